Context: an optimization exercise on an open-source flow, tuned for small area and a short achievable clock period. The choices shown serve that exercise and are no tape-out recipe. RTL that was checked went through simulation tests only; none was proved equivalent to the original. Runs are listed by start time; runs that overlapped did not see each other's results, and the first one shown may already differ from the original design. The series may have gaps, and a smaller design here may also do less where the tests do not look. For run 3, only the layout was checked, not whether the RTL still works.

--- flow/config.mk ---
export PLATFORM = sky130hd
export DESIGN_NAME = me
export DESIGN_NICKNAME = me
export VERILOG_FILES = /design/flow/design.v
export SDC_FILE = /design/flow/constraint.sdc
export NUM_CORES = 4
export LEC_CHECK = 0
export CAP_MARGIN = 20
export CORE_MARGIN = 2
export CORE_UTILIZATION = 40
export SLEW_MARGIN = 20
--- flow/run.sh ---
#!/bin/bash
# synth_recipe.tcl (not shown) runs the flow's synth.tcl, then flattens the netlist and writes it again
# the make line also repeats each setting of config.mk as NAME=value (left out here)
make -C /OpenROAD-flow-scripts/flow DESIGN_CONFIG=/design/flow/config.mk WORK_HOME=/design/flow/orfs CLKGATE_MAP_FILE= SYNTH_SCRIPT=/design/flow/synth_recipe.tcl finish
--- flow/constraint.sdc ---
create_clock -name core_clock -period 40.0 [get_ports {clk}]
set_input_delay 8.0000 -clock core_clock [delete_from_list [all_inputs] [get_ports {clk}]]
set_output_delay 8.0000 -clock core_clock [all_outputs]
set_load 0.01 [all_outputs]
--- flow/design.v ---
module pe(
	input wire	[7:0]data1,
	input wire	[7:0]data2,
	output wire	[7:0]data_out
	);
	assign data_out =(data1>=data2)?(data1-data2):(data2-data1);
endmodule
module array(
	input wire	clk,
	input wire [7:0]data_in0,
	input wire [7:0]data_in1,
	input wire [7:0]data_in2,
	input wire [7:0]data_in3,
	input wire [7:0]data_ref00,
	input wire [7:0]data_ref01,
	input wire [7:0]data_ref02,
	input wire [7:0]data_ref03,
	input wire [7:0]data_ref10,
	input wire [7:0]data_ref11,
	input wire [7:0]data_ref12,
	input wire [7:0]data_ref13,
	input wire [7:0]data_ref20,
	input wire [7:0]data_ref21,
	input wire [7:0]data_ref22,
	input wire [7:0]data_ref23,
	input wire [7:0]data_ref30,
	input wire [7:0]data_ref31,
	input wire [7:0]data_ref32,
	input wire [7:0]data_ref33,
	output reg [11:0]mad
	);
	reg [7:0] re[3:0][3:0];
	wire [7:0] w[3:0][3:0];
	wire [7:0] abs[3:0][3:0];
	wire [11:0]mad_wire;
	genvar i,j;
	always @(posedge clk) begin
			re[0][0]<=data_in0;
			re[0][1]<=data_in1;
			re[0][2]<=data_in2;
			re[0][3]<=data_in3;
			re[1][0]<=re[0][0];
			re[1][1]<=re[0][1];
			re[1][2]<=re[0][2];
			re[1][3]<=re[0][3];
			re[2][0]<=re[1][0];
			re[2][1]<=re[1][1];
			re[2][2]<=re[1][2];
			re[2][3]<=re[1][3];
			re[3][0]<=re[2][0];
			re[3][1]<=re[2][1];
			re[3][2]<=re[2][2];
			re[3][3]<=re[2][3];
	end
	assign w[0][0] = re[3][0];
	assign w[0][1] = re[3][1];
	assign w[0][2] = re[3][2];
	assign w[0][3] = re[3][3];
	assign w[1][0] = re[2][0];
	assign w[1][1] = re[2][1];
	assign w[1][2] = re[2][2];
	assign w[1][3] = re[2][3];
	assign w[2][0] = re[1][0];
	assign w[2][1] = re[1][1];
	assign w[2][2] = re[1][2];
	assign w[2][3] = re[1][3];
	assign w[3][0] = re[0][0];
	assign w[3][1] = re[0][1];
	assign w[3][2] = re[0][2];
	assign w[3][3] = re[0][3];
	pe pe00(.data1(w[0][0]),.data2(data_ref00),.data_out(abs[0][0]));
	pe pe01(.data1(w[0][1]),.data2(data_ref01),.data_out(abs[0][1]));
	pe pe02(.data1(w[0][2]),.data2(data_ref02),.data_out(abs[0][2]));
	pe pe03(.data1(w[0][3]),.data2(data_ref03),.data_out(abs[0][3]));
	pe pe10(.data1(w[1][0]),.data2(data_ref10),.data_out(abs[1][0]));
	pe pe11(.data1(w[1][1]),.data2(data_ref11),.data_out(abs[1][1]));
	pe pe12(.data1(w[1][2]),.data2(data_ref12),.data_out(abs[1][2]));
	pe pe13(.data1(w[1][3]),.data2(data_ref13),.data_out(abs[1][3]));
	pe pe20(.data1(w[2][0]),.data2(data_ref20),.data_out(abs[2][0]));
	pe pe21(.data1(w[2][1]),.data2(data_ref21),.data_out(abs[2][1]));
	pe pe22(.data1(w[2][2]),.data2(data_ref22),.data_out(abs[2][2]));
	pe pe23(.data1(w[2][3]),.data2(data_ref23),.data_out(abs[2][3]));
	pe pe30(.data1(w[3][0]),.data2(data_ref30),.data_out(abs[3][0]));
	pe pe31(.data1(w[3][1]),.data2(data_ref31),.data_out(abs[3][1]));
	pe pe32(.data1(w[3][2]),.data2(data_ref32),.data_out(abs[3][2]));
	pe pe33(.data1(w[3][3]),.data2(data_ref33),.data_out(abs[3][3]));
	assign mad_wire = abs[0][0]+abs[0][1]+abs[0][2]+abs[0][3]
					+abs[1][0]+abs[1][1]+abs[1][2]+abs[1][3]
					+abs[2][0]+abs[2][1]+abs[2][2]+abs[2][3]
					+abs[3][0]+abs[3][1]+abs[3][2]+abs[3][3];
	always @(posedge clk) begin
		mad<=mad_wire;
	end
endmodule
module comparator(
	input wire [191:0] mad_12_16_in,
	input wire	clk,
	input wire	rst,
	input wire	compare, 
	input wire	[3:0]mv_vertical, 
	output	reg [11:0] min,
	output	reg [3:0] mvx,
	output	reg [3:0] mvy 
	);
	wire [11:0] mad[15:0];
	genvar unpk_idx;
	generate for (unpk_idx=0; unpk_idx<16; unpk_idx=unpk_idx+1) begin : unpack
		assign mad[unpk_idx] = mad_12_16_in[12*unpk_idx+11:12*unpk_idx];
	end endgenerate
	integer	i;
	reg [11:0] row_min;
	reg [3:0] row_idx;
	always @(*) begin
		row_min = mad[0];
		row_idx = 0;
		for(i=1;i<16;i=i+1)begin
			if (mad[i]<row_min) begin
				row_min = mad[i];
				row_idx = i;
			end
		end
	end
	always @(posedge clk) begin
		if (rst) begin
			min<=0;
			mvx<=0;
			mvy<=0;
		end
		else if (compare) begin
			if (mv_vertical==0 || row_min<min) begin 
				min<=row_min;
				mvx<=row_idx;
				mvy<=mv_vertical;
			end
		end
	end
endmodule
module ctl(
	input wire clk,
	input wire rst,
	output 	reg	rd1,rd2,
	output	reg	[10:0]	addr1_0, addr1_1, 
	output	reg	[10:0]	addr2_0, addr2_1, 
	output	reg	[3:0]	mv_vertical,
	output	reg	compare
	);
	reg	[4:0] cnt_inloop;
	always @(posedge clk) begin
		if (rst) begin
			cnt_inloop<=0;
			addr2_0<=0;
			addr2_1<=0;
		end
		else if (cnt_inloop==19) begin 
			cnt_inloop<=0;
			if (addr2_0==1916) begin
				addr2_0<=0;
				addr2_1<=addr2_1+4; 
			end
			else begin
				addr2_0<=addr2_0+4; 
			end
		end
		else  begin
			cnt_inloop<=cnt_inloop+1;
		end
	end
	always @(posedge clk) begin
		if (rst) begin
			addr1_0<=0;
			addr1_1<=0;
		end
		else if (cnt_inloop==0) begin
			addr1_0<=addr2_0;
			addr1_1<=addr2_1;
		end
		else if (cnt_inloop != 19) begin
			addr1_1<=addr1_1+1;
		end
	end
	always @(posedge clk ) begin
		if (rst) begin
			compare<=0;
		end
		else if (cnt_inloop==0 || cnt_inloop==1 || cnt_inloop==2 || cnt_inloop==19) begin
			compare<=0;
		end
		else begin
			compare<=1;
		end
	end
	always @(posedge clk) begin
		if (rst) mv_vertical<=0;
		else case(cnt_inloop)
		0:;
		1:;
		2:;
		3:mv_vertical<=0;
		4:mv_vertical<=1;
		5:mv_vertical<=2;
		6:mv_vertical<=3;
		7:mv_vertical<=4;
		8:mv_vertical<=5;
		9:mv_vertical<=6;
		10:mv_vertical<=7;
		11:mv_vertical<=8;
		12:mv_vertical<=9;
		13:mv_vertical<=10;
		14:mv_vertical<=11;
		15:mv_vertical<=12;
		16:mv_vertical<=13;
		17:mv_vertical<=14;
		18:mv_vertical<=15;
		default:;
		endcase
	end
	always @(posedge clk) begin
		if (rst) begin
			rd2<=0;
		end
		else if (cnt_inloop==19) begin
			rd2<=1;
		end
		else begin
			rd2<=0;
		end
	end
	always @(posedge clk) begin
		if (rst) begin
			rd1<=0;
		end
		else if (cnt_inloop !=19) begin
			rd1<=1;
		end
		else begin
			rd1<=0;
		end
	end
endmodule
module me(
	input wire clk,
	input wire rst,
	input wire [7:0]data_in0,
	input wire [7:0]data_in1,
	input wire [7:0]data_in2,
	input wire [7:0]data_in3,
	input wire [7:0]data_in4,
	input wire [7:0]data_in5,
	input wire [7:0]data_in6,
	input wire [7:0]data_in7,
	input wire [7:0]data_in8,
	input wire [7:0]data_in9,
	input wire [7:0]data_in10,
	input wire [7:0]data_in11,
	input wire [7:0]data_in12,
	input wire [7:0]data_in13,
	input wire [7:0]data_in14,
	input wire [7:0]data_in15,
	input wire [7:0]data_in16,
	input wire [7:0]data_in17,
	input wire [7:0]data_in18,
	input wire [7:0]data_ref00,
	input wire [7:0]data_ref01,
	input wire [7:0]data_ref02,
	input wire [7:0]data_ref03,
	input wire [7:0]data_ref10,
	input wire [7:0]data_ref11,
	input wire [7:0]data_ref12,
	input wire [7:0]data_ref13,
	input wire [7:0]data_ref20,
	input wire [7:0]data_ref21,
	input wire [7:0]data_ref22,
	input wire [7:0]data_ref23,
	input wire [7:0]data_ref30,
	input wire [7:0]data_ref31,
	input wire [7:0]data_ref32,
	input wire [7:0]data_ref33,
	output wire rd1,
	output wire rd2,
	output wire [10:0]	addr1_0,
	output wire [10:0]	addr1_1,
	output wire [10:0]	addr2_0,
	output wire [10:0]	addr2_1,
	output wire [3:0]	mvx,
	output wire [3:0]	mvy,
	output wire [11:0]	min
	);
wire [191:0] mad_12_16_in;
wire compare;
wire [3:0]mv_vertical;
array array0(
	.clk(clk),
	.data_in0(data_in0),
	.data_in1(data_in1),
	.data_in2(data_in2),
	.data_in3(data_in3),
	.data_ref00(data_ref00),
	.data_ref01(data_ref01),
	.data_ref02(data_ref02),
	.data_ref03(data_ref03),
	.data_ref10(data_ref10),
	.data_ref11(data_ref11),
	.data_ref12(data_ref12),
	.data_ref13(data_ref13),
	.data_ref20(data_ref20),
	.data_ref21(data_ref21),
	.data_ref22(data_ref22),
	.data_ref23(data_ref23),
	.data_ref30(data_ref30),
	.data_ref31(data_ref31),
	.data_ref32(data_ref32),
	.data_ref33(data_ref33),
	.mad(mad_12_16_in[11:0])
	);
array array1(
	.clk(clk),
	.data_in0(data_in1),
	.data_in1(data_in2),
	.data_in2(data_in3),
	.data_in3(data_in4),
	.data_ref00(data_ref00),
	.data_ref01(data_ref01),
	.data_ref02(data_ref02),
	.data_ref03(data_ref03),
	.data_ref10(data_ref10),
	.data_ref11(data_ref11),
	.data_ref12(data_ref12),
	.data_ref13(data_ref13),
	.data_ref20(data_ref20),
	.data_ref21(data_ref21),
	.data_ref22(data_ref22),
	.data_ref23(data_ref23),
	.data_ref30(data_ref30),
	.data_ref31(data_ref31),
	.data_ref32(data_ref32),
	.data_ref33(data_ref33),
	.mad(mad_12_16_in[23:12])
	);
array array2(
	.clk(clk),
	.data_in0(data_in2),
	.data_in1(data_in3),
	.data_in2(data_in4),
	.data_in3(data_in5),
	.data_ref00(data_ref00),
	.data_ref01(data_ref01),
	.data_ref02(data_ref02),
	.data_ref03(data_ref03),
	.data_ref10(data_ref10),
	.data_ref11(data_ref11),
	.data_ref12(data_ref12),
	.data_ref13(data_ref13),
	.data_ref20(data_ref20),
	.data_ref21(data_ref21),
	.data_ref22(data_ref22),
	.data_ref23(data_ref23),
	.data_ref30(data_ref30),
	.data_ref31(data_ref31),
	.data_ref32(data_ref32),
	.data_ref33(data_ref33),
	.mad(mad_12_16_in[35:24])
	);
array array3(
	.clk(clk),
	.data_in0(data_in3),
	.data_in1(data_in4),
	.data_in2(data_in5),
	.data_in3(data_in6),
	.data_ref00(data_ref00),
	.data_ref01(data_ref01),
	.data_ref02(data_ref02),
	.data_ref03(data_ref03),
	.data_ref10(data_ref10),
	.data_ref11(data_ref11),
	.data_ref12(data_ref12),
	.data_ref13(data_ref13),
	.data_ref20(data_ref20),
	.data_ref21(data_ref21),
	.data_ref22(data_ref22),
	.data_ref23(data_ref23),
	.data_ref30(data_ref30),
	.data_ref31(data_ref31),
	.data_ref32(data_ref32),
	.data_ref33(data_ref33),
	.mad(mad_12_16_in[47:36])
	);
array array4(
	.clk(clk),
	.data_in0(data_in4),
	.data_in1(data_in5),
	.data_in2(data_in6),
	.data_in3(data_in7),
	.data_ref00(data_ref00),
	.data_ref01(data_ref01),
	.data_ref02(data_ref02),
	.data_ref03(data_ref03),
	.data_ref10(data_ref10),
	.data_ref11(data_ref11),
	.data_ref12(data_ref12),
	.data_ref13(data_ref13),
	.data_ref20(data_ref20),
	.data_ref21(data_ref21),
	.data_ref22(data_ref22),
	.data_ref23(data_ref23),
	.data_ref30(data_ref30),
	.data_ref31(data_ref31),
	.data_ref32(data_ref32),
	.data_ref33(data_ref33),
	.mad(mad_12_16_in[59:48])
	);
array array5(
	.clk(clk),
	.data_in0(data_in5),
	.data_in1(data_in6),
	.data_in2(data_in7),
	.data_in3(data_in8),
	.data_ref00(data_ref00),
	.data_ref01(data_ref01),
	.data_ref02(data_ref02),
	.data_ref03(data_ref03),
	.data_ref10(data_ref10),
	.data_ref11(data_ref11),
	.data_ref12(data_ref12),
	.data_ref13(data_ref13),
	.data_ref20(data_ref20),
	.data_ref21(data_ref21),
	.data_ref22(data_ref22),
	.data_ref23(data_ref23),
	.data_ref30(data_ref30),
	.data_ref31(data_ref31),
	.data_ref32(data_ref32),
	.data_ref33(data_ref33),
	.mad(mad_12_16_in[71:60])
	);
array array6(
	.clk(clk),
	.data_in0(data_in6),
	.data_in1(data_in7),
	.data_in2(data_in8),
	.data_in3(data_in9),
	.data_ref00(data_ref00),
	.data_ref01(data_ref01),
	.data_ref02(data_ref02),
	.data_ref03(data_ref03),
	.data_ref10(data_ref10),
	.data_ref11(data_ref11),
	.data_ref12(data_ref12),
	.data_ref13(data_ref13),
	.data_ref20(data_ref20),
	.data_ref21(data_ref21),
	.data_ref22(data_ref22),
	.data_ref23(data_ref23),
	.data_ref30(data_ref30),
	.data_ref31(data_ref31),
	.data_ref32(data_ref32),
	.data_ref33(data_ref33),
	.mad(mad_12_16_in[83:72])
	);
array array7(
	.clk(clk),
	.data_in0(data_in7),
	.data_in1(data_in8),
	.data_in2(data_in9),
	.data_in3(data_in10),
	.data_ref00(data_ref00),
	.data_ref01(data_ref01),
	.data_ref02(data_ref02),
	.data_ref03(data_ref03),
	.data_ref10(data_ref10),
	.data_ref11(data_ref11),
	.data_ref12(data_ref12),
	.data_ref13(data_ref13),
	.data_ref20(data_ref20),
	.data_ref21(data_ref21),
	.data_ref22(data_ref22),
	.data_ref23(data_ref23),
	.data_ref30(data_ref30),
	.data_ref31(data_ref31),
	.data_ref32(data_ref32),
	.data_ref33(data_ref33),
	.mad(mad_12_16_in[95:84])
	);
array array8(
	.clk(clk),
	.data_in0(data_in8),
	.data_in1(data_in9),
	.data_in2(data_in10),
	.data_in3(data_in11),
	.data_ref00(data_ref00),
	.data_ref01(data_ref01),
	.data_ref02(data_ref02),
	.data_ref03(data_ref03),
	.data_ref10(data_ref10),
	.data_ref11(data_ref11),
	.data_ref12(data_ref12),
	.data_ref13(data_ref13),
	.data_ref20(data_ref20),
	.data_ref21(data_ref21),
	.data_ref22(data_ref22),
	.data_ref23(data_ref23),
	.data_ref30(data_ref30),
	.data_ref31(data_ref31),
	.data_ref32(data_ref32),
	.data_ref33(data_ref33),
	.mad(mad_12_16_in[107:96])
	);
array array9(
	.clk(clk),
	.data_in0(data_in9),
	.data_in1(data_in10),
	.data_in2(data_in11),
	.data_in3(data_in12),
	.data_ref00(data_ref00),
	.data_ref01(data_ref01),
	.data_ref02(data_ref02),
	.data_ref03(data_ref03),
	.data_ref10(data_ref10),
	.data_ref11(data_ref11),
	.data_ref12(data_ref12),
	.data_ref13(data_ref13),
	.data_ref20(data_ref20),
	.data_ref21(data_ref21),
	.data_ref22(data_ref22),
	.data_ref23(data_ref23),
	.data_ref30(data_ref30),
	.data_ref31(data_ref31),
	.data_ref32(data_ref32),
	.data_ref33(data_ref33),
	.mad(mad_12_16_in[119:108])
	);
array array10(
	.clk(clk),
	.data_in0(data_in10),
	.data_in1(data_in11),
	.data_in2(data_in12),
	.data_in3(data_in13),
	.data_ref00(data_ref00),
	.data_ref01(data_ref01),
	.data_ref02(data_ref02),
	.data_ref03(data_ref03),
	.data_ref10(data_ref10),
	.data_ref11(data_ref11),
	.data_ref12(data_ref12),
	.data_ref13(data_ref13),
	.data_ref20(data_ref20),
	.data_ref21(data_ref21),
	.data_ref22(data_ref22),
	.data_ref23(data_ref23),
	.data_ref30(data_ref30),
	.data_ref31(data_ref31),
	.data_ref32(data_ref32),
	.data_ref33(data_ref33),
	.mad(mad_12_16_in[131:120])
	);
array array11(
	.clk(clk),
	.data_in0(data_in11),
	.data_in1(data_in12),
	.data_in2(data_in13),
	.data_in3(data_in14),
	.data_ref00(data_ref00),
	.data_ref01(data_ref01),
	.data_ref02(data_ref02),
	.data_ref03(data_ref03),
	.data_ref10(data_ref10),
	.data_ref11(data_ref11),
	.data_ref12(data_ref12),
	.data_ref13(data_ref13),
	.data_ref20(data_ref20),
	.data_ref21(data_ref21),
	.data_ref22(data_ref22),
	.data_ref23(data_ref23),
	.data_ref30(data_ref30),
	.data_ref31(data_ref31),
	.data_ref32(data_ref32),
	.data_ref33(data_ref33),
	.mad(mad_12_16_in[143:132])
	);
array array12(
	.clk(clk),
	.data_in0(data_in12),
	.data_in1(data_in13),
	.data_in2(data_in14),
	.data_in3(data_in15),
	.data_ref00(data_ref00),
	.data_ref01(data_ref01),
	.data_ref02(data_ref02),
	.data_ref03(data_ref03),
	.data_ref10(data_ref10),
	.data_ref11(data_ref11),
	.data_ref12(data_ref12),
	.data_ref13(data_ref13),
	.data_ref20(data_ref20),
	.data_ref21(data_ref21),
	.data_ref22(data_ref22),
	.data_ref23(data_ref23),
	.data_ref30(data_ref30),
	.data_ref31(data_ref31),
	.data_ref32(data_ref32),
	.data_ref33(data_ref33),
	.mad(mad_12_16_in[155:144])
	);
array array13(
	.clk(clk),
	.data_in0(data_in13),
	.data_in1(data_in14),
	.data_in2(data_in15),
	.data_in3(data_in16),
	.data_ref00(data_ref00),
	.data_ref01(data_ref01),
	.data_ref02(data_ref02),
	.data_ref03(data_ref03),
	.data_ref10(data_ref10),
	.data_ref11(data_ref11),
	.data_ref12(data_ref12),
	.data_ref13(data_ref13),
	.data_ref20(data_ref20),
	.data_ref21(data_ref21),
	.data_ref22(data_ref22),
	.data_ref23(data_ref23),
	.data_ref30(data_ref30),
	.data_ref31(data_ref31),
	.data_ref32(data_ref32),
	.data_ref33(data_ref33),
	.mad(mad_12_16_in[167:156])
	);
array array14(
	.clk(clk),
	.data_in0(data_in14),
	.data_in1(data_in15),
	.data_in2(data_in16),
	.data_in3(data_in17),
	.data_ref00(data_ref00),
	.data_ref01(data_ref01),
	.data_ref02(data_ref02),
	.data_ref03(data_ref03),
	.data_ref10(data_ref10),
	.data_ref11(data_ref11),
	.data_ref12(data_ref12),
	.data_ref13(data_ref13),
	.data_ref20(data_ref20),
	.data_ref21(data_ref21),
	.data_ref22(data_ref22),
	.data_ref23(data_ref23),
	.data_ref30(data_ref30),
	.data_ref31(data_ref31),
	.data_ref32(data_ref32),
	.data_ref33(data_ref33),
	.mad(mad_12_16_in[179:168])
	);
array array15(
	.clk(clk),
	.data_in0(data_in15),
	.data_in1(data_in16),
	.data_in2(data_in17),
	.data_in3(data_in18),
	.data_ref00(data_ref00),
	.data_ref01(data_ref01),
	.data_ref02(data_ref02),
	.data_ref03(data_ref03),
	.data_ref10(data_ref10),
	.data_ref11(data_ref11),
	.data_ref12(data_ref12),
	.data_ref13(data_ref13),
	.data_ref20(data_ref20),
	.data_ref21(data_ref21),
	.data_ref22(data_ref22),
	.data_ref23(data_ref23),
	.data_ref30(data_ref30),
	.data_ref31(data_ref31),
	.data_ref32(data_ref32),
	.data_ref33(data_ref33),
	.mad(mad_12_16_in[191:180])
	);
comparator comparator1(
	.clk(clk),
	.rst(rst),
	.compare(compare),
	.mad_12_16_in(mad_12_16_in),
	.mv_vertical(mv_vertical),
	.min(min),
	.mvx(mvx),
	.mvy(mvy)
	);
ctl ctl1(
	.clk(clk),
	.rst(rst),
	.rd1(rd1),
	.rd2(rd2),
	.addr1_0(addr1_0),
	.addr1_1(addr1_1),
	.addr2_0(addr2_0),
	.addr2_1(addr2_1),
	.mv_vertical(mv_vertical),
	.compare(compare)
	);
endmodule
==> results.txt, run 1 <==
----------------------------------------------------
[Final layout]
  Register ranked first by flip-flop count ... array15.re
  Flip-flop count of the largest register after layout ... 128
  Count of filler cells inserted in the layout ... 51,284
  Area Growth Syn to Fin ... 9.07%
  Total area of multi-input combinational cells ... 180,000 um2
  Register area ... 17,400 um2
  Final Net Count ... 30,442
  Share of layout cells above drive strength 1 ... 0.0613

[Setup path]
  Critical Path End Type ... register
  Setup crit start kind ... register
  Required time at the endpoint of the critical path ... 40,750 ps
  Origin of the critical flop-to-flop path ... array0.mad[5]
  Top cell by count, worst path ... sky130_fd_sc_hd__a21o_1
  Data arrival time of the critical path ... 38,200 ps
  Worst Path Max Fanout ... 16
  Largest incremental delay on the critical path ... 550 ps
  Critical setup path kind ... reg -> reg
  Setup crit start ... array0.mad[5]
  Max stage delay cell, worst path ... sky130_fd_sc_hd__or3b_1

[STA]
  Transition at the pin with the smallest max-transition slack ... 1200 ps
  Final-report setup violation count ... 0
  Relative slew margins ... 0.194
  Achievable clock frequency ... 26.7 MHz
  Final-report hold violation count ... 0
  Max-slew violations ... 0
  Final worst path period share ... 0.936
  Setup total negative slack ... 0 ps
  Unrepaired setup endpoints after global routing ... no
  Final period demand of the worst path ... 37,450 ps
  Worst Skew ... 107 ps

[Drt]
  Routed Antenna Nets ... 0
  Drt pass-1 iters ... 8
  1st-iter DRT viols ... 18,862
  Post-detailed-route wirelength per cell ... 30.1 um
  Post-DR vias/cell ... 5.72
  Residual DRC count ... 0
  Final routed wirelength across all metal layers ... 923 mm
  Vias after detailed routing ... 175,213

[Global route]
  Vias in the first global route ... 169,268
  Wire length of the first global-routing pass ... 1280 mm
  Number of antenna violations at the first check in global routing ... 41
  Maximum number of pins on one net before global-route repair ... 61
  Total gr overflow ... 0
  All-layer global routing usage ... 0.338

[Synth]
  Register bit count reported by yosys ... 870
  Number of distinct library cells after synthesis ... 100
  Number of flops mapped to enable cells by yosys ... 0
  Yosys warns ... 5
  Synthesized area divided by synthesized cell count ... 9.21 um2
  Most used flip-flop cell after synthesis ... sky130_fd_sc_hd__dfxtp_1
  Share of synthesized flip-flops with an asynchronous set or reset ... 0
  Cell count after synthesis ... 22,826
  Portion of the post-synthesis area used by sequential elements ... 0.0828
  Post-Syn Area ... 210,000 um2

[Clock network]
  Longest Clk Path Bufs ... 4
  Clock-pin slew on the worst setup and hold paths ... 70 ps
  Clock buffers created by TritonCTS ... 118
  Buffer type at the clock tree root ... sky130_fd_sc_hd__clkbuf_16
  Deepest level of the CTS H-tree ... 3
  Worst-skew pair later-pin latency ... 950 ps
  CTS sink cnt ... 870
  Count of hold buffers inserted by post-cts repair ... 0
  Clock tree from TritonCTS ... done

[Run]
  Maximum capacitance violations ... 0

[Floorplan]
  Site row count ... 266
  Total core area ... 524,000 um2
  I/O Pins ... 348
  Die Span Y ... 729 um
  Die outline width ... 729 um
  Starting utilization of the core area ... 0.401
  Die outline area ... 532,000 um2

[Place]
  Half-perimeter wire length after detailed placement ... 793 mm
  Count of port buffers added during placement ... 341
  Placer congestion estimate ... 1.09

[Worst hold path]
  Worst min-delay path startpoint ... array0.re[7][4]
  Path type of the worst min-delay path ... reg -> reg

[Outcome]
  Run status ... timing/DRC/antenna clean

----------------------------------------------------
## final timing paths
path | to | cells past startpoint | slack [ps]
worst min-delay path | array0.re[3][4] | 0 | 380
worst min register to register | array0.re[3][4] | 0 | 380
worst max register to register | comparator1.min[11] | 175 | 2550
worst max-delay path | comparator1.min[11] | 175 | 2550
## cells by family after synthesis
kind of cell | share of synthesized area
adder cells (fa/ha/maj) | 0.469
AO/OA/AOI/OAI | 0.126
AND/OR/NAND/NOR | 0.0849
buffers and inverters | 0.0612
multiplexers | 0.105
XOR/XNOR | 0.0705
flip-flops | 0.0828
other | 0.0000178
## synthesized netlist by cell type, drive strengths merged, types with 10 or more instances
cell type | number | area, um2
a21oi | 1733 | 8680
nand2b | 298 | 1860
buf | 163 | 662
nor3 | 36 | 180
mux2 | 591 | 6660
nand2 | 2260 | 8490
clkbuf | 98 | 368
a311oi | 17 | 199
inv | 3154 | 11800
o21ai | 663 | 3340
and3 | 17 | 111
o21bai | 261 | 1960
a211oi | 20 | 173
xor2 | 770 | 6740
a221oi | 158 | 1400
mux2i | 1540 | 15400
nand4 | 271 | 1700
o21a | 23 | 173
ha | 4459 | 55800
o211ai | 165 | 1240
and4 | 60 | 526
nor2 | 348 | 1310
a221o | 152 | 1520
a21boi | 143 | 1070
xnor2 | 922 | 8080
nor2b | 410 | 2560
or3 | 100 | 631
dfxtp | 870 | 17400
nand3 | 38 | 190
a2111oi | 10 | 88.8
a31oi | 117 | 738
and2 | 10 | 62.6
a21o | 695 | 5220
fa | 2144 | 42900
## critical path: cells and delay by family (launching register included)
kind            cells  cell delay (ps)
buf+inv            18             2260
mux                 9             2920
compound gates     89            18760
simple gates       43             8500
fa+ha+maj          16             4430
flops               1              330
## layer usage
layer | part of all wire | routed length, um | global-route usage | vias to the layer above
met5 | 0.00062 | 570 | 0.00581 | -
met4 | 0.060 | 54900 | 0.156 | 26
met3 | 0.11 | 106000 | 0.101 | 1989
met2 | 0.39 | 361000 | 0.473 | 9122
met1 | 0.43 | 401000 | 0.474 | 85607
li1 | - | - | - | 78469
## cell type report
class	instances	share of cell area
inverters	3154	0.0516
diodes	14	0.000153
well taps	6968	0.0380
repair buffers	867	0.0313
clock inverters	61	0.00347
multi-input cells	18546	0.785
clock buffers	150	0.0141
flip-flops and latches	870	0.0759
## placed cells by master (no fill, tap or decap), drive strengths merged, types with 143 or more instances in the layout
| master | instances |
|---|---|
| nor2 | 348 |
| o21ai | 663 |
| inv | 3160 |
| buf | 567 |
| a221oi | 158 |
| nand2b | 298 |
| clkdlybuf4s50 | 300 |
| clkbuf | 150 |
| o211ai | 165 |
| nand4 | 271 |
| mux2i | 1540 |
| ha | 4459 |
| a21o | 695 |
| nor2b | 410 |
| dfxtp | 870 |
| o21bai | 261 |
| nand2 | 2260 |
| fa | 2144 |
| a21oi | 1733 |
| xnor2 | 922 |
| mux2 | 591 |
| a221o | 152 |
| a21boi | 143 |
| xor2 | 770 |
## what timing repair did
item                       4_1_cts  5_1_grt
setup buffers                    0        6
setup endpoints to repair        0       20
gates resized for setup          0       18
## metrics by stage
step                      utilization  area, um2  setup WS [ps]  hold WS [ps]  cells
after floorplan                     -     210000           6620           334  22831
after global placement          0.430     225000            696           374  30398
after detailed placement        0.430     225000           1030           378  30399
after CTS                       0.437     229000            751           370  30610
after global routing            0.438     229000           3.93           389  30618
final                           0.438     229000           2550           376  30630
Power of run 1 is not shown: default switching activity piles up to over one toggle a cycle in this logic, so the estimate is an artifact.
==> run 2, diff against run 1 <==
==> flow/design.v (replaced) <==
module fa(input wire a, input wire b, input wire c, output wire s, output wire co);
	assign s  = a ^ b ^ c;
	assign co = (a & b) | (c & (a ^ b));
endmodule
module ha(input wire a, input wire b, output wire s, output wire co);
	assign s  = a ^ b;
	assign co = a & b;
endmodule
module pe(
	input  wire [7:0] a,
	input  wire [7:0] nb,
	output wire [7:0] x,
	output wire       co
	);
	wire [8:1] c;
	wire [7:0] d;
	ha h0(.a(a[0]), .b(nb[0]), .s(d[0]), .co(c[1]));
	genvar i;
	generate for (i = 1; i < 8; i = i + 1) begin : rc
		fa f(.a(a[i]), .b(nb[i]), .c(c[i]), .s(d[i]), .co(c[i+1]));
	end endgenerate
	assign co = c[8];
	assign x  = d ^ {8{~co}};
endmodule
module array(
	input  wire [7:0] x0,
	input  wire [7:0] x1,
	input  wire [7:0] x2,
	input  wire [7:0] x3,
	input  wire [7:0] x4,
	input  wire [7:0] x5,
	input  wire [7:0] x6,
	input  wire [7:0] x7,
	input  wire [7:0] x8,
	input  wire [7:0] x9,
	input  wire [7:0] x10,
	input  wire [7:0] x11,
	input  wire [7:0] x12,
	input  wire [7:0] x13,
	input  wire [7:0] x14,
	input  wire [7:0] x15,
	input  wire [15:0] co,
	output wire [11:0] s,
	output wire [11:0] c
	);
	wire t1, t2;
	fa ft1(.a(co[0]), .b(co[1]), .c(co[2]), .s(t1), .co(t2));
	wire t3, t4;
	fa ft3(.a(co[3]), .b(co[4]), .c(co[5]), .s(t3), .co(t4));
	wire t5, t6;
	fa ft5(.a(co[6]), .b(co[7]), .c(co[8]), .s(t5), .co(t6));
	wire t7, t8;
	fa ft7(.a(co[9]), .b(co[10]), .c(co[11]), .s(t7), .co(t8));
	wire t9, t10;
	fa ft9(.a(co[12]), .b(co[13]), .c(co[14]), .s(t9), .co(t10));
	wire t11, t12;
	fa ft11(.a(co[15]), .b(x0[0]), .c(x1[0]), .s(t11), .co(t12));
	wire t13, t14;
	ha ht13(.a(x2[0]), .b(x3[0]), .s(t13), .co(t14));
	wire t15, t16;
	fa ft15(.a(x0[1]), .b(x1[1]), .c(x2[1]), .s(t15), .co(t16));
	wire t17, t18;
	fa ft17(.a(x3[1]), .b(x4[1]), .c(x5[1]), .s(t17), .co(t18));
	wire t19, t20;
	fa ft19(.a(x4[0]), .b(x5[0]), .c(x6[0]), .s(t19), .co(t20));
	wire t21, t22;
	fa ft21(.a(x7[0]), .b(x8[0]), .c(x9[0]), .s(t21), .co(t22));
	wire t23, t24;
	fa ft23(.a(x10[0]), .b(x11[0]), .c(x12[0]), .s(t23), .co(t24));
	wire t25, t26;
	fa ft25(.a(x6[1]), .b(x7[1]), .c(x8[1]), .s(t25), .co(t26));
	wire t27, t28;
	fa ft27(.a(x9[1]), .b(x10[1]), .c(x11[1]), .s(t27), .co(t28));
	wire t29, t30;
	fa ft29(.a(x12[1]), .b(x13[1]), .c(x14[1]), .s(t29), .co(t30));
	wire t31, t32;
	fa ft31(.a(x15[1]), .b(t6), .c(t8), .s(t31), .co(t32));
	wire t33, t34;
	ha ht33(.a(t10), .b(t2), .s(t33), .co(t34));
	wire t35, t36;
	fa ft35(.a(x0[2]), .b(x1[2]), .c(x2[2]), .s(t35), .co(t36));
	wire t37, t38;
	fa ft37(.a(x3[2]), .b(x4[2]), .c(x5[2]), .s(t37), .co(t38));
	wire t39, t40;
	fa ft39(.a(x6[2]), .b(x7[2]), .c(x8[2]), .s(t39), .co(t40));
	wire t41, t42;
	fa ft41(.a(x9[2]), .b(x10[2]), .c(x11[2]), .s(t41), .co(t42));
	wire t43, t44;
	fa ft43(.a(x12[2]), .b(x13[2]), .c(x14[2]), .s(t43), .co(t44));
	wire t45, t46;
	fa ft45(.a(x0[3]), .b(x1[3]), .c(x2[3]), .s(t45), .co(t46));
	wire t47, t48;
	fa ft47(.a(x3[3]), .b(x4[3]), .c(x5[3]), .s(t47), .co(t48));
	wire t49, t50;
	fa ft49(.a(x6[3]), .b(x7[3]), .c(x8[3]), .s(t49), .co(t50));
	wire t51, t52;
	fa ft51(.a(x9[3]), .b(x10[3]), .c(x11[3]), .s(t51), .co(t52));
	wire t53, t54;
	fa ft53(.a(x0[4]), .b(x1[4]), .c(x2[4]), .s(t53), .co(t54));
	wire t55, t56;
	fa ft55(.a(x3[4]), .b(x4[4]), .c(x5[4]), .s(t55), .co(t56));
	wire t57, t58;
	fa ft57(.a(x6[4]), .b(x7[4]), .c(x8[4]), .s(t57), .co(t58));
	wire t59, t60;
	ha ht59(.a(x9[4]), .b(x10[4]), .s(t59), .co(t60));
	wire t61, t62;
	fa ft61(.a(x0[5]), .b(x1[5]), .c(x2[5]), .s(t61), .co(t62));
	wire t63, t64;
	fa ft63(.a(x3[5]), .b(x4[5]), .c(x5[5]), .s(t63), .co(t64));
	wire t65, t66;
	fa ft65(.a(x6[5]), .b(x7[5]), .c(x8[5]), .s(t65), .co(t66));
	wire t67, t68;
	ha ht67(.a(x9[5]), .b(x10[5]), .s(t67), .co(t68));
	wire t69, t70;
	fa ft69(.a(x0[6]), .b(x1[6]), .c(x2[6]), .s(t69), .co(t70));
	wire t71, t72;
	fa ft71(.a(x3[6]), .b(x4[6]), .c(x5[6]), .s(t71), .co(t72));
	wire t73, t74;
	fa ft73(.a(x6[6]), .b(x7[6]), .c(x8[6]), .s(t73), .co(t74));
	wire t75, t76;
	ha ht75(.a(x9[6]), .b(x10[6]), .s(t75), .co(t76));
	wire t77, t78;
	fa ft77(.a(x0[7]), .b(x1[7]), .c(x2[7]), .s(t77), .co(t78));
	wire t79, t80;
	fa ft79(.a(x3[7]), .b(x4[7]), .c(x5[7]), .s(t79), .co(t80));
	wire t81, t82;
	fa ft81(.a(x6[7]), .b(x7[7]), .c(x8[7]), .s(t81), .co(t82));
	wire t83, t84;
	ha ht83(.a(x9[7]), .b(x10[7]), .s(t83), .co(t84));
	wire t85, t86;
	fa ft85(.a(x13[0]), .b(x14[0]), .c(x15[0]), .s(t85), .co(t86));
	wire t87, t88;
	fa ft87(.a(t5), .b(t7), .c(t9), .s(t87), .co(t88));
	wire t89, t90;
	fa ft89(.a(t4), .b(t14), .c(t33), .s(t89), .co(t90));
	wire t91, t92;
	fa ft91(.a(t20), .b(t22), .c(t24), .s(t91), .co(t92));
	wire t93, t94;
	fa ft93(.a(t12), .b(t25), .c(t27), .s(t93), .co(t94));
	wire t95, t96;
	fa ft95(.a(x15[2]), .b(t34), .c(t26), .s(t95), .co(t96));
	wire t97, t98;
	fa ft97(.a(t28), .b(t30), .c(t16), .s(t97), .co(t98));
	wire t99, t100;
	fa ft99(.a(t18), .b(t35), .c(t37), .s(t99), .co(t100));
	wire t101, t102;
	ha ht101(.a(t39), .b(t41), .s(t101), .co(t102));
	wire t103, t104;
	fa ft103(.a(x12[3]), .b(x13[3]), .c(x14[3]), .s(t103), .co(t104));
	wire t105, t106;
	fa ft105(.a(x15[3]), .b(t36), .c(t38), .s(t105), .co(t106));
	wire t107, t108;
	fa ft107(.a(t40), .b(t42), .c(t44), .s(t107), .co(t108));
	wire t109, t110;
	fa ft109(.a(t45), .b(t47), .c(t49), .s(t109), .co(t110));
	wire t111, t112;
	fa ft111(.a(x11[4]), .b(x12[4]), .c(x13[4]), .s(t111), .co(t112));
	wire t113, t114;
	fa ft113(.a(x14[4]), .b(x15[4]), .c(t59), .s(t113), .co(t114));
	wire t115, t116;
	fa ft115(.a(t46), .b(t48), .c(t50), .s(t115), .co(t116));
	wire t117, t118;
	fa ft117(.a(t52), .b(t53), .c(t55), .s(t117), .co(t118));
	wire t119, t120;
	fa ft119(.a(x11[5]), .b(x12[5]), .c(x13[5]), .s(t119), .co(t120));
	wire t121, t122;
	fa ft121(.a(x14[5]), .b(x15[5]), .c(t60), .s(t121), .co(t122));
	wire t123, t124;
	fa ft123(.a(t67), .b(t54), .c(t56), .s(t123), .co(t124));
	wire t125, t126;
	fa ft125(.a(t58), .b(t61), .c(t63), .s(t125), .co(t126));
	wire t127, t128;
	fa ft127(.a(x11[6]), .b(x12[6]), .c(x13[6]), .s(t127), .co(t128));
	wire t129, t130;
	fa ft129(.a(x14[6]), .b(x15[6]), .c(t68), .s(t129), .co(t130));
	wire t131, t132;
	fa ft131(.a(t75), .b(t62), .c(t64), .s(t131), .co(t132));
	wire t133, t134;
	fa ft133(.a(t66), .b(t69), .c(t71), .s(t133), .co(t134));
	wire t135, t136;
	fa ft135(.a(x11[7]), .b(x12[7]), .c(x13[7]), .s(t135), .co(t136));
	wire t137, t138;
	fa ft137(.a(x14[7]), .b(x15[7]), .c(t76), .s(t137), .co(t138));
	wire t139, t140;
	fa ft139(.a(t83), .b(t70), .c(t72), .s(t139), .co(t140));
	wire t141, t142;
	fa ft141(.a(t74), .b(t77), .c(t79), .s(t141), .co(t142));
	wire t143, t144;
	fa ft143(.a(t1), .b(t3), .c(t13), .s(t143), .co(t144));
	wire t145, t146;
	ha ht145(.a(t85), .b(t19), .s(t145), .co(t146));
	wire t147, t148;
	fa ft147(.a(t86), .b(t29), .c(t15), .s(t147), .co(t148));
	wire t149, t150;
	fa ft149(.a(t17), .b(t88), .c(t31), .s(t149), .co(t150));
	wire t151, t152;
	ha ht151(.a(t89), .b(t91), .s(t151), .co(t152));
	wire t153, t154;
	fa ft153(.a(t43), .b(t32), .c(t101), .s(t153), .co(t154));
	wire t155, t156;
	fa ft155(.a(t90), .b(t92), .c(t94), .s(t155), .co(t156));
	wire t157, t158;
	fa ft157(.a(t95), .b(t97), .c(t99), .s(t157), .co(t158));
	wire t159, t160;
	fa ft159(.a(t103), .b(t51), .c(t102), .s(t159), .co(t160));
	wire t161, t162;
	fa ft161(.a(t96), .b(t98), .c(t100), .s(t161), .co(t162));
	wire t163, t164;
	fa ft163(.a(t105), .b(t107), .c(t109), .s(t163), .co(t164));
	wire t165, t166;
	fa ft165(.a(t104), .b(t111), .c(t57), .s(t165), .co(t166));
	wire t167, t168;
	fa ft167(.a(t113), .b(t106), .c(t108), .s(t167), .co(t168));
	wire t169, t170;
	fa ft169(.a(t110), .b(t115), .c(t117), .s(t169), .co(t170));
	wire t171, t172;
	fa ft171(.a(t112), .b(t119), .c(t65), .s(t171), .co(t172));
	wire t173, t174;
	fa ft173(.a(t114), .b(t121), .c(t116), .s(t173), .co(t174));
	wire t175, t176;
	fa ft175(.a(t118), .b(t123), .c(t125), .s(t175), .co(t176));
	wire t177, t178;
	fa ft177(.a(t120), .b(t127), .c(t73), .s(t177), .co(t178));
	wire t179, t180;
	fa ft179(.a(t122), .b(t129), .c(t124), .s(t179), .co(t180));
	wire t181, t182;
	fa ft181(.a(t126), .b(t131), .c(t133), .s(t181), .co(t182));
	wire t183, t184;
	fa ft183(.a(t128), .b(t135), .c(t81), .s(t183), .co(t184));
	wire t185, t186;
	fa ft185(.a(t130), .b(t137), .c(t132), .s(t185), .co(t186));
	wire t187, t188;
	fa ft187(.a(t134), .b(t139), .c(t141), .s(t187), .co(t188));
	wire t189, t190;
	fa ft189(.a(t84), .b(t136), .c(t78), .s(t189), .co(t190));
	wire t191, t192;
	fa ft191(.a(t80), .b(t82), .c(t138), .s(t191), .co(t192));
	wire t193, t194;
	ha ht193(.a(t140), .b(t142), .s(t193), .co(t194));
	wire t195, t196;
	fa ft195(.a(t21), .b(t23), .c(t11), .s(t195), .co(t196));
	wire t197, t198;
	fa ft197(.a(t144), .b(t146), .c(t147), .s(t197), .co(t198));
	wire t199, t200;
	ha ht199(.a(t93), .b(t149), .s(t199), .co(t200));
	wire t201, t202;
	fa ft201(.a(t148), .b(t150), .c(t152), .s(t201), .co(t202));
	wire t203, t204;
	fa ft203(.a(t153), .b(t155), .c(t157), .s(t203), .co(t204));
	wire t205, t206;
	fa ft205(.a(t154), .b(t159), .c(t156), .s(t205), .co(t206));
	wire t207, t208;
	fa ft207(.a(t158), .b(t161), .c(t163), .s(t207), .co(t208));
	wire t209, t210;
	fa ft209(.a(t165), .b(t160), .c(t162), .s(t209), .co(t210));
	wire t211, t212;
	fa ft211(.a(t167), .b(t164), .c(t169), .s(t211), .co(t212));
	wire t213, t214;
	fa ft213(.a(t166), .b(t171), .c(t168), .s(t213), .co(t214));
	wire t215, t216;
	fa ft215(.a(t173), .b(t170), .c(t175), .s(t215), .co(t216));
	wire t217, t218;
	fa ft217(.a(t172), .b(t177), .c(t174), .s(t217), .co(t218));
	wire t219, t220;
	fa ft219(.a(t179), .b(t176), .c(t181), .s(t219), .co(t220));
	wire t221, t222;
	fa ft221(.a(t178), .b(t183), .c(t180), .s(t221), .co(t222));
	wire t223, t224;
	fa ft223(.a(t185), .b(t182), .c(t187), .s(t223), .co(t224));
	wire t225, t226;
	fa ft225(.a(t184), .b(t189), .c(t191), .s(t225), .co(t226));
	wire t227, t228;
	fa ft227(.a(t193), .b(t186), .c(t188), .s(t227), .co(t228));
	wire t229, t230;
	ha ht229(.a(t190), .b(t192), .s(t229), .co(t230));
	wire t231, t232;
	ha ht231(.a(t87), .b(t143), .s(t231), .co(t232));
	wire t233, t234;
	fa ft233(.a(t196), .b(t151), .c(t199), .s(t233), .co(t234));
	wire t235, t236;
	fa ft235(.a(t200), .b(t198), .c(t201), .s(t235), .co(t236));
	wire t237, t238;
	fa ft237(.a(t202), .b(t205), .c(t204), .s(t237), .co(t238));
	wire t239, t240;
	fa ft239(.a(t206), .b(t209), .c(t208), .s(t239), .co(t240));
	wire t241, t242;
	fa ft241(.a(t210), .b(t213), .c(t212), .s(t241), .co(t242));
	wire t243, t244;
	fa ft243(.a(t214), .b(t217), .c(t216), .s(t243), .co(t244));
	wire t245, t246;
	fa ft245(.a(t218), .b(t221), .c(t220), .s(t245), .co(t246));
	wire t247, t248;
	fa ft247(.a(t225), .b(t222), .c(t224), .s(t247), .co(t248));
	wire t249, t250;
	fa ft249(.a(t194), .b(t229), .c(t226), .s(t249), .co(t250));
	wire t251, t252;
	ha ht251(.a(t145), .b(t195), .s(t251), .co(t252));
	wire t253, t254;
	fa ft253(.a(t232), .b(t197), .c(t233), .s(t253), .co(t254));
	wire t255, t256;
	fa ft255(.a(t234), .b(t203), .c(t235), .s(t255), .co(t256));
	wire t257, t258;
	fa ft257(.a(t207), .b(t236), .c(t237), .s(t257), .co(t258));
	wire t259, t260;
	fa ft259(.a(t211), .b(t238), .c(t239), .s(t259), .co(t260));
	wire t261, t262;
	fa ft261(.a(t215), .b(t240), .c(t241), .s(t261), .co(t262));
	wire t263, t264;
	fa ft263(.a(t219), .b(t242), .c(t243), .s(t263), .co(t264));
	wire t265, t266;
	fa ft265(.a(t223), .b(t244), .c(t245), .s(t265), .co(t266));
	wire t267, t268;
	fa ft267(.a(t227), .b(t246), .c(t247), .s(t267), .co(t268));
	wire t269, t270;
	fa ft269(.a(t228), .b(t249), .c(t248), .s(t269), .co(t270));
	wire t271, t272;
	ha ht271(.a(t230), .b(t250), .s(t271), .co(t272));
	assign s = {t272, t271, t268, t266, t264, t262, t260, t258, t256, t254, t252, t231};
	assign c = {1'b0, t270, t269, t267, t265, t263, t261, t259, t257, t255, t253, t251};
endmodule
module cpa(
	input  wire [11:0] a,
	input  wire [11:0] b,
	output wire [11:0] y
	);
	assign y = a + b;
endmodule
module comparator(
	input  wire [191:0] sad,
	output reg  [11:0] row_min,
	output reg  [3:0] row_idx
	);
	integer b, k;
	reg [15:0] alive, z;
	always @(*) begin
		alive = 16'hffff;
		for (b = 11; b >= 0; b = b - 1) begin
			for (k = 0; k < 16; k = k + 1)
				z[k] = alive[k] & ~sad[12*k + b];
			row_min[b] = ~|z;
			if (|z) alive = z;
		end
		row_idx = 4'd15;
		for (k = 15; k >= 0; k = k - 1)
			if (alive[k]) row_idx = k;
	end
endmodule
module ctl(
	input  wire rst,
	input  wire [4:0]  cnt,
	input  wire [8:0]  a2x,
	input  wire [8:0]  a2y,
	input  wire [8:0]  a1x,
	input  wire [10:0] a1y,
	output reg  [4:0]  cnt_n,
	output reg  [8:0]  a2x_n,
	output reg  [8:0]  a2y_n,
	output reg  [8:0]  a1x_n,
	output reg  [10:0] a1y_n,
	output wire rd1_n,
	output wire rd2_n
	);
	wire last = (cnt == 5'd19);
	always @(*) begin
		cnt_n = cnt;
		a2x_n = a2x;
		a2y_n = a2y;
		a1x_n = a1x;
		a1y_n = a1y;
		if (rst) begin
			cnt_n = 0;
			a2x_n = 0;
			a2y_n = 0;
		end else if (last) begin
			cnt_n = 0;
			if (a2x == 9'd479) begin
				a2x_n = 0;
				a2y_n = a2y + 1'b1;
			end else begin
				a2x_n = a2x + 1'b1;
			end
		end else begin
			cnt_n = cnt + 1'b1;
		end
		if (rst) begin
			a1x_n = 0;
			a1y_n = 0;
		end else if (cnt == 5'd0) begin
			a1x_n = a2x;
			a1y_n = {a2y, 2'b00};
		end else if (!last) begin
			a1y_n = a1y + 1'b1;
		end
	end
	assign rd1_n = !rst & !last;
	assign rd2_n = !rst & last;
endmodule
module me(
	input wire clk,
	input wire rst,
	input wire [7:0]data_in0,
	input wire [7:0]data_in1,
	input wire [7:0]data_in2,
	input wire [7:0]data_in3,
	input wire [7:0]data_in4,
	input wire [7:0]data_in5,
	input wire [7:0]data_in6,
	input wire [7:0]data_in7,
	input wire [7:0]data_in8,
	input wire [7:0]data_in9,
	input wire [7:0]data_in10,
	input wire [7:0]data_in11,
	input wire [7:0]data_in12,
	input wire [7:0]data_in13,
	input wire [7:0]data_in14,
	input wire [7:0]data_in15,
	input wire [7:0]data_in16,
	input wire [7:0]data_in17,
	input wire [7:0]data_in18,
	input wire [7:0]data_ref00,
	input wire [7:0]data_ref01,
	input wire [7:0]data_ref02,
	input wire [7:0]data_ref03,
	input wire [7:0]data_ref10,
	input wire [7:0]data_ref11,
	input wire [7:0]data_ref12,
	input wire [7:0]data_ref13,
	input wire [7:0]data_ref20,
	input wire [7:0]data_ref21,
	input wire [7:0]data_ref22,
	input wire [7:0]data_ref23,
	input wire [7:0]data_ref30,
	input wire [7:0]data_ref31,
	input wire [7:0]data_ref32,
	input wire [7:0]data_ref33,
	output wire rd1,
	output wire rd2,
	output wire [10:0]	addr1_0,
	output wire [10:0]	addr1_1,
	output wire [10:0]	addr2_0,
	output wire [10:0]	addr2_1,
	output wire [3:0]	mvx,
	output wire [3:0]	mvy,
	output wire [11:0]	min
	);
	wire [7:0] row_in [0:18];
	wire [7:0] ref_in [0:15];
	assign row_in[0] = data_in0;
	assign row_in[1] = data_in1;
	assign row_in[2] = data_in2;
	assign row_in[3] = data_in3;
	assign row_in[4] = data_in4;
	assign row_in[5] = data_in5;
	assign row_in[6] = data_in6;
	assign row_in[7] = data_in7;
	assign row_in[8] = data_in8;
	assign row_in[9] = data_in9;
	assign row_in[10] = data_in10;
	assign row_in[11] = data_in11;
	assign row_in[12] = data_in12;
	assign row_in[13] = data_in13;
	assign row_in[14] = data_in14;
	assign row_in[15] = data_in15;
	assign row_in[16] = data_in16;
	assign row_in[17] = data_in17;
	assign row_in[18] = data_in18;
	assign ref_in[0] = data_ref00;
	assign ref_in[1] = data_ref01;
	assign ref_in[2] = data_ref02;
	assign ref_in[3] = data_ref03;
	assign ref_in[4] = data_ref10;
	assign ref_in[5] = data_ref11;
	assign ref_in[6] = data_ref12;
	assign ref_in[7] = data_ref13;
	assign ref_in[8] = data_ref20;
	assign ref_in[9] = data_ref21;
	assign ref_in[10] = data_ref22;
	assign ref_in[11] = data_ref23;
	assign ref_in[12] = data_ref30;
	assign ref_in[13] = data_ref31;
	assign ref_in[14] = data_ref32;
	assign ref_in[15] = data_ref33;
	wire [7:0] nref [0:15];
	generate for (genvar q = 0; q < 16; q = q + 1) begin : nr
		assign nref[q] = ~ref_in[q];
	end endgenerate
	reg [7:0] re0 [0:18];
	reg [7:0] re1 [0:18];
	reg [7:0] re2 [0:18];
	reg [7:0] re3 [0:18];
	integer k;
	always @(posedge clk) begin
		for (k = 0; k < 19; k = k + 1) begin
			re0[k] <= row_in[k];
			re1[k] <= re0[k];
			re2[k] <= re1[k];
			re3[k] <= re2[k];
		end
	end
	reg [4:0] cnt;
	reg [8:0] a2x, a2y, a1x;
	reg [10:0] a1y;
	reg rd1_q, rd2_q;
	wire [4:0] cnt_n;
	wire [8:0] a2x_n, a2y_n, a1x_n;
	wire [10:0] a1y_n;
	wire rd1_n, rd2_n;
	ctl ctl1(.rst(rst), .cnt(cnt), .a2x(a2x), .a2y(a2y), .a1x(a1x), .a1y(a1y),
		.cnt_n(cnt_n), .a2x_n(a2x_n), .a2y_n(a2y_n), .a1x_n(a1x_n), .a1y_n(a1y_n),
		.rd1_n(rd1_n), .rd2_n(rd2_n));
	always @(posedge clk) begin
		cnt <= cnt_n;
		a2x <= a2x_n;
		a2y <= a2y_n;
		a1x <= a1x_n;
		a1y <= a1y_n;
		rd1_q <= rd1_n;
		rd2_q <= rd2_n;
	end
	assign rd1 = rd1_q;
	assign rd2 = rd2_q;
	assign addr2_0 = {a2x, 2'b00};
	assign addr2_1 = {a2y, 2'b00};
	assign addr1_0 = {a1x, 2'b00};
	assign addr1_1 = a1y;
	wire [7:0] w [0:3][0:18];
	genvar x, i, j;
	generate for (j = 0; j < 19; j = j + 1) begin : wr
		assign w[0][j] = re3[j];
		assign w[1][j] = re2[j];
		assign w[2][j] = re1[j];
		assign w[3][j] = re0[j];
	end endgenerate
	reg  [11:0] sad_s [0:15];
	reg  [11:0] sad_c [0:15];
	wire [191:0] sad;
	generate for (x = 0; x < 16; x = x + 1) begin : cand
		wire [7:0] xd [0:15];
		wire [15:0] co;
		for (i = 0; i < 4; i = i + 1) begin : pr
			for (j = 0; j < 4; j = j + 1) begin : pc
				pe pe0(.a(w[i][x+j]), .nb(nref[4*i+j]), .x(xd[4*i+j]), .co(co[4*i+j]));
			end
		end
		wire [11:0] s, c;
		array sum(.x0(xd[0]), .x1(xd[1]), .x2(xd[2]), .x3(xd[3]), .x4(xd[4]), .x5(xd[5]), .x6(xd[6]), .x7(xd[7]), .x8(xd[8]), .x9(xd[9]), .x10(xd[10]), .x11(xd[11]), .x12(xd[12]), .x13(xd[13]), .x14(xd[14]), .x15(xd[15]),
			.co(co), .s(s), .c(c));
		always @(posedge clk) begin
			sad_s[x] <= s;
			sad_c[x] <= c;
		end
		cpa add(.a(sad_s[x]), .b(sad_c[x]), .y(sad[12*x +: 12]));
	end endgenerate
	wire [11:0] row_min;
	wire [3:0] row_idx;
	comparator cmp(.sad(sad), .row_min(row_min), .row_idx(row_idx));
	reg [11:0] m_r;
	reg [3:0] x_r, y_r;
	reg vld, first;
	reg [11:0] min_q;
	reg [3:0] mvx_q, mvy_q;
	wire take = vld & (first | (m_r < min_q));
	assign min = take ? m_r : min_q;
	assign mvx = take ? x_r : mvx_q;
	assign mvy = take ? y_r : mvy_q;
	always @(posedge clk) begin
		m_r <= row_min;
		x_r <= row_idx;
		y_r <= cnt[3:0] - 4'd4;
		first <= (cnt == 5'd4);
		if (rst) begin
			vld <= 1'b0;
			min_q <= 0;
			mvx_q <= 0;
			mvy_q <= 0;
		end else begin
			vld <= (cnt >= 5'd4);
			min_q <= min;
			mvx_q <= mvx;
			mvy_q <= mvy;
		end
	end
endmodule
--- a/flow/config.mk
+++ b/flow/config.mk
@@ -9,3 +9,4 @@
 export CORE_MARGIN = 2
 export CORE_UTILIZATION = 40
 export SLEW_MARGIN = 20
+export SYNTH_HIERARCHICAL = 1
==> run 2 against run 1 <==
Die area decreased by 33%. Still clean. Sequential share of layout area increased by 6.7 points. Setup slack improved by 18000 ps. Register-to-register slack improved by 18000 ps. Utilization decreased by 0.63 points. Clock-buffer cell count increased by 28. Clock skew decreased by 43 ps. Fmax increased by 96%. First-iteration DRC count decreased by 40%. Non-clock buffer count decreased by 334.
==> results.txt, run 2 <==
----------------------------------------------------
[Synth]
  Top cells by area in the synthesized netlist ... sky130_fd_sc_hd__fa_1 53%, sky130_fd_sc_hd__dfxtp_1 15%, sky130_fd_sc_hd__xnor2_1 13%
  Leading post-synthesis cells by instance count ... 3,744 x sky130_fd_sc_hd__fa_1, 2,171 x sky130_fd_sc_hd__xnor2_1, 1,079 x sky130_fd_sc_hd__dfxtp_1
  Cell count after synthesis ... 10,147 (-56%)
  Number of distinct library cells after synthesis ... 92 (-8.0%)
  Synthesized area divided by synthesized cell count ... 13.9 um2 (+51%)
  Share of synthesized flip-flops with an asynchronous set or reset ... 0 (unchanged)
  Most used flip-flop cell after synthesis ... sky130_fd_sc_hd__dfxtp_1
  Number of flops mapped to enable cells by yosys ... 0 (unchanged)
  Portion of the post-synthesis area used by sequential elements ... 0.153 (+0.0705)
  Largest area contributor in the synthesized netlist ... sky130_fd_sc_hd__fa_1
  Register bit count reported by yosys ... 1,079 (+24%)
  Yosys warns ... 21 (+16)
  Post-Syn Area ... 141,000 um2 (-33%)
  Most common cell in the synthesized netlist ... sky130_fd_sc_hd__fa_1
  Share of Yosys cell area claimed by the top area cell type ... 0.532 (+0.267)

[Setup path]
  Number of stages on the worst setup path ... 46 (-74%)
  Reg-to-reg critical path endpoint ... x_r[0]
  End point of the critical path ... x_r[0]
  Worst Path Max Fanout ... 38 (+22)
  Setup crit start kind ... register
  Crit path max-delay family ... compound AO/OA/AOI/OAI gates
  Number of cell instances on the worst register-to-register path ... 46 (-74%)
  Origin of the critical flop-to-flop path ... sad_s[5][3]
  R2R setup slack ... 20,850 ps (+18,300 ps)
  Largest incremental delay on the critical path ... 1090 ps (+540 ps)
  Sum of buffers and inverters on the critical path ... 5 (-13)
  Critical setup path kind ... reg -> reg
  Data arrival time of the critical path ... 19,980 ps (-18,220 ps)
  Required time at the endpoint of the critical path ... 40,830 ps (+80 ps)
  Max stage delay cell, worst path ... sky130_fd_sc_hd__or4_2
  Setup crit start ... sad_s[5][3]
  Critical Path End Type ... register

[Global route]
  All-layer global routing usage ... 0.391 (+0.0528)
  Number of antenna violations at the first check in global routing ... 57 (+39%)
  Wire length of the first global-routing pass ... 908 mm (-29%)
  Maximum number of pins on one net before global-route repair ... 88 (+44%)
  Total gr overflow ... 0 (unchanged)
  Vias in the first global route ... 97,424 (-42%)

[Floorplan]
  Site row count ... 217 (-18%)
  I/O Pins ... 348 (unchanged)
  Starting utilization of the core area ... 0.403 (+0.00136)
  Die Span Y ... 597 um (-18%)
  Die outline area ... 357,000 um2 (-33%)
  Die outline width ... 597 um (-18%)
  Total core area ... 350,000 um2 (-33%)

[STA]
  Final-report hold violation count ... 0 (unchanged)
  Worst Skew ... 63.9 ps (-43.3 ps)
  Final-report setup violation count ... 0 (unchanged)
  Transition at the pin with the smallest max-transition slack ... 1340 ps (+141 ps)
  Setup total negative slack ... 0 ps (unchanged)
  Achievable clock frequency ... 52.2 MHz (+96%)
  Max-slew violations ... 0 (unchanged)
  Final worst path period share ... 0.479 (-0.458)
  Final period demand of the worst path ... 19,150 ps (-18,300 ps)
  Relative slew margins ... 0.101 (-0.0926)
  Unrepaired setup endpoints after global routing ... no

[Clock network]
  Clock-pin slew on the worst setup and hold paths ... 70 ps (about the same)
  Number of setup buffers added after CTS ... 0 (unchanged)
  Clock tree from TritonCTS ... done
  Deepest level of the CTS H-tree ... 4 (+1)
  Clock buffers created by TritonCTS ... 146 (+24%)
  Total of cells resized after clock tree synthesis ... 0 (unchanged)
  CTS sink cnt ... 1,079 (+24%)
  Buffer type at the clock tree root ... sky130_fd_sc_hd__clkbuf_16
  Count of hold buffers inserted by post-cts repair ... 0 (unchanged)
  Worst-skew pair later-pin latency ... 950 ps (about the same)
  Longest Clk Path Bufs ... 4 (unchanged)

[Final layout]
  Top Registers ... sad_c (192), sad_s (192)
  Most common library cell in the layout ignoring fill and taps ... sky130_fd_sc_hd__fa_1
  Share of layout cells above drive strength 1 ... 0.0645 (+0.00321)
  Area Growth Syn to Fin ... 7.13%
  Final Net Count ... 14,833 (-51%)
  Commonest cells after routing, fill and taps aside ... 3,744 x sky130_fd_sc_hd__fa_1, 2,142 x sky130_fd_sc_hd__xnor2_1, 1,079 x sky130_fd_sc_hd__dfxtp_1, 689 x sky130_fd_sc_hd__ha_1, 340 x sky130_fd_sc_hd__clkdlybuf4s50_1

[Drt]
  DR top layer ... met5
  Residual DRC count ... 0 (unchanged)
  Final routed wirelength across all metal layers ... 692 mm (-25%)
  Drt pass-1 iters ... 5 (-3)
  Routed Antenna Nets ... 0 (unchanged)
  DR WL met3 ... 90.0 mm (-15%)
  Met2 routed wirelength ... 285 mm (-21%)
  Vias after detailed routing ... 89,940 (-49%)
  1st-iter DRT viols ... 11,304 (-40%)
  Post-detailed-route wirelength per cell ... 46.5 um (+54%)
  Sum of routed wire segments on met1 ... 250 mm (-38%)
  Post-DR vias/cell ... 6.05 (+5.7%)

[Place]
  Half-perimeter wire length after detailed placement ... 553 mm (-30%)
  Placer congestion estimate ... 1.08 (-0.73%)
  Count of port buffers added during placement ... 341 (unchanged)

[Outcome]
  Run status ... timing/DRC/antenna clean

[Run]
  Maximum capacitance violations ... 0 (unchanged)

[Worst hold path]
  Path type of the worst min-delay path ... reg -> reg

----------------------------------------------------
-- run 2: changes by cell type after synthesis, sizes merged, moves of 374 or more --
cell   change
nor2b    -374
a21oi   -1565
inv     -2877
ha      -3770
xor2     -718
o21ai    -553
xnor2   +1249
nand2   -2130
mux2     -571
a21o     -641
mux2i   -1517
fa      +1600
buf      +516
-- run 2: worst reg2reg max path, delay by kind of cell (launching register included) --
family	cells	cell delay (ps)
flops	1	310
buf+inv	5	1570
compound gates	23	9530
simple gates	16	6860
fa+ha+maj	1	360
xor+xnor	1	470
-- run 2: layout make-up --
class,count,area [um2]
antenna,49,123
clock buffer,178,3970
timing repair buffer,533,4870
tap,4599,5750
multi-input combinational,8081,112000
clock inverter,80,1140
fill,31663,199000
sequential,1079,21600
inverter,277,1110
-- run 2: per-module statistics from Yosys (local to each module, per instance), excerpt --
module | area, um2 | flops+latches | copies in the design
me | 23200 | 1079 | 1
array | 184 | 0 | 16
ha | 12.5 | 0 | 496
ctl | 1120 | 0 | 1
comparator | 4430 | 0 | 1
cpa | 473 | 0 | 16
-- run 2: worst min path at each step --
stage,startpoint,to,slack [ps],cells past startpoint
2_1_floorplan,re0[0][0],re1[0][0],340,0
3_3_place_gp,re2[0][0],re3[0][0],360,0
3_5_place_dp,re2[0][0],re3[0][0],350,0
4_1_cts,re2[0][0],re3[0][0],360,0
5_1_grt,re2[0][0],re3[0][0],360,0
6_report,re1[18][1],re2[18][1],370,0
-- run 2: cells by family after synthesis --
family / count (synthesis) / share of synthesized area
muxes: 43 / 0.00323
AOI/OAI and AO/OA: 704 / 0.0364
xor gates and xnor gates: 2223 / 0.138
buffers and inverters: 992 / 0.0514
and+or+nand+nor: 656 / 0.0238
DFF: 1079 / 0.153
adders and majority gates: 4433 / 0.593
other: 17 / 0.000453
-- run 2: layer usage --
metal  GRT usage  vias up
li1            -    31964
met2       0.546     7179
met3       0.161     2160
met4       0.310       22
met1       0.475    48615
met5     0.00541        -
-- run 2: stage by stage --
step	hold WS, ps	worst slack (ps)	cell area (um2)	instances	utilization
after CTS	357	20880	151000	14825	0.431
after global placement	357	19990	146000	14566	0.416
after global routing	359	20410	151000	14833	0.431
final	370	20850	151000	14876	0.431
after floorplan	337	25480	141000	10152	-
after detailed placement	347	20960	146000	14567	0.416
Power of run 2 is left out for the same reason.
==> run 3, diff against run 2 <==
--- a/flow/design.v
+++ b/flow/design.v
@@ -40,8 +40,7 @@
 	input  wire [7:0] x14,
 	input  wire [7:0] x15,
 	input  wire [15:0] co,
-	output wire [11:0] s,
-	output wire [11:0] c
+	output wire [22:0] cs
 	);
 	wire t1, t2;
 	fa ft1(.a(co[0]), .b(co[1]), .c(co[2]), .s(t1), .co(t2));
@@ -315,14 +314,14 @@
 	fa ft269(.a(t228), .b(t249), .c(t248), .s(t269), .co(t270));
 	wire t271, t272;
 	ha ht271(.a(t230), .b(t250), .s(t271), .co(t272));
-	assign s = {t272, t271, t268, t266, t264, t262, t260, t258, t256, t254, t252, t231};
-	assign c = {1'b0, t270, t269, t267, t265, t263, t261, t259, t257, t255, t253, t251};
+	assign cs = {t272, t270, t271, t269, t268, t267, t266, t265, t264, t263, t262, t261, t260, t259, t258, t257, t256, t255, t254, t253, t252, t251, t231};
 endmodule
 module cpa(
-	input  wire [11:0] a,
-	input  wire [11:0] b,
+	input  wire [22:0] cs,
 	output wire [11:0] y
 	);
+	wire [11:0] a = {cs[22], cs[20], cs[18], cs[16], cs[14], cs[12], cs[10], cs[8], cs[6], cs[4], cs[2], cs[0]};
+	wire [11:0] b = {1'b0, cs[21], cs[19], cs[17], cs[15], cs[13], cs[11], cs[9], cs[7], cs[5], cs[3], cs[1]};
 	assign y = a + b;
 endmodule
 module comparator(
@@ -531,8 +530,7 @@
 		assign w[2][j] = re1[j];
 		assign w[3][j] = re0[j];
 	end endgenerate
-	reg  [11:0] sad_s [0:15];
-	reg  [11:0] sad_c [0:15];
+	reg  [22:0] cs_r [0:15];
 	wire [191:0] sad;
 	generate for (x = 0; x < 16; x = x + 1) begin : cand
 		wire [7:0] xd [0:15];
@@ -542,14 +540,11 @@
 				pe pe0(.a(w[i][x+j]), .nb(nref[4*i+j]), .x(xd[4*i+j]), .co(co[4*i+j]));
 			end
 		end
-		wire [11:0] s, c;
+		wire [22:0] cs;
 		array sum(.x0(xd[0]), .x1(xd[1]), .x2(xd[2]), .x3(xd[3]), .x4(xd[4]), .x5(xd[5]), .x6(xd[6]), .x7(xd[7]), .x8(xd[8]), .x9(xd[9]), .x10(xd[10]), .x11(xd[11]), .x12(xd[12]), .x13(xd[13]), .x14(xd[14]), .x15(xd[15]),
-			.co(co), .s(s), .c(c));
-		always @(posedge clk) begin
-			sad_s[x] <= s;
-			sad_c[x] <= c;
-		end
-		cpa add(.a(sad_s[x]), .b(sad_c[x]), .y(sad[12*x +: 12]));
+			.co(co), .cs(cs));
+		always @(posedge clk) cs_r[x] <= cs;
+		cpa add(.cs(cs_r[x]), .y(sad[12*x +: 12]));
 	end endgenerate
 	wire [11:0] row_min;
 	wire [3:0] row_idx;
--- a/flow/config.mk
+++ b/flow/config.mk
@@ -8,5 +8,6 @@
 export CAP_MARGIN = 20
 export CORE_MARGIN = 2
 export CORE_UTILIZATION = 40
+export CTS_BUF_LIST = sky130_fd_sc_hd__clkbuf_4 sky130_fd_sc_hd__clkbuf_8
 export SLEW_MARGIN = 20
 export SYNTH_HIERARCHICAL = 1
==> run 3 against run 2 <==
Worst hold slack got worse by 11 ps. Clock skew grew 75 ps. Final cell count shrank 0.18%. Sequential share of layout area shrank 0.11 points. Sequential cell count is 16 lower. Via count down 0.39%. Critical path type unchanged. Critical endpoint unchanged.
==> results.txt, run 3 <==
----------------------------------------------------
[Drt]
  1st-iter DRT viols ... 11,699 (+3.5%)
  Routed Antenna Nets ... 0 (unchanged)
  Vias after detailed routing ... 89,588 (-0.39%)
  Post-detailed-route wirelength per cell ... 46.6 um (+0.27%)
  Post-DR vias/cell ... 6.03 (-0.21%)
  Residual DRC count ... 0 (unchanged)
  Final routed wirelength across all metal layers ... 692 mm (about the same)
  Drt pass-1 iters ... 7 (+2)

[Synth]
  Number of flops mapped to enable cells by yosys ... 0 (unchanged)
  Largest area contributor in the synthesized netlist ... sky130_fd_sc_hd__fa_1
  Post-Syn Area ... 140,000 um2 (-0.71%)
  Yosys warns ... 19 (-9.5%)
  Register bit count reported by yosys ... 1,063 (-1.5%)
  Number of distinct library cells after synthesis ... 90 (-2.2%)
  Synth Area in Compound Gates ... 0.0378 (+0.00141)
  Cell count after synthesis ... 9,955 (-1.9%)
  Multiplexer fraction of the synthesized cell area ... 0.00326 (+0.0000231)
  Simple-Gate Fraction of Synth Area ... 0.0214 (-0.00241)
  Most common cell in the synthesized netlist ... sky130_fd_sc_hd__fa_1
  Share of synthesized flip-flops with an asynchronous set or reset ... 0 (unchanged)
  XOR/XNOR share of the synthesized area ... 0.139 (+0.000989)
  Share of Yosys cell area claimed by the top area cell type ... 0.536 (+0.00381)
  Top cells by area in the synthesized netlist ... sky130_fd_sc_hd__fa_1 54%, sky130_fd_sc_hd__dfxtp_1 15%, sky130_fd_sc_hd__xnor2_1 13%
  Synthesized area divided by synthesized cell count ... 14.1 um2 (+1.2%)
  Most used flip-flop cell after synthesis ... sky130_fd_sc_hd__dfxtp_1
  Synth Area in Adders ... 0.597 (+0.00424)
  Portion of the post-synthesis area used by sequential elements ... 0.152 (-0.00119)
  Leading post-synthesis cells by instance count ... 3,744 x sky130_fd_sc_hd__fa_1, 2,155 x sky130_fd_sc_hd__xnor2_1, 1,063 x sky130_fd_sc_hd__dfxtp_1
  Main combinational cell family by area after synthesis ... adder cells

[Global route]
  Wire length of the first global-routing pass ... 905 mm (-0.36%)
  Total gr overflow ... 0 (unchanged)
  All-layer global routing usage ... 0.393 (+0.00208)
  Maximum number of pins on one net before global-route repair ... 88 (unchanged)
  Number of antenna violations at the first check in global routing ... 58 (+1.8%)
  Vias in the first global route ... 97,617 (+0.20%)

[Setup path]
  Top cell by count, worst path ... sky130_fd_sc_hd__nor4_1
  Critical Path End Type ... register
  Setup crit start kind ... register
  Largest incremental delay on the critical path ... 1110 ps (+20 ps)
  Data arrival time of the critical path ... 20,660 ps (+680 ps)
  Max stage delay cell, worst path ... sky130_fd_sc_hd__or4_2
  Required time at the endpoint of the critical path ... 41,040 ps (+210 ps)
  Critical setup path kind ... reg -> reg
  Worst Path Max Fanout ... 38 (unchanged)
  R2R setup slack ... 20,380 ps (-470 ps)

[Place]
  Cell area reported after detailed placement ... 145,000 um2 (-0.57%)
  Count of port buffers added during placement ... 341 (unchanged)
  Placer congestion estimate ... 1.07 (-0.95%)
  Half-perimeter wire length after detailed placement ... 550 mm (-0.57%)

[Clock network]
  Longest Clk Path Bufs ... 4 (unchanged)
  Count of hold buffers inserted by post-cts repair ... 0 (unchanged)
  Clock-pin slew on the worst setup and hold paths ... 70 ps (about the same)
  Total of cells resized after clock tree synthesis ... 0 (unchanged)
  Number of setup buffers added after CTS ... 0 (unchanged)
  Clock tree from TritonCTS ... done
  Clock buffers created by TritonCTS ... 217 (+49%)
  Deepest level of the CTS H-tree ... 4 (unchanged)
  CTS sink cnt ... 1,063 (-1.5%)
  Buffer type at the clock tree root ... sky130_fd_sc_hd__clkbuf_8
  Worst-skew pair later-pin latency ... 1180 ps (+230 ps)

[Final layout]
  Flip-flop count of the largest register after layout ... 368
  Share of layout cells above drive strength 1 ... 0.0824 (+0.0179)
  Final instance area ... 150,000 um2 (-0.70%)
  Register ranked first by flip-flop count ... cs_r
  Utilization of the core after routing ... 0.430 (-0.00137)
  Most common library cell in the layout ignoring fill and taps ... sky130_fd_sc_hd__fa_1
  Area Growth Syn to Fin ... 7.14% (about the same)
  Commonest cells after routing, fill and taps aside ... 3,744 x sky130_fd_sc_hd__fa_1, 2,132 x sky130_fd_sc_hd__xnor2_1, 1,063 x sky130_fd_sc_hd__dfxtp_1, 689 x sky130_fd_sc_hd__ha_1, 340 x sky130_fd_sc_hd__clkdlybuf4s50_1
  Final Net Count ... 14,743 (-0.61%)

[STA]
  Final-report setup violation count ... 0 (unchanged)
  Setup total negative slack ... 0 ps (unchanged)
  Achievable clock frequency ... 51.0 MHz (-2.4%)
  Relative slew margins ... 0.148 (+0.0469)
  Final-report hold violation count ... 0 (unchanged)
  Final worst path period share ... 0.490 (+0.0117)
  Transition at the pin with the smallest max-transition slack ... 1270 ps (-70.0 ps)
  Max-slew violations ... 0 (unchanged)
  Unrepaired setup endpoints after global routing ... no
  Final period demand of the worst path ... 19,620 ps (+468 ps)
  Worst Skew ... 139 ps (+75.4 ps)
  Tightest hold margin ... 359 ps (-11.1 ps)

[Floorplan]
  Die outline area ... 354,000 um2 (-0.71%)
  Starting utilization of the core area ... 0.401 (-0.00130)
  I/O Pins ... 348 (unchanged)
  Die outline width ... 595 um (-0.35%)
  Die Span Y ... 595 um (-0.35%)
  Site row count ... 217 (unchanged)
  Total core area ... 349,000 um2 (-0.39%)

[Run]
  Maximum capacitance violations ... 0 (unchanged)

[Worst hold path]
  Path type of the worst min-delay path ... reg -> reg

[Outcome]
  Run status ... timing/DRC/antenna clean

----------------------------------------------------
-- run 3: cell types whose count changed after synthesis, moves of 32 or more --
cell,delta
sky130_fd_sc_hd__inv_1,-64
sky130_fd_sc_hd__nand3_1,-48
sky130_fd_sc_hd__nor2_1,-48
sky130_fd_sc_hd__o21a_1,-32
-- run 3: layout make-up --
type	count	area [um2]
fillers	31910	199000
well taps	4599	5750
repair buffers	532	4850
inverters	213	878
clock inverters	93	1070
clock buffers	293	3830
multi-input cells	8001	112000
diodes	55	138
flip-flops and latches	1063	21300
-- run 3: path summary, 6_finish.rpt --
kind,cells past startpoint,end,from
worst min-delay path,0,re2[18][0],re1[18][0]
worst max-delay path,44,x_r[0],cs_r[7][9]
worst max register to register,44,x_r[0],cs_r[7][9]
worst min register to register,0,re2[18][0],re1[18][0]
-- run 3: layer usage --
layer | vias up | wire length, um | global-route usage
met3 | 2327 | 89000 | 0.162
met5 | - | 293 | 0.00622
met4 | 17 | 72000 | 0.333
li1 | 31742 | - | -
met1 | 48133 | 245000 | 0.465
met2 | 7369 | 286000 | 0.554
-- run 3: critical path: cells and delay by family, from the launching register on --
kind	cells	cell delay [ps]
AOI/OAI and AO/OA	23	9930
and+or+nand+nor	16	7540
buffers and inverters	3	1020
adders and majority gates	1	410
DFF	1	350
xor gates and xnor gates	1	170
-- run 3: logic make-up (layout without fill, tap and decap cells) --
family	Yosys count	count (layout)
adder cells (fa/ha/maj)	4433	4433
XOR/XNOR	2223	2223
flip-flops	1063	1063
buffers and inverters	896	1131
AO/OA/AOI/OAI	720	720
AND/OR/NAND/NOR	576	576
multiplexers	43	43
other	1	61
-- run 3: modules after synthesis (local to each module, per instance) --
module / cell area [um2] / flops+latches
me: 22900 / 1063
cpa: 442 / 0
array: 173 / 0
ha: 12.5 / 0
fa: 20.0 / 0
comparator: 4430 / 0
ctl: 1120 / 0
pe: 81.3 / 0
-- run 3: per-stage QoR --
| step | setup slack (ps) | cells |
|---|---|---|
| finish | 20380 | 14849 |
| global route | 20030 | 14797 |
| CTS | 20670 | 14794 |
| detailed placement | 20710 | 14408 |
| global placement | 19640 | 14407 |
| floorplan | 25480 | 9960 |
Power of run 3 is left out for the same reason.
==> run 4, diff against run 3 <==
--- a/flow/design.v
+++ b/flow/design.v
@@ -322,26 +322,66 @@
 	);
 	wire [11:0] a = {cs[22], cs[20], cs[18], cs[16], cs[14], cs[12], cs[10], cs[8], cs[6], cs[4], cs[2], cs[0]};
 	wire [11:0] b = {1'b0, cs[21], cs[19], cs[17], cs[15], cs[13], cs[11], cs[9], cs[7], cs[5], cs[3], cs[1]};
-	assign y = a + b;
+	wire [12:1] c;
+	ha h0(.a(a[0]), .b(b[0]), .s(y[0]), .co(c[1]));
+	genvar i;
+	generate for (i = 1; i < 12; i = i + 1) begin : rc
+		fa f(.a(a[i]), .b(b[i]), .c(c[i]), .s(y[i]), .co(c[i+1]));
+	end endgenerate
+endmodule
+module ltr(
+	input  wire [11:0] a,
+	input  wire [11:0] b,
+	output wire lt
+	);
+	wire [12:0] l;
+	assign l[0] = 1'b0;
+	genvar i;
+	generate for (i = 0; i < 12; i = i + 1) begin : rc
+		assign l[i+1] = (a[i] & ~b[i]) | (l[i] & (a[i] | ~b[i]));
+	end endgenerate
+	assign lt = l[12];
 endmodule
 module comparator(
 	input  wire [191:0] sad,
-	output reg  [11:0] row_min,
-	output reg  [3:0] row_idx
+	output reg  [11:0] ma,
+	output reg  [11:0] mb,
+	output reg  [2:0] ia,
+	output reg  [2:0] ib
 	);
-	integer b, k;
-	reg [15:0] alive, z;
+	integer i;
+	wire [7:0] l1;
+	genvar g;
+	generate for (g = 0; g < 8; g = g + 1) begin : r1
+		ltr c(.a(sad[12*(2*g) +: 12]), .b(sad[12*(2*g+1) +: 12]), .lt(l1[g]));
+	end endgenerate
+	reg [11:0] m1 [0:7];
+	reg [11:0] m2 [0:3];
+	reg [11:0] m3 [0:1];
+	reg [0:0] i1 [0:7];
+	reg [1:0] i2 [0:3];
+	reg [2:0] i3 [0:1];
 	always @(*) begin
-		alive = 16'hffff;
-		for (b = 11; b >= 0; b = b - 1) begin
-			for (k = 0; k < 16; k = k + 1)
-				z[k] = alive[k] & ~sad[12*k + b];
-			row_min[b] = ~|z;
-			if (|z) alive = z;
-		end
-		row_idx = 4'd15;
-		for (k = 15; k >= 0; k = k - 1)
-			if (alive[k]) row_idx = k;
+		for (i = 0; i < 8; i = i + 1) begin
+			m1[i] = l1[i] ? sad[12*(2*i+1) +: 12] : sad[12*(2*i) +: 12];
+			i1[i] = l1[i];
+		end
+		for (i = 0; i < 4; i = i + 1) begin
+			if (m1[2*i+1] < m1[2*i]) begin
+				m2[i] = m1[2*i+1]; i2[i] = {1'b1, i1[2*i+1]};
+			end else begin
+				m2[i] = m1[2*i]; i2[i] = {1'b0, i1[2*i]};
+			end
+		end
+		for (i = 0; i < 2; i = i + 1) begin
+			if (m2[2*i+1] < m2[2*i]) begin
+				m3[i] = m2[2*i+1]; i3[i] = {1'b1, i2[2*i+1]};
+			end else begin
+				m3[i] = m2[2*i]; i3[i] = {1'b0, i2[2*i]};
+			end
+		end
+		ma = m3[0]; ia = i3[0];
+		mb = m3[1]; ib = i3[1];
 	end
 endmodule
 module ctl(
@@ -479,10 +519,6 @@
 	assign ref_in[13] = data_ref31;
 	assign ref_in[14] = data_ref32;
 	assign ref_in[15] = data_ref33;
-	wire [7:0] nref [0:15];
-	generate for (genvar q = 0; q < 16; q = q + 1) begin : nr
-		assign nref[q] = ~ref_in[q];
-	end endgenerate
 	reg [7:0] re0 [0:18];
 	reg [7:0] re1 [0:18];
 	reg [7:0] re2 [0:18];
@@ -490,7 +526,7 @@
 	integer k;
 	always @(posedge clk) begin
 		for (k = 0; k < 19; k = k + 1) begin
-			re0[k] <= row_in[k];
+			re0[k] <= ~row_in[k];
 			re1[k] <= re0[k];
 			re2[k] <= re1[k];
 			re3[k] <= re2[k];
@@ -537,7 +573,7 @@
 		wire [15:0] co;
 		for (i = 0; i < 4; i = i + 1) begin : pr
 			for (j = 0; j < 4; j = j + 1) begin : pc
-				pe pe0(.a(w[i][x+j]), .nb(nref[4*i+j]), .x(xd[4*i+j]), .co(co[4*i+j]));
+				pe pe0(.a(ref_in[4*i+j]), .nb(w[i][x+j]), .x(xd[4*i+j]), .co(co[4*i+j]));
 			end
 		end
 		wire [22:0] cs;
@@ -546,11 +582,15 @@
 		always @(posedge clk) cs_r[x] <= cs;
 		cpa add(.cs(cs_r[x]), .y(sad[12*x +: 12]));
 	end endgenerate
-	wire [11:0] row_min;
-	wire [3:0] row_idx;
-	comparator cmp(.sad(sad), .row_min(row_min), .row_idx(row_idx));
-	reg [11:0] m_r;
-	reg [3:0] x_r, y_r;
+	wire [11:0] ma, mb;
+	wire [2:0] ia, ib;
+	comparator cmp(.sad(sad), .ma(ma), .mb(mb), .ia(ia), .ib(ib));
+	reg [11:0] ma_r, mb_r;
+	reg [2:0] ia_r, ib_r;
+	wire selb = mb_r < ma_r;
+	wire [11:0] m_r = selb ? mb_r : ma_r;
+	wire [3:0] x_r = {selb, selb ? ib_r : ia_r};
+	reg [3:0] y_r;
 	reg vld, first;
 	reg [11:0] min_q;
 	reg [3:0] mvx_q, mvy_q;
@@ -559,8 +599,10 @@
 	assign mvx = take ? x_r : mvx_q;
 	assign mvy = take ? y_r : mvy_q;
 	always @(posedge clk) begin
-		m_r <= row_min;
-		x_r <= row_idx;
+		ma_r <= ma;
+		mb_r <= mb;
+		ia_r <= ia;
+		ib_r <= ib;
 		y_r <= cnt[3:0] - 4'd4;
 		first <= (cnt == 5'd4);
 		if (rst) begin
--- a/flow/config.mk
+++ b/flow/config.mk
@@ -7,7 +7,6 @@
 export LEC_CHECK = 0
 export CAP_MARGIN = 20
 export CORE_MARGIN = 2
-export CORE_UTILIZATION = 40
-export CTS_BUF_LIST = sky130_fd_sc_hd__clkbuf_4 sky130_fd_sc_hd__clkbuf_8
+export CORE_UTILIZATION = 65
 export SLEW_MARGIN = 20
 export SYNTH_HIERARCHICAL = 1
==> run 4 against run 3 <==
Final area is 3.1% lower. First-iteration DRC count rose by 6.4%. Synthesized area is 1.3% lower. Critical path type is now in -> reg. Critical endpoint is now cs_r[14][17].
==> results.txt, run 4 <==
----------------------------------------------------
[Setup path]
  Crit path max-delay family ... adder cells
  Required time at the endpoint of the critical path ... 40,750 ps (-290 ps)
  Setup crit start kind ... primary input
  Max stage delay cell, worst path ... sky130_fd_sc_hd__xnor2_1
  Data arrival time of the critical path ... 15,710 ps (-4950 ps)
  Critical Path End Type ... register
  Largest incremental delay on the critical path ... 850 ps (-260 ps)
  Worst-path cell chain ... buf_2, buf_4, ha_1, fa_1, fa_1, fa_1, fa_1, fa_1, fa_1, fa_1, xnor2_1, fa_1, fa_1, fa_1, fa_1, fa_1
  Critical setup path kind ... in -> reg
  Sum of buffers and inverters on the critical path ... 2 (-1)
  R2R setup slack ... 27,670 ps (+7290 ps)
  Top cell by count, worst path ... sky130_fd_sc_hd__fa_1
  Origin of the critical flop-to-flop path ... cs_r[14][0]
  Setup crit start ... data_ref33[0]
  Worst Path Max Fanout ... 12 (-68%)

[Floorplan]
  Total core area ... 212,000 um2 (-39%)
  Starting utilization of the core area ... 0.652 (+0.251)
  Die outline area ... 216,000 um2 (-39%)
  Die outline width ... 465 um (-22%)
  Site row count ... 169 (-22%)
  Die Span Y ... 465 um (-22%)
  I/O Pins ... 348 (unchanged)

[Synth]
  Top cells by area in the synthesized netlist ... sky130_fd_sc_hd__fa_1 57%, sky130_fd_sc_hd__dfxtp_1 16%, sky130_fd_sc_hd__xnor2_1 13%
  Synthesized area divided by synthesized cell count ... 14.7 um2 (+4.3%)
  Portion of the post-synthesis area used by sequential elements ... 0.156 (+0.00410)
  Post-Syn Area ... 138,000 um2 (-1.3%)
  Leading post-synthesis cells by instance count ... 3,904 x sky130_fd_sc_hd__fa_1, 2,060 x sky130_fd_sc_hd__xnor2_1, 1,077 x sky130_fd_sc_hd__dfxtp_1
  Cell count after synthesis ... 9,420 (-5.4%)
  Register bit count reported by yosys ... 1,077 (+1.3%)
  Yosys warns ... 25 (+6)
  Share of Yosys cell area claimed by the top area cell type ... 0.566 (+0.0305)
  Number of flops mapped to enable cells by yosys ... 0 (unchanged)
  Largest area contributor in the synthesized netlist ... sky130_fd_sc_hd__fa_1
  Most common cell in the synthesized netlist ... sky130_fd_sc_hd__fa_1
  Number of distinct library cells after synthesis ... 71 (-21%)
  Share of synthesized flip-flops with an asynchronous set or reset ... 0 (unchanged)
  Most used flip-flop cell after synthesis ... sky130_fd_sc_hd__dfxtp_1

[STA]
  Unrepaired setup endpoints after global routing ... no
  Max-slew violations ... 0 (unchanged)
  Final worst path period share ... 0.374 (-0.116)
  Final-report setup violation count ... 0 (unchanged)
  Achievable clock frequency ... 66.8 MHz (+31%)
  Final-report hold violation count ... 0 (unchanged)
  Relative slew margins ... 0.0732 (-0.0749)
  Setup total negative slack ... 0 ps (unchanged)
  Worst Skew ... 51.7 ps (-87.7 ps)
  Final period demand of the worst path ... 14,960 ps (-4650 ps)
  Transition at the pin with the smallest max-transition slack ... 1380 ps (+104 ps)

[Drt]
  Post-DR vias/cell ... 7.03 (+16%)
  Drt pass-1 iters ... 8 (+1)
  Routed Antenna Nets ... 0 (unchanged)
  Post-detailed-route wirelength per cell ... 48.4 um (+3.9%)
  Residual DRC count ... 0 (unchanged)
  Final routed wirelength across all metal layers ... 605 mm (-13%)
  1st-iter DRT viols ... 12,449 (+6.4%)
  Vias after detailed routing ... 87,779 (-2.0%)

[Clock network]
  CTS sink cnt ... 1,077 (+1.3%)
  Clock buffers created by TritonCTS ... 135 (-38%)
  Clock-pin slew on the worst setup and hold paths ... 60 ps (about the same)
  Longest Clk Path Bufs ... 3 (-1)
  Count of hold buffers inserted by post-cts repair ... 0 (unchanged)
  Clock tree from TritonCTS ... done
  Deepest level of the CTS H-tree ... 4 (unchanged)
  Buffer type at the clock tree root ... sky130_fd_sc_hd__clkbuf_16
  Total of cells resized after clock tree synthesis ... 0 (unchanged)
  Worst-skew pair later-pin latency ... 880 ps (-300 ps)
  Number of setup buffers added after CTS ... 0 (unchanged)

[Final layout]
  Area Growth Syn to Fin ... 5.28%
  Final instance area ... 145,000 um2 (-3.1%)
  Register ranked first by flip-flop count ... cs_r
  Most common library cell in the layout ignoring fill and taps ... sky130_fd_sc_hd__fa_1
  Post-Layout Cell Count ... 12,495 (-16%)
  Share of layout cells above drive strength 1 ... 0.0677 (-0.0147)
  Final Net Count ... 14,206 (-3.6%)
  Commonest cells after routing, fill and taps aside ... 3,904 x sky130_fd_sc_hd__fa_1, 2,060 x sky130_fd_sc_hd__xnor2_1, 1,077 x sky130_fd_sc_hd__dfxtp_1, 606 x sky130_fd_sc_hd__ha_1, 304 x sky130_fd_sc_hd__inv_1
  Count of filler cells inserted in the layout ... 14,652 (-54%)
  Flip-flop count of the largest register after layout ... 368 (unchanged)

[Outcome]
  Run status ... timing/DRC/antenna clean

[Place]
  Number of instances in the placed design ... 12,097 (-16%)
  Count of port buffers added during placement ... 341 (unchanged)
  Placer congestion estimate ... 1.11 (+3.4%)
  Half-perimeter wire length after detailed placement ... 455 mm (-17%)
  Cell area reported after detailed placement ... 140,000 um2 (-3.4%)

[Global route]
  Total gr overflow ... 0 (unchanged)
  Vias in the first global route ... 94,217 (-3.5%)
  Wire length of the first global-routing pass ... 804 mm (-11%)
  All-layer global routing usage ... 0.577 (+0.184)
  Number of antenna violations at the first check in global routing ... 63 (+8.6%)
  Maximum number of pins on one net before global-route repair ... 46 (-48%)

[Run]
  Maximum capacitance violations ... 0 (unchanged)

[Worst hold path]
  Path type of the worst min-delay path ... reg -> reg
  Worst min-delay path startpoint ... re2[18][0]

----------------------------------------------------
-- run 4: changes by cell type after synthesis, sizes merged, moves of 42 or more --
cell,delta
nand3,-58
a21oi,-121
o21ai,-42
ha,-83
xnor2,-95
a21o,-62
xor2,-63
nand2b,-55
mux2,+47
mux2i,+68
inv,+91
fa,+160
-- run 4: worst reg2reg max path, delay by kind of cell, from the launching register on --
| family | cells | cell delay, ps |
|---|---|---|
| compound gates | 10 | 3690 |
| fa+ha+maj | 14 | 5710 |
| buf+inv | 3 | 510 |
| flops | 1 | 300 |
| mux | 3 | 890 |
| simple gates | 2 | 1100 |
-- run 4: logic make-up (layout without fill, tap and decap cells) --
group / Yosys count / count (layout) / share of synthesized area
AO/OA/AOI/OAI: 314 / 314 / 0.0165
AND/OR/NAND/NOR: 282 / 282 / 0.0100
buffers and inverters: 981 / 1080 / 0.0512
multiplexers: 158 / 158 / 0.0121
adder cells (fa/ha/maj): 4526 / 4526 / 0.622
flip-flops: 1077 / 1077 / 0.156
XOR/XNOR: 2065 / 2065 / 0.131
other: 17 / 172 / 0.000462
-- run 4: per-layer routing --
metal	track usage	wire length, um	vias to the layer above
met3	0.383	110000	3396
li1	-	-	29053
met5	0.0668	2080	-
met4	0.515	72500	59
met2	0.740	236000	9538
met1	0.637	185000	45733
-- run 4: final cells by class --
type | instances | area (um2) | share of cell area
multi-input combinational | 7367 | 109000 | 0.753
sequential | 1077 | 21600 | 0.148
timing repair buffer | 529 | 4290 | 0.0295
clock buffer | 178 | 3770 | 0.0259
tap | 2821 | 3530 | 0.0243
clock inverter | 69 | 1180 | 0.00810
inverter | 304 | 1140 | 0.00785
antenna | 150 | 375 | 0.00258
-- run 4: final timing paths --
kind	to	depth (start not counted)
min	re3[18][0]	0
max reg2reg	mb_r[7]	32
min reg2reg	re3[18][0]	0
max	cs_r[14][17]	16
-- run 4: Yosys stat by module, one instance, submodules excluded, a selection --
| module | area, um2 | cells inside | copies in the design |
|---|---|---|---|
| array | 173 | 23 | 16 |
| comparator | 3580 | 456 | 1 |
| cpa | 3.75 | 1 | 16 |
| ctl | 1110 | 187 | 1 |
| fa | 20.0 | 1 | 3904 |
| ha | 12.5 | 1 | 512 |
| ltr | 190 | 31 | 8 |
| me | 23600 | 1425 | 1 |
-- run 4: per-stage QoR --
step,utilization,hold slack (ps),setup WS (ps)
after floorplan,-,334,25800
after global placement,0.661,363,24320
after detailed placement,0.661,365,24300
after CTS,0.685,366,25180
after global routing,0.686,379,25000
final,0.686,368,25040
Power of run 4 is left out for the same reason.
==> run 5, diff against run 4 <==
--- a/flow/design.v
+++ b/flow/design.v
@@ -40,7 +40,7 @@
 	input  wire [7:0] x14,
 	input  wire [7:0] x15,
 	input  wire [15:0] co,
-	output wire [22:0] cs
+	output wire [31:0] cs
 	);
 	wire t1, t2;
 	fa ft1(.a(co[0]), .b(co[1]), .c(co[2]), .s(t1), .co(t2));
@@ -292,36 +292,36 @@
 	fa ft247(.a(t225), .b(t222), .c(t224), .s(t247), .co(t248));
 	wire t249, t250;
 	fa ft249(.a(t194), .b(t229), .c(t226), .s(t249), .co(t250));
+	assign cs = {t250, t230, t248, t249, t228, t247, t246, t227, t245, t244, t223, t243, t242, t219, t241, t240, t215, t239, t238, t211, t237, t236, t207, t235, t203, t234, t233, t197, t232, t231, t195, t145};
+endmodule
+module cpa(
+	input  wire [31:0] cs,
+	output wire [11:0] y
+	);
 	wire t251, t252;
-	ha ht251(.a(t145), .b(t195), .s(t251), .co(t252));
+	ha ht251(.a(cs[0]), .b(cs[1]), .s(t251), .co(t252));
 	wire t253, t254;
-	fa ft253(.a(t232), .b(t197), .c(t233), .s(t253), .co(t254));
+	fa ft253(.a(cs[3]), .b(cs[4]), .c(cs[5]), .s(t253), .co(t254));
 	wire t255, t256;
-	fa ft255(.a(t234), .b(t203), .c(t235), .s(t255), .co(t256));
+	fa ft255(.a(cs[6]), .b(cs[7]), .c(cs[8]), .s(t255), .co(t256));
 	wire t257, t258;
-	fa ft257(.a(t207), .b(t236), .c(t237), .s(t257), .co(t258));
+	fa ft257(.a(cs[9]), .b(cs[10]), .c(cs[11]), .s(t257), .co(t258));
 	wire t259, t260;
-	fa ft259(.a(t211), .b(t238), .c(t239), .s(t259), .co(t260));
+	fa ft259(.a(cs[12]), .b(cs[13]), .c(cs[14]), .s(t259), .co(t260));
 	wire t261, t262;
-	fa ft261(.a(t215), .b(t240), .c(t241), .s(t261), .co(t262));
+	fa ft261(.a(cs[15]), .b(cs[16]), .c(cs[17]), .s(t261), .co(t262));
 	wire t263, t264;
-	fa ft263(.a(t219), .b(t242), .c(t243), .s(t263), .co(t264));
+	fa ft263(.a(cs[18]), .b(cs[19]), .c(cs[20]), .s(t263), .co(t264));
 	wire t265, t266;
-	fa ft265(.a(t223), .b(t244), .c(t245), .s(t265), .co(t266));
+	fa ft265(.a(cs[21]), .b(cs[22]), .c(cs[23]), .s(t265), .co(t266));
 	wire t267, t268;
-	fa ft267(.a(t227), .b(t246), .c(t247), .s(t267), .co(t268));
+	fa ft267(.a(cs[24]), .b(cs[25]), .c(cs[26]), .s(t267), .co(t268));
 	wire t269, t270;
-	fa ft269(.a(t228), .b(t249), .c(t248), .s(t269), .co(t270));
+	fa ft269(.a(cs[27]), .b(cs[28]), .c(cs[29]), .s(t269), .co(t270));
 	wire t271, t272;
-	ha ht271(.a(t230), .b(t250), .s(t271), .co(t272));
-	assign cs = {t272, t270, t271, t269, t268, t267, t266, t265, t264, t263, t262, t261, t260, t259, t258, t257, t256, t255, t254, t253, t252, t251, t231};
-endmodule
-module cpa(
-	input  wire [22:0] cs,
-	output wire [11:0] y
-	);
-	wire [11:0] a = {cs[22], cs[20], cs[18], cs[16], cs[14], cs[12], cs[10], cs[8], cs[6], cs[4], cs[2], cs[0]};
-	wire [11:0] b = {1'b0, cs[21], cs[19], cs[17], cs[15], cs[13], cs[11], cs[9], cs[7], cs[5], cs[3], cs[1]};
+	ha ht271(.a(cs[30]), .b(cs[31]), .s(t271), .co(t272));
+	wire [11:0] a = {t272, t270, t268, t266, t264, t262, t260, t258, t256, t254, t252, t251};
+	wire [11:0] b = {1'b0, t271, t269, t267, t265, t263, t261, t259, t257, t255, t253, cs[2]};
 	wire [12:1] c;
 	ha h0(.a(a[0]), .b(b[0]), .s(y[0]), .co(c[1]));
 	genvar i;
@@ -566,7 +566,7 @@
 		assign w[2][j] = re1[j];
 		assign w[3][j] = re0[j];
 	end endgenerate
-	reg  [22:0] cs_r [0:15];
+	reg  [31:0] cs_r [0:15];
 	wire [191:0] sad;
 	generate for (x = 0; x < 16; x = x + 1) begin : cand
 		wire [7:0] xd [0:15];
@@ -576,7 +576,7 @@
 				pe pe0(.a(ref_in[4*i+j]), .nb(w[i][x+j]), .x(xd[4*i+j]), .co(co[4*i+j]));
 			end
 		end
-		wire [22:0] cs;
+		wire [31:0] cs;
 		array sum(.x0(xd[0]), .x1(xd[1]), .x2(xd[2]), .x3(xd[3]), .x4(xd[4]), .x5(xd[5]), .x6(xd[6]), .x7(xd[7]), .x8(xd[8]), .x9(xd[9]), .x10(xd[10]), .x11(xd[11]), .x12(xd[12]), .x13(xd[13]), .x14(xd[14]), .x15(xd[15]),
 			.co(co), .cs(cs));
 		always @(posedge clk) cs_r[x] <= cs;
@@ -594,7 +594,9 @@
 	reg vld, first;
 	reg [11:0] min_q;
 	reg [3:0] mvx_q, mvy_q;
-	wire take = vld & (first | (m_r < min_q));
+	wire lta = ma_r < min_q;
+	wire ltb = mb_r < min_q;
+	wire take = vld & (first | (selb ? ltb : lta));
 	assign min = take ? m_r : min_q;
 	assign mvx = take ? x_r : mvx_q;
 	assign mvy = take ? y_r : mvy_q;
--- a/flow/config.mk
+++ b/flow/config.mk
@@ -7,6 +7,6 @@
 export LEC_CHECK = 0
 export CAP_MARGIN = 20
 export CORE_MARGIN = 2
-export CORE_UTILIZATION = 65
+export CORE_UTILIZATION = 40
 export SLEW_MARGIN = 20
 export SYNTH_HIERARCHICAL = 1
==> run 5 against run 4 <==
Critical path depth fell by 1. Sequential cell count rose by 144. Final cell count rose by 16%. Routed wire length rose by 0.22%. Non-clock buffer count fell by 50. Global-route usage fell by 23 points. Utilization fell by 26 points. Critical path type unchanged. Highest routed layer unchanged.
==> results.txt, run 5 <==
----------------------------------------------------
[Final layout]
  Count of filler cells inserted in the layout ... 32,140 (+120%)
  Share of layout cells above drive strength 1 ... 0.0683 (+0.000554)
  Most common library cell in the layout ignoring fill and taps ... sky130_fd_sc_hd__fa_1
  Area Growth Syn to Fin ... 6.05%
  Register ranked first by flip-flop count ... cs_r
  Flip-flop count of the largest register after layout ... 512 (+39%)
  Commonest cells after routing, fill and taps aside ... 3,904 x sky130_fd_sc_hd__fa_1, 2,060 x sky130_fd_sc_hd__xnor2_1, 1,221 x sky130_fd_sc_hd__dfxtp_1, 617 x sky130_fd_sc_hd__ha_1, 299 x sky130_fd_sc_hd__inv_1
  Final Net Count ... 14,359 (+1.1%)

[Global route]
  All-layer global routing usage ... 0.345 (-0.232)
  Total gr overflow ... 0 (unchanged)
  Wire length of the first global-routing pass ... 811 mm (+0.88%)
  Maximum number of pins on one net before global-route repair ... 64 (+39%)
  Vias in the first global route ... 91,737 (-2.6%)
  Number of antenna violations at the first check in global routing ... 42 (-33%)

[Setup path]
  Critical setup path kind ... in -> reg
  Setup crit start ... data_ref10[0]
  R2R setup slack ... 26,460 ps (-1210 ps)
  Origin of the critical flop-to-flop path ... cs_r[15][3]
  Number of stages on the worst setup path ... 15 (-1)
  Largest incremental delay on the critical path ... 740 ps (-110 ps)
  End point of the critical path ... cs_r[7][11]
  Data arrival time of the critical path ... 14,870 ps (-840 ps)
  Number of cell instances on the worst register-to-register path ... 33 (+3.1%)
  Worst Path Max Fanout ... 16 (+4)
  Max stage delay cell, worst path ... sky130_fd_sc_hd__fa_1
  Setup crit start kind ... primary input
  Crit path max-delay family ... adder cells
  Required time at the endpoint of the critical path ... 40,750 ps (about the same)
  Critical Path End Type ... register
  Worst-path cell chain ... buf_2, ha_1, fa_1, fa_1, fa_1, fa_1, fa_1, fa_1, fa_1, xnor2_1, fa_1, fa_1, fa_1, fa_1, fa_1
  Reg-to-reg critical path endpoint ... mb_r[5]
  Top cell by count, worst path ... sky130_fd_sc_hd__fa_1
  Sum of buffers and inverters on the critical path ... 1 (-1)

[STA]
  Final WS setup ... 25,880 ps (+847 ps)
  Worst Skew ... 85.2 ps (+33.5 ps)
  Max-slew violations ... 0 (unchanged)
  Transition at the pin with the smallest max-transition slack ... 1220 ps (-161 ps)
  Final period demand of the worst path ... 14,120 ps (-847 ps)
  Final worst path period share ... 0.353 (-0.0212)
  Unrepaired setup endpoints after global routing ... no
  Achievable clock frequency ... 70.8 MHz (+6.0%)
  Relative slew margins ... 0.190 (+0.117)
  Final-report setup violation count ... 0 (unchanged)
  Setup total negative slack ... 0 ps (unchanged)
  Final-report hold violation count ... 0 (unchanged)

[Synth]
  XOR/XNOR share of the synthesized area ... 0.127 (-0.00375)
  Register bit count reported by yosys ... 1,221 (+13%)
  Share of synthesized flip-flops with an asynchronous set or reset ... 0 (unchanged)
  Simple-Gate Fraction of Synth Area ... 0.0103 (+0.000303)
  Most used flip-flop cell after synthesis ... sky130_fd_sc_hd__dfxtp_1
  Post-Syn Area ... 142,000 um2 (+2.9%)
  Share of Yosys cell area claimed by the top area cell type ... 0.550 (-0.0162)
  Main combinational cell family by area after synthesis ... adder cells
  Most common cell in the synthesized netlist ... sky130_fd_sc_hd__fa_1
  Cell count after synthesis ... 9,726 (+3.2%)
  Yosys warns ... 25 (unchanged)
  Leading post-synthesis cells by instance count ... 3,904 x sky130_fd_sc_hd__fa_1, 2,060 x sky130_fd_sc_hd__xnor2_1, 1,221 x sky130_fd_sc_hd__dfxtp_1
  Portion of the post-synthesis area used by sequential elements ... 0.172 (+0.0158)
  Synth Area in Adders ... 0.606 (-0.0168)
  Multiplexer fraction of the synthesized cell area ... 0.0111 (-0.00101)
  Synth Area in Compound Gates ... 0.0160 (-0.000508)
  Synthesized area divided by synthesized cell count ... 14.6 um2 (-0.29%)
  Top cells by area in the synthesized netlist ... sky130_fd_sc_hd__fa_1 55%, sky130_fd_sc_hd__dfxtp_1 17%, sky130_fd_sc_hd__xnor2_1 13%
  Number of flops mapped to enable cells by yosys ... 0 (unchanged)
  Number of distinct library cells after synthesis ... 70 (-1.4%)
  Largest area contributor in the synthesized netlist ... sky130_fd_sc_hd__fa_1

[Clock network]
  Number of setup buffers added after CTS ... 0 (unchanged)
  Buffer type at the clock tree root ... sky130_fd_sc_hd__clkbuf_16
  Total of cells resized after clock tree synthesis ... 0 (unchanged)
  Worst-skew pair later-pin latency ... 950 ps (+70 ps)
  Count of hold buffers inserted by post-cts repair ... 0 (unchanged)
  Clock-pin slew on the worst setup and hold paths ... 60 ps (about the same)
  Longest Clk Path Bufs ... 4 (+1)
  Clock buffers created by TritonCTS ... 163 (+21%)
  CTS sink cnt ... 1,221 (+13%)
  Deepest level of the CTS H-tree ... 4 (unchanged)
  Clock tree from TritonCTS ... done

[Drt]
  Post-DR vias/cell ... 5.64 (-20%)
  1st-iter DRT viols ... 9,422 (-24%)
  Vias after detailed routing ... 81,481 (-7.2%)
  Drt pass-1 iters ... 9 (+1)
  Post-detailed-route wirelength per cell ... 42.0 um (-13%)
  Routed Antenna Nets ... 0 (unchanged)
  Final routed wirelength across all metal layers ... 607 mm (+0.22%)
  Residual DRC count ... 0 (unchanged)

[Floorplan]
  Die outline area ... 360,000 um2 (+67%)
  Die outline width ... 600 um (+29%)
  Site row count ... 218 (+29%)
  Starting utilization of the core area ... 0.403 (-0.249)
  Die Span Y ... 600 um (+29%)
  Total core area ... 353,000 um2 (+67%)
  I/O Pins ... 348 (unchanged)

[Place]
  Half-perimeter wire length after detailed placement ... 481 mm (+5.8%)
  Pre-CTS WS ... 25,080 ps (+785 ps)
  Placer congestion estimate ... 1.02 (-7.4%)
  Count of port buffers added during placement ... 341 (unchanged)

[Worst hold path]
  Worst hold stages ... 0 (unchanged)
  Path type of the worst min-delay path ... reg -> reg

[Outcome]
  Run status ... timing/DRC/antenna clean

[Run]
  Maximum capacitance violations ... 0 (unchanged)

----------------------------------------------------
run 5: metal layers:
metal / track usage / routed length [um]
met3: 0.0992 / 63600
met4: 0.211 / 45300
met5: 0.00241 / 191
met1: 0.445 / 231000
met2: 0.513 / 266000
run 5: worst min path at each step:
stage                          start    endpoint
final                      re0[0][0]   re1[0][0]
after global routing       re0[0][0]   re1[0][0]
after CTS                  re0[0][0]   re1[0][0]
after detailed placement  re1[18][0]  re2[18][0]
after global placement    re2[18][0]  re3[18][0]
after floorplan            re0[0][0]   re1[0][0]
run 5: area by class of cell:
type                       count  area, um2  area share
inverter                     299       1120     0.00745
timing repair buffer         479       3850      0.0256
multi-input combinational   7392     110000       0.728
tap                         4730       5920      0.0393
sequential                  1221      24400       0.162
clock inverter                85       1160     0.00771
antenna                       28       70.1    0.000465
clock buffer                 205       4490      0.0298
run 5: cells by family after synthesis:
kind of cell / count (synthesis)
AND/OR/NAND/NOR: 297
adder cells (fa/ha/maj): 4537
AO/OA/AOI/OAI: 322
flip-flops: 1221
multiplexers: 149
XOR/XNOR: 2065
buffers and inverters: 1118
other: 17
run 5: Yosys stat by module (local to each module, per instance):
module	area, um2	copies in the design
ha	12.5	512
me	26600	1
ctl	1110	1
array	240	16
pe	81.3	256
ltr	190	8
fa	20.0	3904
cpa	3.75	16
comparator	3580	1
run 5: stage by stage:
step | cells | area (um2) | hold slack [ps] | utilization
after global placement | 14120 | 145000 | 351 | 0.411
final | 14439 | 151000 | 357 | 0.427
after floorplan | 9731 | 142000 | 334 | -
after CTS | 14410 | 151000 | 358 | 0.427
after detailed placement | 14120 | 145000 | 356 | 0.411
after global routing | 14418 | 151000 | 351 | 0.427
Power of run 5 is left out for the same reason.
==> run 6, diff against run 5 <==
--- a/flow/config.mk
+++ b/flow/config.mk
@@ -8,5 +8,7 @@
 export CAP_MARGIN = 20
 export CORE_MARGIN = 2
 export CORE_UTILIZATION = 40
+export CTS_CLUSTER_DIAMETER = 70
+export CTS_CLUSTER_SIZE = 30
 export SLEW_MARGIN = 20
 export SYNTH_HIERARCHICAL = 1
==> run 6 against run 5 <==
Die area did not move. Clock skew increased by 17 ps. First-iteration DRC count down 0.49%. Critical path depth stayed put. Highest routed layer unchanged.
==> results.txt, run 6 <==
----------------------------------------------------
[Synth]
  Share of synthesized flip-flops with an asynchronous set or reset ... 0 (unchanged)
  Number of distinct library cells after synthesis ... 70 (unchanged)
  Post-Syn Area ... 142,000 um2 (unchanged)
  Yosys warns ... 25 (unchanged)
  Share of Yosys cell area claimed by the top area cell type ... 0.550 (unchanged)
  Top cells by area in the synthesized netlist ... sky130_fd_sc_hd__fa_1 55%, sky130_fd_sc_hd__dfxtp_1 17%, sky130_fd_sc_hd__xnor2_1 13%
  Cell count after synthesis ... 9,726 (unchanged)
  Largest area contributor in the synthesized netlist ... sky130_fd_sc_hd__fa_1
  Synthesized area divided by synthesized cell count ... 14.6 um2 (unchanged)
  Portion of the post-synthesis area used by sequential elements ... 0.172 (unchanged)
  Leading post-synthesis cells by instance count ... 3,904 x sky130_fd_sc_hd__fa_1, 2,060 x sky130_fd_sc_hd__xnor2_1, 1,221 x sky130_fd_sc_hd__dfxtp_1
  Register bit count reported by yosys ... 1,221 (unchanged)
  Most common cell in the synthesized netlist ... sky130_fd_sc_hd__fa_1
  Number of flops mapped to enable cells by yosys ... 0 (unchanged)
  Most used flip-flop cell after synthesis ... sky130_fd_sc_hd__dfxtp_1

[Global route]
  Met1 usage in global routing ... 0.444 (-0.00133)
  All-layer global routing usage ... 0.344 (-0.000472)
  GR Util met3 ... 0.100 (+0.00125)
  Routing usage on met2 ... 0.509 (-0.00383)
  Vias in the first global route ... 91,380 (-0.39%)
  Number of antenna violations at the first check in global routing ... 49 (+17%)
  Total gr overflow ... 0 (unchanged)
  Most congested layer reported by global routing ... met2
  Maximum number of pins on one net before global-route repair ... 64 (unchanged)
  Wire length of the first global-routing pass ... 810 mm (-0.17%)

[Outcome]
  Run status ... timing/DRC/antenna clean

[Drt]
  Post-DR vias/cell ... 5.62 (-0.47%)
  Vias after detailed routing ... 80,961 (-0.64%)
  Drt pass-1 iters ... 8 (-1)
  1st-iter DRT viols ... 9,376 (-0.49%)
  Final routed wirelength across all metal layers ... 605 mm (-0.25%)
  Post-detailed-route wirelength per cell ... 42.0 um (about the same)
  Routed Antenna Nets ... 0 (unchanged)
  Residual DRC count ... 0 (unchanged)

[Clock network]
  Clock buffers created by TritonCTS ... 145 (-11%)
  Clock tree from TritonCTS ... done
  Worst-skew pair later-pin latency ... 950 ps (about the same)
  Deepest level of the CTS H-tree ... 4 (unchanged)
  Longest Clk Path Bufs ... 4 (unchanged)
  Clock-pin slew on the worst setup and hold paths ... 100 ps (+40 ps)
  Total of cells resized after clock tree synthesis ... 0 (unchanged)
  Buffer type at the clock tree root ... sky130_fd_sc_hd__clkbuf_16
  CTS sink cnt ... 1,221 (unchanged)
  Count of hold buffers inserted by post-cts repair ... 0 (unchanged)
  Number of setup buffers added after CTS ... 0 (unchanged)

[Floorplan]
  I/O Pins ... 348 (unchanged)
  Die outline area ... 360,000 um2 (unchanged)
  Die outline width ... 600 um (unchanged)
  Die Span Y ... 600 um (unchanged)
  Total core area ... 353,000 um2 (unchanged)
  Site row count ... 218 (unchanged)
  Starting utilization of the core area ... 0.403 (unchanged)

[Place]
  Cell area reported after detailed placement ... 145,000 um2 (unchanged)
  Count of port buffers added during placement ... 341 (unchanged)
  Pre-CTS WS ... 25,080 ps (unchanged)
  Half-perimeter wire length after detailed placement ... 481 mm (unchanged)
  Placer congestion estimate ... 1.02 (unchanged)

[Setup path]
  Critical setup path kind ... in -> reg
  Sum of buffers and inverters on the critical path ... 1 (unchanged)
  Largest incremental delay on the critical path ... 750 ps (about the same)
  Max stage delay cell, worst path ... sky130_fd_sc_hd__fa_1
  Required time at the endpoint of the critical path ... 40,790 ps (+40 ps)
  Setup crit start kind ... primary input
  Top cell by count, worst path ... sky130_fd_sc_hd__fa_1
  Critical Path End Type ... register
  Data arrival time of the critical path ... 14,890 ps (+20 ps)
  Worst Path Max Fanout ... 16 (unchanged)
  Worst-path cell chain ... buf_2, ha_1, fa_1, fa_1, fa_1, fa_1, fa_1, fa_1, fa_1, xnor2_1, fa_1, fa_1, fa_1, fa_1, fa_1
  Crit path max-delay family ... adder cells

[STA]
  Worst Skew ... 102 ps (+16.6 ps)
  Unrepaired setup endpoints after global routing ... no
  Max-slew violations ... 0 (unchanged)
  Relative slew margins ... 0.181 (-0.00928)
  Final-report setup violation count ... 0 (unchanged)
  Final period demand of the worst path ... 14,100 ps (-16.0 ps)
  Final-report hold violation count ... 0 (unchanged)
  Final WS setup ... 25,900 ps (+16.0 ps)
  Setup total negative slack ... 0 ps (unchanged)
  Final worst path period share ... 0.353 (-0.000400)
  Achievable clock frequency ... 70.9 MHz (+0.11%)
  Transition at the pin with the smallest max-transition slack ... 1230 ps (+13.9 ps)

[Final layout]
  Commonest cells after routing, fill and taps aside ... 3,904 x sky130_fd_sc_hd__fa_1, 2,060 x sky130_fd_sc_hd__xnor2_1, 1,221 x sky130_fd_sc_hd__dfxtp_1, 617 x sky130_fd_sc_hd__ha_1, 299 x sky130_fd_sc_hd__inv_1
  Count of filler cells inserted in the layout ... 32,123 (-0.053%)
  Area Growth Syn to Fin ... 5.87%
  Final Net Count ... 14,341 (-0.13%)
  Register ranked first by flip-flop count ... cs_r
  Register area ... 24,400 um2 (unchanged)
  Share of layout cells above drive strength 1 ... 0.0674 (-0.000852)
  Flip-flop count of the largest register after layout ... 512 (unchanged)
  Most common library cell in the layout ignoring fill and taps ... sky130_fd_sc_hd__fa_1
  Total area of multi-input combinational cells ... 110,000 um2 (unchanged)
  Final instance area ... 150,000 um2 (-0.17%)
  Utilization of the core after routing ... 0.426 (-0.000741)

[Run]
  Maximum capacitance violations ... 0 (unchanged)

[Worst hold path]
  Path type of the worst min-delay path ... reg -> reg

----------------------------------------------------
-- run 6: cell counts after synthesis --
Identical to the previous run, type by type.
-- run 6: stage by stage --
step	std cells	hold WS (ps)
after floorplan	9731	334
after detailed placement	14120	356
after CTS	14384	335
after global placement	14120	351
after global routing	14397	334
final	14415	348
-- run 6: metal layers --
layer | share of wire | vias to the layer above
li1 | - | 29399
met1 | 0.38 | 45012
met2 | 0.44 | 5158
met3 | 0.11 | 1374
met4 | 0.078 | 18
met5 | 0.00034 | -
-- run 6: final cells by class --
type                    count  share of cell area
multi-input cells        7392               0.729
clock inverters           109              0.0109
well taps                4730              0.0393
diodes                     30            0.000499
clock buffers             155              0.0249
repair buffers            479              0.0256
inverters                 299             0.00746
flip-flops and latches   1221               0.162
-- run 6: kinds of logic after synthesis --
kind of cell             after synthesis  share of synthesized area
multiplexers                         149                     0.0111
adder cells (fa/ha/maj)             4537                      0.606
other                                 17                   0.000449
flip-flops                          1221                      0.172
XOR/XNOR                            2065                      0.127
AND/OR/NAND/NOR                      297                     0.0103
buffers and inverters               1118                     0.0572
AO/OA/AOI/OAI                        322                     0.0160
-- run 6: per-module statistics from Yosys, one instance, submodules excluded --
module      cells  flip-flops and latches  cell area, um2  copies in the design
array          32                       0             240                    16
comparator    456                       0            3580                     1
cpa             1                       0            3.75                    16
ctl           187                       0            1110                     1
fa              1                       0            20.0                  3904
ha              1                       0            12.5                   512
ltr            31                       0             190                     8
me           1587                    1221           26600                     1
pe              9                       0            81.3                   256
-- run 6: worst paths after layout --
| check | start | endpoint | slack (ps) | cells after the start |
|---|---|---|---|---|
| max | data_ref10[0] | cs_r[7][11] | 25900 | 15 |
| max reg2reg | cs_r[15][3] | mb_r[4] | 26520 | 33 |
| min | re0[0][0] | re1[0][0] | 350 | 0 |
| min reg2reg | re0[0][0] | re1[0][0] | 350 | 0 |
Power of run 6 is left out for the same reason.
==> run 7, diff against run 6 <==
--- a/flow/config.mk
+++ b/flow/config.mk
@@ -8,7 +8,7 @@
 export CAP_MARGIN = 20
 export CORE_MARGIN = 2
 export CORE_UTILIZATION = 40
-export CTS_CLUSTER_DIAMETER = 70
-export CTS_CLUSTER_SIZE = 30
+export CTS_CLUSTER_DIAMETER = 100
+export CTS_CLUSTER_SIZE = 20
 export SLEW_MARGIN = 20
 export SYNTH_HIERARCHICAL = 1
==> run 7 against run 6 <==
Via count about the same. Register-to-register slack got worse by 50 ps. First-iteration DRC count rose by 3.0%. Critical path type unchanged. Routed wire length about the same. Clock skew shrank 33 ps. Largest cell class unchanged. Highest routed layer unchanged. Final area shrank 1.1%. Die area stayed put. Clock-buffer cell count down 41. Still clean on timing, DRC and antenna. Setup slack improved by 27 ps. Sequential cell count unchanged.
==> results.txt, run 7 <==
----------------------------------------------------
[Drt]
  Post-detailed-route wirelength per cell ... 42.2 um (+0.46%)
  Residual DRC count ... 0 (unchanged)
  1st-iter DRT viols ... 9,659 (+3.0%)
  Routed Antenna Nets ... 0 (unchanged)
  Post-DR vias/cell ... 5.65 (+0.61%)
  Drt pass-1 iters ... 8 (unchanged)
  Vias after detailed routing ... 81,003 (+0.052%)
  Final routed wirelength across all metal layers ... 605 mm (about the same)

[Floorplan]
  Die outline width ... 600 um (unchanged)
  Site row count ... 218 (unchanged)
  Starting utilization of the core area ... 0.403 (unchanged)
  I/O Pins ... 348 (unchanged)
  Total core area ... 353,000 um2 (unchanged)
  Die Span Y ... 600 um (unchanged)
  Die outline area ... 360,000 um2 (unchanged)

[Setup path]
  Setup crit start kind ... primary input
  Reg-to-reg critical path endpoint ... mb_r[5]
  Sum of buffers and inverters on the critical path ... 1 (unchanged)
  Worst-path cell chain ... buf_2, ha_1, fa_1, fa_1, fa_1, fa_1, fa_1, fa_1, fa_1, xnor2_1, fa_1, fa_1, fa_1, fa_1, fa_1
  Critical Path End Type ... register
  Top cell by count, worst path ... sky130_fd_sc_hd__fa_1
  Crit path max-delay family ... adder cells
  R2R setup slack ... 26,470 ps (-50 ps)
  Largest incremental delay on the critical path ... 740 ps (about the same)
  Data arrival time of the critical path ... 14,870 ps (-20 ps)
  Critical setup path kind ... in -> reg
  Required time at the endpoint of the critical path ... 40,800 ps (about the same)
  Worst Path Max Fanout ... 16 (unchanged)
  Max stage delay cell, worst path ... sky130_fd_sc_hd__fa_1
  Origin of the critical flop-to-flop path ... cs_r[15][3]
  Number of cell instances on the worst register-to-register path ... 33 (unchanged)

[Synth]
  Yosys warns ... 25 (unchanged)
  Largest area contributor in the synthesized netlist ... sky130_fd_sc_hd__fa_1
  Synthesized area divided by synthesized cell count ... 14.6 um2 (unchanged)
  Leading post-synthesis cells by instance count ... 3,904 x sky130_fd_sc_hd__fa_1, 2,060 x sky130_fd_sc_hd__xnor2_1, 1,221 x sky130_fd_sc_hd__dfxtp_1
  Most used flip-flop cell after synthesis ... sky130_fd_sc_hd__dfxtp_1
  Top cells by area in the synthesized netlist ... sky130_fd_sc_hd__fa_1 55%, sky130_fd_sc_hd__dfxtp_1 17%, sky130_fd_sc_hd__xnor2_1 13%
  Share of synthesized flip-flops with an asynchronous set or reset ... 0 (unchanged)
  Number of flops mapped to enable cells by yosys ... 0 (unchanged)
  Post-Syn Area ... 142,000 um2 (unchanged)
  Number of distinct library cells after synthesis ... 70 (unchanged)
  Cell count after synthesis ... 9,726 (unchanged)
  Most common cell in the synthesized netlist ... sky130_fd_sc_hd__fa_1
  Share of Yosys cell area claimed by the top area cell type ... 0.550 (unchanged)
  Portion of the post-synthesis area used by sequential elements ... 0.172 (unchanged)
  Register bit count reported by yosys ... 1,221 (unchanged)

[STA]
  Final-report hold violation count ... 0 (unchanged)
  Unrepaired setup endpoints after global routing ... no
  Worst Skew ... 68.5 ps (-33.3 ps)
  Final-report setup violation count ... 0 (unchanged)
  Final worst path period share ... 0.352 (-0.000665)
  Transition at the pin with the smallest max-transition slack ... 1210 ps (-17.9 ps)
  Max-slew violations ... 0 (unchanged)
  Achievable clock frequency ... 71.1 MHz (+0.19%)
  Setup total negative slack ... 0 ps (unchanged)
  Final period demand of the worst path ... 14,070 ps (-26.6 ps)
  Relative slew margins ... 0.193 (+0.0119)

[Clock network]
  Worst-skew pair later-pin latency ... 950 ps (about the same)
  CTS sink cnt ... 1,221 (unchanged)
  Total of cells resized after clock tree synthesis ... 0 (unchanged)
  Longest Clk Path Bufs ... 4 (unchanged)
  Clock buffers created by TritonCTS ... 107 (-26%)
  Clock-pin slew on the worst setup and hold paths ... 90 ps (about the same)
  Count of hold buffers inserted by post-cts repair ... 0 (unchanged)
  Clock tree from TritonCTS ... done
  Buffer type at the clock tree root ... sky130_fd_sc_hd__clkbuf_16
  Number of setup buffers added after CTS ... 0 (unchanged)
  Deepest level of the CTS H-tree ... 3 (-1)

[Final layout]
  Area Growth Syn to Fin ... 4.65%
  Share of layout cells above drive strength 1 ... 0.0595 (-0.00789)
  Flip-flop count of the largest register after layout ... 512 (unchanged)
  Final Net Count ... 14,303 (-0.26%)
  Count of filler cells inserted in the layout ... 32,299 (+0.55%)
  Register ranked first by flip-flop count ... cs_r
  Most common library cell in the layout ignoring fill and taps ... sky130_fd_sc_hd__fa_1
  Commonest cells after routing, fill and taps aside ... 3,904 x sky130_fd_sc_hd__fa_1, 2,060 x sky130_fd_sc_hd__xnor2_1, 1,221 x sky130_fd_sc_hd__dfxtp_1, 617 x sky130_fd_sc_hd__ha_1, 299 x sky130_fd_sc_hd__inv_1

[Outcome]
  Run status ... timing/DRC/antenna clean

[Global route]
  Vias in the first global route ... 91,040 (-0.37%)
  Wire length of the first global-routing pass ... 808 mm (-0.19%)
  Number of antenna violations at the first check in global routing ... 45 (-8.2%)
  All-layer global routing usage ... 0.344 (-0.000610)
  Maximum number of pins on one net before global-route repair ... 64 (unchanged)
  Total gr overflow ... 0 (unchanged)

[Worst hold path]
  Worst hold stages ... 0 (unchanged)
  Worst min-delay path startpoint ... re2[18][0]
  Terminating pin of the worst hold path ... re3[18][0]
  Path type of the worst min-delay path ... reg -> reg

[Place]
  Placer congestion estimate ... 1.02 (unchanged)
  Count of port buffers added during placement ... 341 (unchanged)
  Half-perimeter wire length after detailed placement ... 481 mm (unchanged)

[Run]
  Maximum capacitance violations ... 0 (unchanged)

----------------------------------------------------
run 7: final cells by class:
| cell class | instances | area (um2) | area share |
|---|---|---|---|
| Clock inverter | 69 | 922 | 0.00620 |
| Sequential cell | 1221 | 24400 | 0.164 |
| Multi-Input combinational cell | 7392 | 110000 | 0.737 |
| Inverter | 299 | 1120 | 0.00755 |
| Clock buffer | 114 | 2730 | 0.0184 |
| Antenna cell | 31 | 77.6 | 0.000522 |
| Tap cell | 4730 | 5920 | 0.0398 |
| Timing Repair Buffer | 479 | 3850 | 0.0259 |
run 7: layer usage:
layer / vias to the layer above / GRT usage / share of wire
met2: 5146 / 0.513 / 0.44
met1: 45270 / 0.446 / 0.38
met5: - / 0.00241 / 0.00029
met3: 1318 / 0.0959 / 0.10
met4: 14 / 0.207 / 0.074
li1: 29255 / - / -
run 7: cell families after synthesis:
kind of cell / count (synthesis) / synth area share
buffers and inverters: 1118 / 0.0572
XOR/XNOR: 2065 / 0.127
adder cells (fa/ha/maj): 4537 / 0.606
flip-flops: 1221 / 0.172
multiplexers: 149 / 0.0111
AO/OA/AOI/OAI: 322 / 0.0160
other: 17 / 0.000449
AND/OR/NAND/NOR: 297 / 0.0103
run 7: worst max-delay path by stage:
stage | start | to | slack [ps] | cells past startpoint
floorplan | data_ref01[0] | cs_r[10][14] | 26270 | 16
global placement | data_ref01[0] | cs_r[11][14] | 25140 | 15
detailed placement | data_ref01[0] | cs_r[11][14] | 25080 | 15
CTS | data_ref01[0] | cs_r[11][14] | 26100 | 15
global route | data_ref10[0] | cs_r[4][14] | 25880 | 15
finish | data_ref10[0] | cs_r[7][11] | 25930 | 15
run 7: Yosys stat by module (local to each module, per instance):
module,flops+latches,cell area [um2]
ctl,0,1110
array,0,240
ha,0,12.5
pe,0,81.3
fa,0,20.0
comparator,0,3580
cpa,0,3.75
ltr,0,190
me,1221,26600
run 7: through the flow:
step / utilization / cells / setup slack [ps] / hold WS, ps / instance area, um2
global route: 0.421 / 14317 / 25880 / 375 / 149000
detailed placement: 0.411 / 14120 / 25080 / 356 / 145000
finish: 0.421 / 14335 / 25930 / 364 / 149000
global placement: 0.411 / 14120 / 25140 / 351 / 145000
floorplan: - / 9731 / 26270 / 334 / 142000
CTS: 0.421 / 14303 / 26100 / 366 / 149000
Power of run 7 is left out for the same reason.
==> run 8, diff against run 7 <==
--- a/flow/config.mk
+++ b/flow/config.mk
@@ -8,7 +8,7 @@
 export CAP_MARGIN = 20
 export CORE_MARGIN = 2
 export CORE_UTILIZATION = 40
-export CTS_CLUSTER_DIAMETER = 100
-export CTS_CLUSTER_SIZE = 20
+export CTS_CLUSTER_DIAMETER = 120
+export CTS_CLUSTER_SIZE = 24
 export SLEW_MARGIN = 20
 export SYNTH_HIERARCHICAL = 1
==> run 8 against run 7 <==
Still clean on timing, DRC and antenna. Sequential share of layout area grew 0.065 points. Utilization shrank 0.17 points. Via count shrank 0.45%. Synthesized area is the same. Die area is the same. Worst hold slack gained 5.1 ps. Final cell count shrank 0.20%. Register-to-register slack gained 140 ps. Sequential cell count is the same. Critical endpoint unchanged. Highest routed layer unchanged.
==> results.txt, run 8 <==
----------------------------------------------------
[STA]
  Max-slew violations ... 0 (unchanged)
  Final-report setup violation count ... 0 (unchanged)
  Transition at the pin with the smallest max-transition slack ... 1210 ps (+2.17 ps)
  Achievable clock frequency ... 71.1 MHz (about the same)
  Unrepaired setup endpoints after global routing ... no
  Setup total negative slack ... 0 ps (unchanged)
  Final period demand of the worst path ... 14,070 ps (-0.400 ps)
  Final worst path period share ... 0.352 (about the same)
  Worst Skew ... 92.4 ps (+23.9 ps)
  Final-report hold violation count ... 0 (unchanged)
  Relative slew margins ... 0.191 (-0.00145)

[Synth]
  Share of Yosys cell area claimed by the top area cell type ... 0.550 (unchanged)
  Number of flops mapped to enable cells by yosys ... 0 (unchanged)
  Yosys warns ... 25 (unchanged)
  Register bit count reported by yosys ... 1,221 (unchanged)
  Most common cell in the synthesized netlist ... sky130_fd_sc_hd__fa_1
  Number of distinct library cells after synthesis ... 70 (unchanged)
  Leading post-synthesis cells by instance count ... 3,904 x sky130_fd_sc_hd__fa_1, 2,060 x sky130_fd_sc_hd__xnor2_1, 1,221 x sky130_fd_sc_hd__dfxtp_1
  Largest area contributor in the synthesized netlist ... sky130_fd_sc_hd__fa_1
  Cell count after synthesis ... 9,726 (unchanged)
  Most used flip-flop cell after synthesis ... sky130_fd_sc_hd__dfxtp_1
  Post-Syn Area ... 142,000 um2 (unchanged)
  Synthesized area divided by synthesized cell count ... 14.6 um2 (unchanged)
  Top cells by area in the synthesized netlist ... sky130_fd_sc_hd__fa_1 55%, sky130_fd_sc_hd__dfxtp_1 17%, sky130_fd_sc_hd__xnor2_1 13%
  Share of synthesized flip-flops with an asynchronous set or reset ... 0 (unchanged)
  Portion of the post-synthesis area used by sequential elements ... 0.172 (unchanged)

[Global route]
  Vias in the first global route ... 90,857 (-0.20%)
  All-layer global routing usage ... 0.344 (about the same)
  Number of antenna violations at the first check in global routing ... 45 (unchanged)
  Wire length of the first global-routing pass ... 808 mm (about the same)
  Maximum number of pins on one net before global-route repair ... 64 (unchanged)
  Total gr overflow ... 0 (unchanged)

[Clock network]
  CTS sink cnt ... 1,221 (unchanged)
  Count of hold buffers inserted by post-cts repair ... 0 (unchanged)
  Total of cells resized after clock tree synthesis ... 0 (unchanged)
  Clock-pin slew on the worst setup and hold paths ... 100 ps (about the same)
  Clock buffers created by TritonCTS ... 88 (-18%)
  Clock tree from TritonCTS ... done
  Longest Clk Path Bufs ... 4 (unchanged)
  Number of setup buffers added after CTS ... 0 (unchanged)
  Worst-skew pair later-pin latency ... 920 ps (-30 ps)
  Deepest level of the CTS H-tree ... 3 (unchanged)
  Buffer type at the clock tree root ... sky130_fd_sc_hd__clkbuf_16

[Final layout]
  Most common library cell in the layout ignoring fill and taps ... sky130_fd_sc_hd__fa_1
  Register ranked first by flip-flop count ... cs_r
  Share of layout cells above drive strength 1 ... 0.0565 (-0.00305)
  Area Growth Syn to Fin ... 4.24%
  Commonest cells after routing, fill and taps aside ... 3,904 x sky130_fd_sc_hd__fa_1, 2,060 x sky130_fd_sc_hd__xnor2_1, 1,221 x sky130_fd_sc_hd__dfxtp_1, 617 x sky130_fd_sc_hd__ha_1, 299 x sky130_fd_sc_hd__inv_1
  Flip-flop count of the largest register after layout ... 512 (unchanged)
  Final Net Count ... 14,284 (-0.13%)

[Place]
  Placer congestion estimate ... 1.02 (unchanged)
  Count of port buffers added during placement ... 341 (unchanged)
  Half-perimeter wire length after detailed placement ... 481 mm (unchanged)

[Drt]
  Residual DRC count ... 0 (unchanged)
  Drt pass-1 iters ... 8 (unchanged)
  Post-detailed-route wirelength per cell ... 42.2 um (about the same)
  Final routed wirelength across all metal layers ... 604 mm (-0.12%)
  Vias after detailed routing ... 80,635 (-0.45%)
  Routed Antenna Nets ... 0 (unchanged)
  Post-DR vias/cell ... 5.64 (-0.25%)
  1st-iter DRT viols ... 9,195 (-4.8%)

[Floorplan]
  I/O Pins ... 348 (unchanged)
  Site row count ... 218 (unchanged)
  Total core area ... 353,000 um2 (unchanged)
  Die outline area ... 360,000 um2 (unchanged)
  Die Span Y ... 600 um (unchanged)
  Starting utilization of the core area ... 0.403 (unchanged)
  Die outline width ... 600 um (unchanged)

[Setup path]
  Number of stages on the worst setup path ... 15 (unchanged)
  Max stage delay cell, worst path ... sky130_fd_sc_hd__fa_1
  Sum of buffers and inverters on the critical path ... 1 (unchanged)
  R2R setup slack ... 26,610 ps (+140 ps)
  Data arrival time of the critical path ... 14,860 ps (about the same)
  Crit path max-delay family ... adder cells
  Worst Path Max Fanout ... 16 (unchanged)
  Critical setup path kind ... in -> reg
  Critical Path End Type ... register
  Required time at the endpoint of the critical path ... 40,790 ps (about the same)
  Setup crit start kind ... primary input
  Worst-path cell chain ... buf_2, ha_1, fa_1, fa_1, fa_1, fa_1, fa_1, fa_1, fa_1, xnor2_1, fa_1, fa_1, fa_1, fa_1, fa_1
  Number of cell instances on the worst register-to-register path ... 33 (unchanged)
  Top cell by count, worst path ... sky130_fd_sc_hd__fa_1
  Largest incremental delay on the critical path ... 760 ps (+20 ps)

[Worst hold path]
  Path type of the worst min-delay path ... reg -> reg
  Worst hold stages ... 0 (unchanged)

[Run]
  Maximum capacitance violations ... 0 (unchanged)

[Outcome]
  Run status ... timing/DRC/antenna clean

----------------------------------------------------
-- run 8: cell counts after synthesis --
Identical to the previous run, type by type.
-- run 8: final timing paths --
kind | from | end
worst min-delay path | re2[18][4] | re3[18][4]
worst min register to register | re2[18][4] | re3[18][4]
worst max-delay path | data_ref10[0] | cs_r[7][11]
worst max register to register | cs_r[15][3] | mb_r[4]
-- run 8: per-module statistics from Yosys (local to each module, per instance), excerpt --
| module | flops+latches | cell area, um2 |
|---|---|---|
| fa | 0 | 20.0 |
| ctl | 0 | 1110 |
| me | 1221 | 26600 |
| ha | 0 | 12.5 |
| ltr | 0 | 190 |
| array | 0 | 240 |
| pe | 0 | 81.3 |
| cpa | 0 | 3.75 |
-- run 8: routing by layer --
| layer | vias to the layer above | wire [um] | track usage |
|---|---|---|---|
| li1 | 29193 | - | - |
| met1 | 45004 | 229000 | 0.445 |
| met2 | 5127 | 264000 | 0.511 |
| met3 | 1297 | 64500 | 0.0962 |
| met4 | 14 | 46100 | 0.210 |
| met5 | - | 176 | 0.00241 |
-- run 8: logic make-up after synthesis --
family	synth area share
flip-flops	0.172
other	0.000449
multiplexers	0.0111
AND/OR/NAND/NOR	0.0103
adder cells (fa/ha/maj)	0.606
AO/OA/AOI/OAI	0.0160
buffers and inverters	0.0572
XOR/XNOR	0.127
-- run 8: cell type report --
cell class	instances	area (um2)
fillers	32337	205000
multi-input cells	7392	110000
well taps	4730	5920
flip-flops and latches	1221	24400
repair buffers	479	3850
clock buffers	98	2330
inverters	299	1120
clock inverters	53	727
diodes	34	85.1
-- run 8: per-stage QoR --
| stage | cell area (um2) | hold slack (ps) | instances | util | setup slack [ps] |
|---|---|---|---|---|---|
| 6_report | 148000 | 369 | 14306 | 0.420 | 25930 |
| 5_1_grt | 148000 | 383 | 14281 | 0.419 | 25830 |
| 4_1_cts | 148000 | 371 | 14271 | 0.419 | 26050 |
| 3_5_place_dp | 145000 | 356 | 14120 | 0.411 | 25080 |
| 3_3_place_gp | 145000 | 351 | 14120 | 0.411 | 25140 |
| 2_1_floorplan | 142000 | 334 | 9731 | - | 26270 |
Power of run 8 is left out for the same reason.

-- afterwards: timing with drivers on the ports --
No port has a modelled driver above. Below, the same layouts with a new extraction and two added sets of constraints.
Step 1, drivers: a clkbuf_16 drives clk and a buf_2 each remaining input, both assumed.
Step 2 times the ports against the registers' clock, not the clock port: input delays grow and output delays shrink by t, the midpoint of the rising clock arrivals with the driver on.
a / b / c = no drivers / after step 1 / after step 2; a / b = the first two.
| run | shift t [ns] | slack for setup (ns) | hold slack, ns | latest minus earliest clock arrival (ns) | worst data-port slew with drivers (ns) |
|---|---|---|---|---|---|
| run 1 | 1.011 | 2.547 / 2.547 / 2.547 | 0.376 / 0.376 / 0.376 | 0.108 / 0.108 | 0.15 |
| run 2 | 1.014 | 20.851 / 20.851 / 20.851 | 0.370 / 0.370 / 0.370 | 0.069 / 0.068 | 0.10 |
| run 3 | 1.211 | 20.383 / 20.383 / 20.383 | 0.359 / 0.359 / 0.359 | 0.139 / 0.139 | 0.09 |
| run 4 | 0.962 | 25.036 / 25.118 / 24.157 | 0.368 / 0.368 / 0.368 | 0.054 / 0.055 | 0.09 |
| run 5 | 1.010 | 25.883 / 25.951 / 24.940 | 0.357 / 0.357 / 0.357 | 0.095 / 0.095 | 0.20 |
| run 6 | 1.003 | 25.899 / 25.981 / 24.977 | 0.348 / 0.348 / 0.348 | 0.103 / 0.103 | 0.22 |
| run 7 | 1.028 | 25.925 / 26.016 / 24.988 | 0.364 / 0.364 / 0.364 | 0.076 / 0.076 | 0.23 |
| run 8 | 0.993 | 25.926 / 25.972 / 24.979 | 0.369 / 0.369 / 0.369 | 0.095 / 0.094 | 0.21 |
After both steps every run listed still meets setup and hold. For run 8, which loses most, drivers alone change the setup slack by +0.046 ns; drivers and shift together by -0.947 ns.
